Background: an optimization exercise with open tools, aiming at small area. Do not read the settings as production practice.
In this exercise RTL edits were held to simulation tests only and were not proved equivalent to the original.
Runs are listed by start time; runs that overlapped did not see each other's results, and the first one shown may already differ from the original design.
The series may have gaps, and a smaller design here may also do less where the tests do not look.
The flow treats the clock pin as an ideal source, which a real chip does not have.

==> flow/design.v <==
module pix_clk(clk,reset,clkdiv4);
input clk, reset;
output clkdiv4;
reg [1:0] counter;
assign clkdiv4=(counter==2'd3);
always@(posedge clk or posedge reset)
begin
    if (reset) counter<=2'd0;
    else 
    begin
        if (counter==2'd3) counter<=2'd0;   
        else        counter<=counter+1;
    end
end
endmodule
module kbd_protocol (reset, clk, ce, ps2clk, ps2data, scancode,flag);
  input        reset, clk, ce, ps2clk, ps2data;
  output [7:0] scancode;
  output flag;
  reg    [7:0] scancode;
  reg    [7:0] ps2clksamples;  
  reg flag;
  always @(posedge clk or posedge reset)
    if (reset) ps2clksamples <= 8'd0;
      else if (ce) ps2clksamples <= {ps2clksamples[7:0], ps2clk};
  wire fall_edge;  
  assign fall_edge = (ps2clksamples[7:4] == 4'hF) & (ps2clksamples[3:0] == 4'h0);
  reg    [9:0] shift;    
  reg    [3:0] cnt;      
  reg          f0;       
  always @(posedge clk or posedge reset)
  begin
    if (reset) 
      begin
        cnt    <= 4'd0;
        scancode <= 8'd0;
        shift    <= 10'd0;
        f0       <= 1'b0;
        flag<=0;
      end  
     else if (ce)
       begin
       flag<=1'd0;
       if (fall_edge)
         begin
           if (cnt == 4'd10)  
             begin
               cnt <= 0;
               if ((shift[0] == 0) && (ps2data == 1) && (^shift[9:1]==1))  
                 begin
                   if (f0)  
                     begin
                       scancode <= shift[8:1];
                       f0 <= 0;
                       flag<=1;
                     end
                    else if (shift[8:1] == 8'hF0) f0 <= 1'b1;
                 end  
             end
            else
             begin
               shift <= {ps2data, shift[9:1]};  
               cnt <= cnt+1;
             end
         end
       end
         end
endmodule
module kbd_decoder(clock,ce,reset,flag,scancode,start_address_out,r,g,b,f,up,char_enable);
input [7:0] scancode;
input flag,clock,ce,reset;
output reg f,r,g,b,char_enable;
output reg [5:0] start_address_out;
output reg [2:0] up;
always @(posedge clock or posedge reset)  
if (reset)
begin
	r<=0;
    g<=0;
    b<=0;
    f<=0;
	char_enable<=0;
    up<=3'b000;
end
else if (ce) begin
    r<=0;
    g<=0;
    b<=0;
    f<=0;
    up<=3'b000;
if(flag)
begin
    case(scancode)
        8'h16: begin  
					start_address_out<=6'b000000; 
					char_enable<=1; 
					end
        8'h1e: begin  
					start_address_out<=6'b010000; 
					char_enable<=1;
					end					
        8'h26: begin  
					start_address_out<=6'b100000; 
					char_enable<=1;
					end
        8'h25: begin  
					start_address_out<=6'b110000 ; 
					char_enable<=1;
					end
        8'h2d: r<=1'b1;  
        8'h34: g<=1'b1;  
        8'h32: b<=1'b1;  
        8'h2b: f<=1'b1;  
        8'h75: up<=3'b100; 
        8'h72: up<=3'b011; 
        8'h6B: up<=3'b001; 
        8'h74: up<=3'b010; 
    endcase
end
else 
    begin
    r<=0;
    g<=0;
    b<=0;
    f<=0;
    up<=3'b000;
    end
end
endmodule
module vgasync(clk,ce,reset,up,hsync,vsync,display_area,line);
input ce,clk,reset;
input [2:0] up;
output hsync,vsync,display_area;
output[3:0] line;
wire hsync,vsync,visible;
reg [9:0] left,right;
reg [8:0] top,down;
reg [9:0] pixel_counter;
reg [8:0] line_counter;
parameter H_FRONT_PORCH = 16 ;
parameter H_SYNC_PULSE = 96 ;
parameter H_BACK_PORCH = 48 ;
parameter H_VISIBLE_PIXELS = 640 ;
parameter H_END=800;
parameter V_FRONT_PORCH = 12 ;
parameter V_SYNC_PULSE = 2 ;
parameter V_BACK_PORCH = 35 ;
parameter V_VISIBLE_LINES = 400 ;
parameter V_END=449;
parameter H_LEFT_BORDER=475; 
parameter H_RIGHT_BORDER=482; 
parameter V_TOP_BORDER=216; 
parameter V_BOTTOM_BORDER=231; 
always @(posedge clk or posedge reset) 
begin
    if (reset)  
    begin
        pixel_counter<=10'd0;
        line_counter<=9'd0;
    end
    else if (ce) begin
    if (pixel_counter==H_END)  
         begin
             pixel_counter<=10'd0;
             if (line_counter==V_END) line_counter<=9'd0;  
             else line_counter<=line_counter+9'd1;  
         end
    else pixel_counter<=pixel_counter+10'd1;  
    end
    end
 always @(posedge clk or posedge reset) 
begin
    if(reset)
    begin
        top<=V_TOP_BORDER;
        left<=H_LEFT_BORDER;
        down<=V_BOTTOM_BORDER;
        right<=H_RIGHT_BORDER;
    end
    else
    begin
        case(up)
         3'b100: begin
                    top<=top-1;
                    down<=down-1;
                    end
         3'b011: begin
                    top<=top+1;
                    down<=down+1;
                        end
         3'b001: begin
                    left<=left-1;
                    right<=right-1;
                       end
         3'b010: begin
                    left<=left+1;
                    right<=right+1;
                       end
        endcase
    end
end 
assign hsync =(pixel_counter>H_FRONT_PORCH-1 && pixel_counter<H_FRONT_PORCH+H_SYNC_PULSE)? 0:1; 
assign vsync =(line_counter>V_FRONT_PORCH-1 && line_counter<V_FRONT_PORCH+V_SYNC_PULSE)? 1:0;  
assign visible= (pixel_counter>H_FRONT_PORCH+H_SYNC_PULSE+H_BACK_PORCH-1 && line_counter>V_FRONT_PORCH+V_SYNC_PULSE+V_BACK_PORCH-1)? 1:0;
assign display_area=(pixel_counter>=left && pixel_counter<= right && line_counter>=top && line_counter<=down)? 1:0;
assign line[3:0]=(line_counter>=top ) ? (line_counter - top):0; 
endmodule
module iterator(line,display,starting_address,address_output);
input [5:0]starting_address;
input [3:0]line;
input display;
output [5:0]address_output;
assign address_output=(display) ? starting_address+line:0;
endmodule
module char_rom(enable,address,data_out);
input [5:0] address;
input enable;
output [7:0] data_out;
assign data_out=   (enable) ?   (address==6'b000000) ? 8'b00011000 : 
								(address==6'b000001) ? 8'b00111000 :		
								(address==6'b000010) ? 8'b01111000 :
								(address==6'b000011) ? 8'b11011000 :
								(address==6'b000100) ? 8'b00011000 :
								(address==6'b000101) ? 8'b00011000 :
								(address==6'b000110) ? 8'b00011000 :
								(address==6'b000111) ? 8'b00011000 :
								(address==6'b001000) ? 8'b00011000 :
								(address==6'b001001) ? 8'b00011000 :
								(address==6'b001010) ? 8'b00011000 :
								(address==6'b001011) ? 8'b00011000 :
								(address==6'b001100) ? 8'b00011000 :
								(address==6'b001101) ? 8'b00011000 :
								(address==6'b001110) ? 8'b11111111 :
								(address==6'b001111) ? 8'b11111111 :
								(address==6'b010000) ? 8'b00111100 :		
								(address==6'b010001) ? 8'b01111110 :
								(address==6'b010010) ? 8'b11000011 :
								(address==6'b010011) ? 8'b11000011 :
								(address==6'b010100) ? 8'b00000011 :
								(address==6'b010101) ? 8'b00000011 :
								(address==6'b010110) ? 8'b00000110 :
								(address==6'b010111) ? 8'b00001100 :
								(address==6'b011000) ? 8'b00011000 :
								(address==6'b011001) ? 8'b00110000 :
								(address==6'b011010) ? 8'b01100000 :
								(address==6'b011011) ? 8'b11000000 :
								(address==6'b011100) ? 8'b11000000 :
								(address==6'b011101) ? 8'b11000000 :
								(address==6'b011110) ? 8'b11111111 :
								(address==6'b011111) ? 8'b01111111 :
								(address==6'b100000) ? 8'b11111111 :		
								(address==6'b100001) ? 8'b11111111 :
								(address==6'b100010) ? 8'b00000011 :
								(address==6'b100011) ? 8'b00000011 :
								(address==6'b100100) ? 8'b00000011 :
								(address==6'b100101) ? 8'b00000011 :
								(address==6'b100110) ? 8'b00000011 :
								(address==6'b100111) ? 8'b01111110 :
								(address==6'b101000) ? 8'b01111110 :
								(address==6'b101001) ? 8'b00000010 :
								(address==6'b101010) ? 8'b00000011 :
								(address==6'b101011) ? 8'b00000011 :
								(address==6'b101100) ? 8'b00000011 :
								(address==6'b101101) ? 8'b00000011 :
								(address==6'b101110) ? 8'b11111111 :
								(address==6'b101111) ? 8'b11111111 :
								(address==6'b110000) ? 8'b11000011 :		
								(address==6'b110001) ? 8'b11000011 :
								(address==6'b110010) ? 8'b11000011 :
								(address==6'b110011) ? 8'b11000011 :
								(address==6'b110100) ? 8'b11000011 :
								(address==6'b110101) ? 8'b11000011 :
								(address==6'b110110) ? 8'b11000011 :
								(address==6'b110111) ? 8'b11111111 :
								(address==6'b111000) ? 8'b11111111 :
								(address==6'b111001) ? 8'b00000011 :
								(address==6'b111010) ? 8'b00000011 :
								(address==6'b111011) ? 8'b00000011 :
								(address==6'b111100) ? 8'b00000011 :
								(address==6'b111101) ? 8'b00000011 :
								(address==6'b111110) ? 8'b00000011 : 
                                                       8'b00000011 : 
								8'b00000000; 
endmodule
module shifter(reset,char_rom_data_out,clk,vga_clk,display_area_enable,one_bit_output);
input [7:0]char_rom_data_out;
input clk,vga_clk,display_area_enable,reset;
output reg one_bit_output;
reg [2:0]counter;
always @(posedge clk or posedge reset)
begin
if (reset)
	begin
		counter<=3'd0;
		one_bit_output<=0;
	end
	else if (vga_clk) begin
	if (display_area_enable==0) 
    begin
    counter<=0;
    one_bit_output<=0;
    end
	else  
		begin  
		if (char_rom_data_out[7-counter]==1) one_bit_output<=1; 
		else one_bit_output<=3'd0;
		counter<=counter+1;
        if (counter==3'd7) counter<=0;
        else counter<=counter+1;
		end
	end
end
endmodule
module coloriser(reset,fpga_clk,vga_clk,display_area,shifter_output,Rin,Gin,Bin,Redout,Greenout,Blueout);
input reset,Rin,Gin,Bin,vga_clk,display_area,fpga_clk;
input shifter_output;
output reg [2:0]  Redout,Greenout,Blueout;
reg [2:0]  Red,Green,Blue;
reg red_up,green_up,blue_up;  
always @(posedge fpga_clk or posedge reset)  
begin
if (reset)
    begin 
	    Red<=3'd0;
		Green<=3'd0;
		Blue<=3'd0;
		red_up<=1;
		green_up<=1;
		blue_up<=1;
    end
else if (vga_clk)
begin
	if (Rin==1)
		begin
			if (red_up==1) 
				begin
					Red<=Red+3'b1;
					if (Red==3'd6) red_up<=0;
				end
			else if (red_up==0) 
				begin
					Red<=Red-3'b1;
					if (Red==3'd1) red_up<=1;
				end
		end
		if (Gin==1)
		begin
			if (green_up==1) 
				begin
					Green<=Green+3'b1;
					if (Green==3'd6) green_up<=0;
				end
			else if (green_up==0) 
				begin
					Green<=Green-3'b1;
					if (Green==3'd1) green_up<=1;
				end
		end
		if (Bin==1)
		begin
			if (blue_up==1) 
				begin
					Blue<=Blue+3'b1;
					if (Blue==3'd6) blue_up<=0;
				end
			else if (blue_up==0) 
				begin
					Blue<=Blue-3'b1;
					if (Blue==3'd1) blue_up<=1;
				end
		end
end
end
always @(posedge fpga_clk)
begin
    if (vga_clk) begin
    if (display_area & shifter_output)
    begin
        Redout<=Red;
        Greenout<=Green;
        Blueout<=Blue;
    end
    else 
    begin 
        Redout<=3'b000;
        Greenout<=3'b000;
        Blueout<=3'b000;
    end
    end
end
endmodule
module bonus(clk,vga_clk,reset,f,vsync,rin,gin,bin,rout,gout,bout);
input clk,reset,vsync,f,vga_clk;
input [2:0] rin,gin,bin;
output [2:0] rout,gout,bout;
reg[6:0] counterv;
reg f_state;
reg [7:0]samples;
wire rising_edge;
always @(posedge clk or posedge reset)
begin
if (reset) samples <= 8'd0;
else if (vga_clk) samples <= {samples[7:0], vsync};
end
    assign rising_edge = (samples[7:4] == 4'h0) & (samples[3:0] == 4'hF);
always @(posedge clk or posedge reset )
begin
    if(reset)
    begin
        counterv<=7'd0;
        f_state<=1'd0;
    end
    else if (vga_clk)
    begin
        if(f==1'b1)  f_state<=~f_state;
        else if(rising_edge)
        begin
            if(counterv==127) counterv<=7'd0;
            else if(counterv<127) counterv<=counterv+1'd1;
        end
   end
end
assign rout =(f_state )? (counterv<63)? rin:3'b000:rin;
assign gout =(f_state )? (counterv<63)? gin:3'b000:gin;
assign bout =(f_state )? (counterv<63)? bin:3'b000:bin;
endmodule
module vga_kbd_top(reset,clk,ps2clk,ps2data,hsync,vsync, Red, Green, Blue);
input reset,clk;
input ps2clk,ps2data;
output hsync,vsync;
output [2:0]Red,Green,Blue;
wire [7:0]scancode,data_out;
wire clkdiv4,display_area,flag,char_enable;
wire [5:0] start_address_out,address_output;
wire one_bit_output,r,g,b,fv;
wire [3:0]line;
wire[2:0] r1,g1,b1,up;
pix_clk pix (clk,reset,clkdiv4);
kbd_protocol kbdp (reset, clk, clkdiv4, ps2clk, ps2data, scancode,flag);
kbd_decoder kbdd (clk,clkdiv4,reset,flag,scancode,start_address_out,r,g,b,fv,up,char_enable);
vgasync syn (clk,clkdiv4,reset,up,hsync,vsync,display_area,line);
iterator ite(line,display_area,start_address_out,address_output);
char_rom chr (char_enable,address_output,data_out);
shifter shf (reset,data_out,clk,clkdiv4,display_area,one_bit_output);
coloriser clr (reset,clk,clkdiv4,display_area,one_bit_output,r,g,b,r1,g1,b1);
bonus bns (clk,clkdiv4,reset,fv,vsync,r1,g1,b1,Red,Green,Blue);
endmodule
==> flow/run.sh <==
#!/bin/bash
# synth_recipe.tcl (not shown) runs the flow's synth.tcl, then flattens the netlist and writes it again
# the make line also repeats each setting of config.mk as NAME=value (left out here)
make -C /OpenROAD-flow-scripts/flow DESIGN_CONFIG=/design/flow/config.mk WORK_HOME=/design/flow/orfs CLKGATE_MAP_FILE= SYNTH_SCRIPT=/design/flow/synth_recipe.tcl finish
==> flow/config.mk <==
export PLATFORM = sky130hd
export DESIGN_NAME = vga_kbd_top
export DESIGN_NICKNAME = vga_kbd_top
export VERILOG_FILES = /design/flow/design.v
export SDC_FILE = /design/flow/constraint.sdc
export NUM_CORES = 4
export LEC_CHECK = 0
export CAP_MARGIN = 20
export CORE_MARGIN = 2
export CORE_UTILIZATION = 40
export PLACE_DENSITY = 0.6
export SLEW_MARGIN = 20
==> flow/constraint.sdc <==
create_clock -name core_clock -period 10.0 [get_ports {clk}]
set_input_delay 2.0000 -clock core_clock [delete_from_list [all_inputs] [get_ports {clk}]]
set_output_delay 2.0000 -clock core_clock [all_outputs]
set_load 0.01 [all_outputs]
==> impl_metrics.csv, run 1 <==
group,metric,value,unit
floorplanning,die_w,153.7,um
worst_hold_path,holdPathStages,1,
timing,setup_viol,0,
timing,fmax,222.5,MHz
clock_network,clk_path_buf_depth,2,
setup_path,r2r_start,"kbdd.up[0]",
drt,drt-initial-drc-count,362,
place,gp_congestion,0.8217,
clock_network,post_cts_buffers,0,
setup_path,path_max_fanout,7,
yosys,synth.avg_cell_area,9.562,sq um
drt,remaining_drc_errors,0,
timing,rsz0062_at_grt,"false",
yosys,syn_inst,937,
setup_path,r2r_end,"syn.top[8]",
place,dp.final_hpwl,12220,um
clock_network,numCtsBuffers,17,
global_route,met2_usage,25.08,%
drt,vias,6473,
global_route,grt_pass1_wl,30740,um
outcome,outcome,"no timing/DRC/antenna violations",
yosys,synthXorXnorAreaFrac,7.317,%
clock_network,clock_latency,430,ps
cells_and_area,drive_gt1_share,10.86,%
yosys,synth-simple-area-share,15.12,%
yosys,synth_mux_area_share,4.874,%
setup_path,start_kind,"flip-flop",
timing,slew_headroom,41.28,%
cells_and_area,syn2layout_area_growth,11.58,%
yosys,synth_fa_ha_area_share,13.96,%
yosys,synth-compound-area-share,13.36,%
drt,first_pass_iters,5,
drt,drt-vias-per-instance,5.229,
global_route,grt_pass1_vias,6367,
timing,drv_slew,0,
timing,hold_viol_final,0,
yosys,yosysSeqAreaShare,40.62,%
global_route,top_usage_layer,"met2",
timing,setup_tns,0,ps
setup_path,worstRegToRegCells,13,
yosys,ys_warn_count,7,
timing,finClkSkew,12.88,ps
yosys,synth_top_family_by_area,"simple AND/OR/NAND/NOR gates",
worst_hold_path,hold_end,"pix.counter[0]",
global_route,gr-usage-met3,2.959,%
clock_network,hold_buffers,0,
global_route,antenna_found_initial,0,
drt,ant_nets,0,
worst_hold_path,hp-class,"flip-flop to flip-flop",
timing,timing.final.crit_share,44.95,%
yosys,ys_ff_latch,142,
timing,worst_slew_pin_slew,880.7,ps
yosys,syn_area,8960,sq um
timing,period_minus_slack,4495,ps
drt,drt_wl_total,17250,um
yosys,syn_nets,1038,
global_route,met1_usage,21.41,%
yosys,synth_edf_count,11,
clock_network,clock-root-buffer,"clkbuf_16",
drt,routedWlPerCell,13.94,um
floorplanning,start_util,40.93,%
yosys,synth_ff_type,"dfrtp_1",
global_route,grt_max_degree,70,
place,port_buffers,14,
clock_network,cts_tree,"built",
global_route,overflow,0,
yosys,synth_cell_types,61,
yosys,async_reset_ff_share,92.25,%
floorplanning,die-area,23610,sq um
floorplanning,io-pin-count,15,
clock_network,postCtsResizedCells,0,
floorplanning,rows,54,
clock_network,cts_sinks,142,
clock_network,htree_levels,4,
run,drv_cap,0,
setup_path,required,8000,ps
floorplanning,die-height,153.7,um
setup_path,crit_type,"flip-flop to primary output",
setup_path,end_kind,"primary output",
setup_path,rrSetupSlack,6530,ps
setup_path,arrival,2490,ps
cells_and_area,num-nets-final,1046,
clock_network,cts.clk_slew.worst_paths,60,ps
global_route,grt.total_usage,15.55,%
worst_hold_path,hold_path_startpoint,"pix.counter[0]",
cells_and_area,num_antenna_cells,0,
floorplanning,core,21890,sq um
## layout by cell type, fill, tap and decap left out, types with 17 or more instances in the layout
| cell type | count |
|---|---|
| a21oi_1 | 45 |
| clkbuf_16 | 17 |
| dfrtp_1 | 106 |
| dfstp_2 | 25 |
| ha_1 | 91 |
| inv_1 | 82 |
| mux2_2 | 29 |
| nand2_1 | 83 |
| nand3_1 | 18 |
| nand4_1 | 22 |
| nor2_1 | 64 |
| nor3_1 | 19 |
| o21ai_0 | 72 |
| xnor2_1 | 44 |
| xor2_1 | 28 |
## worst max-delay path by stage
stage                      endpoint                 from  slack [ps]  depth (start not counted)
floorplan           bns.counterv[0]                reset        4540                          1
global placement              vsync  syn.line_counter[4]        5910                          3
detailed placement            vsync  syn.line_counter[4]        5880                          3
CTS                           vsync  syn.line_counter[4]        5420                          3
global route                  vsync  syn.line_counter[1]        5310                          5
finish                        vsync  syn.line_counter[4]        5510                          3
## cell type report
type                    count  area [sq um]
fillers                  2146         11890
multi-input cells         683          4921
flip-flops and latches    142          3640
clock buffers              17         425.4
well taps                 280         350.3
inverters                  83         316.6
clock inverters            15         173.9
repair buffers             18         170.2
## registers in the layout, indices dropped and copies added, names as in the netlist, 3 cells and up
signal / cells
syn.right: 10
clr.Redout: 3
syn.top: 9
kbdp.shift: 10
syn.left: 10
clr.Blue: 3
kbdd.up: 3
clr.Blueout: 3
kbdp.ps2clksamples: 8
bns.counterv: 7
kbdp.cnt: 4
syn.pixel_counter: 10
clr.Greenout: 3
syn.down: 9
clr.Red: 3
bns.samples: 8
syn.line_counter: 9
clr.Green: 3
shf.counter: 3
kbdp.scancode: 8
## critical path, stage by stage (launching register included)
cell,delay [ps]
dfrtp_1,460
or4_1,540
nor4b_1,450
clkdlybuf4s50_1,620
## cell families (layout without fill, tap and decap cells)
family,count (synthesis),count (layout)
and+or+nand+nor,276,276
AOI/OAI and AO/OA,196,196
DFF,142,142
buffers and inverters,112,133
adders and majority gates,97,97
xor gates and xnor gates,74,74
muxes,40,40
## metrics by stage
step / std cells / setup WS [ps] / area (sq um) / hold WS, ps / utilization (%)
final: 1238 / 5505 / 9997 / 443.9 / 45.67
after global routing: 1238 / 5308 / 9997 / 464.0 / 45.67
after CTS: 1238 / 5424 / 9988 / 445.6 / 45.63
after detailed placement: 1206 / 5881 / 9389 / 433.4 / 42.89
after global placement: 1206 / 5913 / 9382 / 419.4 / 42.86
after floorplan: 937 / 4544 / 8960 / 403.1 / -
## cells in the mapped netlist, types with 3 or more instances
cell      instances  area [sq um]
dfrtp_1         106          2653
ha_1             92          1151
nand2_1          84         315.3
inv_1            83         311.6
o21ai_0          72         360.4
nor2_1           64         240.2
a21oi_1          45         225.2
xnor2_1          45         394.1
mux2_2           29         326.6
xor2_1           28         245.2
dfstp_2          25         656.9
clkbuf_1         23         86.33
nand4_1          22         137.6
nor3_1           19         95.09
nand3_1          18         90.09
a31oi_1          15         93.84
nand2b_1         14         87.58
o21bai_1         13         97.59
a21o_1           12         90.09
and3_1           12         75.07
edfxtp_1         11         330.3
mux2i_1          11         110.1
and2_1            9         56.30
a211oi_1          6         45.04
nor2b_1           6         37.54
nor4_1            6         37.54
fa_1              5         100.1
o31ai_1           4         30.03
o41ai_1           4         35.03
buf_1             3         11.26
buf_2             3         15.01
nand3b_1          3         22.52
nor3b_1           3         22.52
o211ai_1          3         22.52
o22ai_1           3         18.77
o32ai_1           3         26.28
or3_1             3         18.77
## routing by layer
metal  part of all wire, %  vias up  routed length (um)
met5                     0        -                   0
met4                   1.2        0                 211
met3                   2.4       20                 406
met2                    47       85                8158
met1                    49     3075                8477
li1                      -     3293                   -
Power of run 1 is not shown: the default activity estimate is doubtful for this run.
==> run 2, diff against run 1 <==
==> flow/design.v (replaced) <==
module vga_kbd_top(reset,clk,ps2clk,ps2data,hsync,vsync, Red, Green, Blue);
input reset,clk;
input ps2clk,ps2data;
output hsync,vsync;
output [2:0] Red,Green,Blue;
genvar gi;
reg [1:0] div;
wire ce = div[1] & div[0];
always @(posedge clk or posedge reset)
  if (reset) div <= 2'd0;
  else div <= {div[1] ^ div[0], ~div[0]};
reg [9:0] pc;
reg [8:0] lc;
wire pwrap = pc[9] & pc[8] & pc[5];           
wire lwrap = lc[8] & lc[7] & lc[6] & lc[0];   
wire [9:0] pt;
wire [8:0] lt;
assign pt[0] = 1'b1;
assign lt[0] = 1'b1;
generate
  for (gi = 1; gi < 10; gi = gi + 1) begin : g_pt
    assign pt[gi] = pt[gi-1] & pc[gi-1];
  end
  for (gi = 1; gi < 9; gi = gi + 1) begin : g_lt
    assign lt[gi] = lt[gi-1] & lc[gi-1];
  end
endgenerate
always @(posedge clk or posedge reset)
  if (reset) begin
    pc <= 10'd0;
    lc <= 9'd0;
  end else if (ce) begin
    pc <= pwrap ? 10'd0 : pc ^ pt;
    if (pwrap) lc <= lwrap ? 9'd0 : lc ^ lt;
  end
assign hsync = ~(pc >= 10'd16 && pc <= 10'd111);
assign vsync = (lc == 9'd12 || lc == 9'd13);
wire rise = (lc == 9'd12 && pc == 10'd4);     
reg [3:0] ks;
wire fall = ks[3];
always @(posedge clk or posedge reset)
  if (reset) ks <= 4'd0;
  else if (ce) begin
    if (ps2clk) ks <= (ks[3] | (ks[2] & (ks[1] | ks[0]))) ? 4'd1 : ks[2] ? 4'd4 : ks + 4'd1;
    else        ks <= (ks[2] & ~ks[3]) ? ks + 4'd1 : 4'd0;
  end
reg [3:0] cnt;
reg [8:0] shift;
reg       par;
reg       f0;
wire [7:0] sc = shift[8:1];
wire c10  = cnt[3] & ~cnt[2] & cnt[1];            
wire cpst = cnt[3] & cnt[2];                       
always @(posedge clk or posedge reset)
  if (reset) begin
    cnt <= 4'd0;
    f0  <= 1'b0;
  end else if (ce) begin
    if (cpst) cnt <= cnt + 4'd1;
    else if (fall) begin
      if (c10) begin
        cnt <= 4'd0;
        if (~shift[0] & ps2data & par) begin
          if (f0) begin
            f0  <= 1'b0;
            cnt <= 4'd13;
          end else if (sc == 8'hF0) f0 <= 1'b1;
        end
      end else cnt <= cnt + 4'd1;
    end
  end
wire c_le8 = ~cnt[3] | ~(cnt[2] | cnt[1] | cnt[0]);    
wire c_le9 = ~cnt[3] | ~(cnt[2] | cnt[1]);             
wire c0    = ~(cnt[3] | cnt[2] | cnt[1] | cnt[0]);
always @(posedge clk)
  if (ce & fall & c_le8) shift <= {ps2data, shift[8:1]};
always @(posedge clk)
  if (ce & fall & c_le9) par <= ~c0 & (par ^ ps2data);
wire p1 = cpst & ~cnt[1];             
wire p2 = cpst & cnt[1] & ~cnt[0];    
wire p3 = cpst & cnt[1] & cnt[0];     
reg [1:0] sa;
reg       char_en;
wire k1 = (sc == 8'h16), k2 = (sc == 8'h1e), k3 = (sc == 8'h26), k4 = (sc == 8'h25);
wire dig = ce & p1 & (k1 | k2 | k3 | k4);
always @(posedge clk)
  if (dig) sa <= {k3 | k4, k2 | k4};
always @(posedge clk or posedge reset)
  if (reset) char_en <= 1'b0;
  else if (dig) char_en <= 1'b1;
reg [8:0] top;
reg [9:0] left;
wire vu = p2 & (sc == 8'h75), vd = p2 & (sc == 8'h72);
wire hl = p2 & (sc == 8'h6B), hr = p2 & (sc == 8'h74);
wire [8:0] tx = top ^ {9{vu}};
wire [9:0] lx = left ^ {10{hl}};
wire [8:0] tt;
wire [9:0] ltg;
assign tt[0] = vu | vd;
assign ltg[0] = hl | hr;
generate
  for (gi = 1; gi < 9; gi = gi + 1) begin : g_tt
    assign tt[gi] = tt[gi-1] & tx[gi-1];
  end
  for (gi = 1; gi < 10; gi = gi + 1) begin : g_lg
    assign ltg[gi] = ltg[gi-1] & lx[gi-1];
  end
endgenerate
always @(posedge clk or posedge reset)
  if (reset) begin
    top  <= 9'd216;
    left <= 10'd475;
  end else begin
    top  <= top ^ tt;
    left <= left ^ ltg;
  end
wire       hb = pc[2:0] < left[2:0];
wire [7:0] hc = {1'b0, left[9:3]} + {7'd0, hb};
wire       dh = ({1'b0, pc[9:3]} == hc);
wire [4:0] dl = {1'b0, lc[3:0]} - {1'b0, top[3:0]};
wire [5:0] vc = {1'b0, top[8:4]} + {5'd0, dl[4]};
wire       dv = ({1'b0, lc[8:4]} == vc);
wire disp = dh & dv;
wire [3:0] line = dl[3:0];
reg [7:0] row;
always @* begin
  case ({sa, line})
    6'o00: row = 8'b00011000; 6'o01: row = 8'b00111000; 6'o02: row = 8'b01111000; 6'o03: row = 8'b11011000;
    6'o04: row = 8'b00011000; 6'o05: row = 8'b00011000; 6'o06: row = 8'b00011000; 6'o07: row = 8'b00011000;
    6'o10: row = 8'b00011000; 6'o11: row = 8'b00011000; 6'o12: row = 8'b00011000; 6'o13: row = 8'b00011000;
    6'o14: row = 8'b00011000; 6'o15: row = 8'b00011000; 6'o16: row = 8'b11111111; 6'o17: row = 8'b11111111;
    6'o20: row = 8'b00111100; 6'o21: row = 8'b01111110; 6'o22: row = 8'b11000011; 6'o23: row = 8'b11000011;
    6'o24: row = 8'b00000011; 6'o25: row = 8'b00000011; 6'o26: row = 8'b00000110; 6'o27: row = 8'b00001100;
    6'o30: row = 8'b00011000; 6'o31: row = 8'b00110000; 6'o32: row = 8'b01100000; 6'o33: row = 8'b11000000;
    6'o34: row = 8'b11000000; 6'o35: row = 8'b11000000; 6'o36: row = 8'b11111111; 6'o37: row = 8'b01111111;
    6'o40: row = 8'b11111111; 6'o41: row = 8'b11111111; 6'o42: row = 8'b00000011; 6'o43: row = 8'b00000011;
    6'o44: row = 8'b00000011; 6'o45: row = 8'b00000011; 6'o46: row = 8'b00000011; 6'o47: row = 8'b01111110;
    6'o50: row = 8'b01111110; 6'o51: row = 8'b00000010; 6'o52: row = 8'b00000011; 6'o53: row = 8'b00000011;
    6'o54: row = 8'b00000011; 6'o55: row = 8'b00000011; 6'o56: row = 8'b11111111; 6'o57: row = 8'b11111111;
    6'o60: row = 8'b11000011; 6'o61: row = 8'b11000011; 6'o62: row = 8'b11000011; 6'o63: row = 8'b11000011;
    6'o64: row = 8'b11000011; 6'o65: row = 8'b11000011; 6'o66: row = 8'b11000011; 6'o67: row = 8'b11111111;
    6'o70: row = 8'b11111111; 6'o71: row = 8'b00000011; 6'o72: row = 8'b00000011; 6'o73: row = 8'b00000011;
    6'o74: row = 8'b00000011; 6'o75: row = 8'b00000011; 6'o76: row = 8'b00000011; default: row = 8'b00000011;
  endcase
end
reg [2:0] col;
reg       pbit;
always @(posedge clk)
  if (ce) begin
    if (disp) begin
      pbit <= char_en & row[~col];
      col  <= col + 3'd1;
    end else begin
      pbit <= 1'b0;
      col  <= 3'd0;
    end
  end
reg [2:0] rl, gl, bl;
reg       rdn, gdn, bdn;
wire rk = ce & p3 & (sc == 8'h2d);
wire gk = ce & p3 & (sc == 8'h34);
wire bk = ce & p3 & (sc == 8'h32);
always @(posedge clk or posedge reset)
  if (reset) begin
    rl <= 3'd0; gl <= 3'd0; bl <= 3'd0;
    rdn <= 1'b0; gdn <= 1'b0; bdn <= 1'b0;
  end else begin
    rl <= rl ^ {rk & (rl[1] ^ rdn) & (rl[0] ^ rdn), rk & (rl[0] ^ rdn), rk};
    gl <= gl ^ {gk & (gl[1] ^ gdn) & (gl[0] ^ gdn), gk & (gl[0] ^ gdn), gk};
    bl <= bl ^ {bk & (bl[1] ^ bdn) & (bl[0] ^ bdn), bk & (bl[0] ^ bdn), bk};
    if (rk & (rdn ? (rl == 3'd1) : (rl == 3'd6))) rdn <= ~rdn;
    if (gk & (gdn ? (gl == 3'd1) : (gl == 3'd6))) gdn <= ~gdn;
    if (bk & (bdn ? (bl == 3'd1) : (bl == 3'd6))) bdn <= ~bdn;
  end
reg lit;
always @(posedge clk)
  if (ce) lit <= disp & pbit;
reg [6:0] cv;
reg       fst;
always @(posedge clk or posedge reset)
  if (reset) begin
    cv  <= 7'd0;
    fst <= 1'b0;
  end else if (ce) begin
    if (p2 & (sc == 8'h2b)) fst <= ~fst;
    else if (rise) cv <= cv + 7'd1;
  end
wire on = lit & ~(fst & (cv[6] | (&cv[5:0])));
assign Red   = on ? rl : 3'd0;
assign Green = on ? gl : 3'd0;
assign Blue  = on ? bl : 3'd0;
endmodule
==> flow/flow/run.sh (new file) <==
#!/bin/bash
# Own layout flow: the standard flow (standard.sh) with these changes:
#  - synthesis maps logic with an area-oriented ABC script (flow/area.abc:
#    deepsyn for 200 s, then amap)
#    and leaves adders to ABC instead of fixed half/full-adder cells; the
#    registers are mapped before ABC and are the standard synthesis's;
#  - ports are buffered with the smallest buffer;
#  - the clock tree uses one buffer type, without dummy loads, and
#    flow/post_cts.tcl may merge its leaf buffers (flow/own.cfg).
# The make output goes to own_flow.log; each ORFS step logs to orfs/logs/.
set -euo pipefail
W=$(pwd)
source flow/own.cfg
export OWN_ABC_SCRIPT=$W/flow/area.abc
export OWN_CTS_LEAVES
EXTRA="SYNTH_SCRIPT=$W/flow/synth.tcl ADDER_MAP_FILE= 'BUFFER_PORTS_ARGS=-buffer_cell sky130_fd_sc_hd__buf_1' 'CTS_ARGS=-sink_clustering_enable -repair_clock_nets -buf_list $OWN_CTS_BUF -dont_use_dummy_load'"
if [ "$OWN_CTS_LEAVES" != 0 ]; then EXTRA="$EXTRA POST_CTS_TCL=$W/flow/post_cts.tcl"; fi
# standard.sh's make command, with the settings above added
sed -e "s|SYNTH_SCRIPT=[^ ]*|$EXTRA|" standard.sh > own_standard.sh
grep -q "$W/flow/synth.tcl" own_standard.sh
bash own_standard.sh finish > own_flow.log 2>&1
test -s out/final.def
==> flow/flow/area.abc (new file) <==
strash
&get -n
&deepsyn -T 200
&put
strash
dch -f
amap
==> flow/flow/own.cfg (new file) <==
# clock tree: buffer type, and number of leaf buffers to keep
# (0: as CTS builds them)
OWN_CTS_BUF=sky130_fd_sc_hd__clkbuf_8

OWN_CTS_LEAVES=0
==> flow/flow/post_cts.tcl (new file) <==
# Shrink the clock tree that CTS built: CTS always makes eight leaf buffers,
# more than this design's few flip-flops need. The leaves are merged into
# OWN_CTS_LEAVES groups by position; each group keeps one buffer, moved to the
# centre of its flip-flops. The clock port still drives only the root buffer.
set block [ord::get_db_block]
set nkeep $::env(OWN_CTS_LEAVES)
set clk_net [[$block findBTerm clk] getNet]
set roots {}
foreach it [$clk_net getITerms] { lappend roots [$it getInst] }
proc out_net {inst} {
  foreach o [$inst getITerms] { if {[$o isOutputSignal]} { return [$o getNet] } }
  return {}
}
if {[llength $roots] == 1} {
  set root [lindex $roots 0]
  set rnet [out_net $root]
  set leaves {}
  foreach it [$rnet getITerms] {
    set inst [$it getInst]
    if {$inst ne $root && [string match *clkbuf* [[$inst getMaster] getName]]} { lappend leaves $inst }
  }
  # groups: split by y, then by x
  proc ycoord {i} { return [lindex [$i getLocation] 1] }
  proc xcoord {i} { return [lindex [$i getLocation] 0] }
  set byy [lsort -command {apply {{a b} {expr {[ycoord $a] - [ycoord $b]}}}} $leaves]
  set n [llength $byy]
  if {$nkeep == 1} {
    set groups [list $byy]
  } elseif {$nkeep == 2} {
    set groups [list [lrange $byy 0 [expr {$n/2 - 1}]] [lrange $byy [expr {$n/2}] end]]
  } else {
    set groups {}
    foreach half [list [lrange $byy 0 [expr {$n/2 - 1}]] [lrange $byy [expr {$n/2}] end]] {
      set bx [lsort -command {apply {{a b} {expr {[xcoord $a] - [xcoord $b]}}}} $half]
      set m [llength $bx]
      lappend groups [lrange $bx 0 [expr {$m/2 - 1}]] [lrange $bx [expr {$m/2}] end]
    }
  }
  foreach g $groups {
    if {[llength $g] == 0} { continue }
    set keep [lindex $g 0]
    set knet [out_net $keep]
    foreach inst [lrange $g 1 end] {
      set onet [out_net $inst]
      set sinks {}
      foreach s [$onet getITerms] { if {[$s getInst] ne $inst} { lappend sinks $s } }
      foreach s $sinks { $s disconnect; $s connect $knet }
      odb::dbInst_destroy $inst
      odb::dbNet_destroy $onet
    }
    set sx 0; set sy 0; set k 0
    foreach s [$knet getITerms] {
      set i [$s getInst]
      if {$i eq $keep} { continue }
      set loc [$i getLocation]
      incr sx [lindex $loc 0]; incr sy [lindex $loc 1]; incr k
    }
    if {$k} {
      $keep setPlacementStatus PLACED
      $keep setLocation [expr {$sx / $k}] [expr {$sy / $k}]
    }
    puts "post_cts: leaf [$keep getName] drives $k flip-flops"
  }
  detailed_placement
  check_placement
} else {
  puts "post_cts: clock port drives [llength $roots] cells; tree left as built"
}
==> flow/flow/synth.tcl (new file) <==
# synth_recipe.tcl with one change: ABC maps the logic with an area-oriented
# script (flow/area.abc) instead of ORFS's delay-oriented one. Registers are
# mapped before ABC runs, so they are the same as in the standard synthesis.
proc synth {args} { yosys synth -nofsm -noshare {*}$args }
proc abc {args} {
  set i [lsearch -exact $args -script]
  if {$i >= 0} {
    set args [lreplace $args [expr {$i + 1}] [expr {$i + 1}] $::env(OWN_ABC_SCRIPT)]
  }
  yosys abc {*}$args
}
source $::env(SCRIPTS_DIR)/synth.tcl
# left out here: clear keep_hierarchy, flatten, clean up, hide names made inside functions, write 1_2_yosys.v
==> flow/standard.sh (new file) <==
#!/bin/bash
# synth_recipe.tcl (not shown) runs the flow's synth.tcl, then flattens the netlist and writes it again
# the make line also repeats each setting of config.mk as NAME=value (left out here)
make -C /OpenROAD-flow-scripts/flow DESIGN_CONFIG=/design/flow/config.mk WORK_HOME=/design/flow/orfs CLKGATE_MAP_FILE= SYNTH_SCRIPT=/design/flow/synth_recipe.tcl "${@:-finish}"
removed: flow/run.sh
==> run 2 against run 1 <==
Effect of this change: first-iteration DRC count down 43%; non-clock buffer count decreased by 1; via count down 40%; global-route usage grew 0.72 points; final area is 51% lower; core utilization is 1.8 points lower; register-to-register slack better by 270 ps; highest routed layer unchanged.
==> impl_metrics.csv, run 2 <==
group,metric,value,unit
timing,drv_slew,0,
timing,worst_slew_pin_slew,888.9,ps
setup_path,end_kind,"primary output",
drt,vias,3872,
timing,rsz0062_at_grt,"false",
floorplanning,die_w,110.8,um
setup_path,cp_slowest_cell,"dfrtp_1",
drt,drt-vias-per-instance,5.311,
global_route,grt_pass1_vias,3641,
setup_path,worstRegToRegCells,11,
clock_network,cts_sinks,87,
global_route,grt_max_degree,71,
place,gp_congestion,0.8276,
run,drv_cap,0,
global_route,met1_usage,21.16,%
setup_path,critical_path.top_delay_family,"simple AND/OR/NAND/NOR gates",
yosys,synth.avg_cell_area,8.151,sq um
place,place_inst,720,
timing,setup_tns,0,ps
setup_path,crit_chain,"and3_1, nand4_1, clkinv_1, o21ai_0, nand2_1, nor2_1, buf_1",
timing,slew_headroom,40.74,%
clock_network,cts_tree,"built",
global_route,overflow,0,
timing,timing.final.crit_share,37.93,%
global_route,grt.total_usage,16.27,%
yosys,yosysSeqAreaShare,49.86,%
global_route,top_usage_layer,"met2",
setup_path,rrSetupSlack,6800,ps
drt,remaining_drc_errors,0,
drt,drt_wl_total,9321,um
yosys,synth_ff_type,"dfrtp_1",
place,dp.final_hpwl,7109,um
setup_path,slowest_delay,410,ps
cells_and_area,drive_gt1_share,4.096,%
worst_hold_path,holdPathStages,1,
global_route,met2_usage,26.91,%
cells_and_area,num_antenna_cells,0,
cells_and_area,num-nets-final,592,
yosys,ys_warn_count,1,
cells_and_area,largestRegisters,"left x10, pc x10",
floorplanning,die-height,110.8,um
global_route,gr-usage-met3,3.554,%
setup_path,crit_type,"flip-flop to primary output",
floorplanning,io-pin-count,15,
yosys,ys_ff_latch,87,
floorplanning,rows,39,
global_route,grt_pass1_wl,16410,um
timing,period_minus_slack,3793,ps
setup_path,start_kind,"flip-flop",
cells_and_area,mostFrequentLayoutCell,"nor2_1",
clock_network,cts.clk_slew.worst_paths,90,ps
yosys,syn_area,4564,sq um
floorplanning,core,11270,sq um
drt,first_pass_iters,4,
floorplanning,die-area,12280,sq um
timing,finClkSkew,27.00,ps
drt,routedWlPerCell,12.79,um
yosys,syn_nets,564,
yosys,syn_inst,560,
cells_and_area,layout.cells.non_filler,729,
cells_and_area,syn2layout_area_growth,8.278,%
yosys,synth_cell_types,43,
outcome,outcome,"no timing/DRC/antenna violations",
place,port_buffers,14,
setup_path,arrival,1790,ps
global_route,antenna_found_initial,0,
yosys,yosys.area.top_type,"dfrtp_1",
yosys,synth_edf_count,17,
cells_and_area,final_cell_mix,"117 x nor2_1, 86 x clkinv_1, 59 x dfrtp_1",
yosys,yosys.cell_count.top_type,"nor2_1",
timing,fmax,263.7,MHz
timing,setup_viol,0,
yosys,synth_top_cells_by_count,"117 x nor2_1, 87 x clkinv_1, 59 x dfrtp_1, 57 x o21ai_0, 49 x nand2_1",
floorplanning,start_util,40.49,%
drt,ant_nets,0,
setup_path,path_buf_inv,2,
clock_network,clock_latency,360,ps
setup_path,cp_num_cells,7,
drt,drt-initial-drc-count,207,
yosys,synth_area_leaders,"dfrtp_1 32%, edfxtp_1 11%, nor2_1 9.6%",
setup_path,required,8000,ps
yosys,yosysTopAreaCellShare,32.35,%
yosys,async_reset_ff_share,80.46,%
timing,hold_viol_final,0,
setup_path,path_max_fanout,9,
worst_hold_path,hp-class,"flip-flop to flip-flop",
==> run 2: cell count changes after synthesis, sizes merged, moves of 29 or more <==
| cell | previous run | this run |
|---|---|---|
| dfrtp | 106 | 59 |
| mux2 | 29 | 0 |
| inv | 83 | 0 |
| xnor2 | 45 | 0 |
| nor2 | 64 | 117 |
| ha | 92 | 0 |
| clkinv | 0 | 87 |
| nand2 | 84 | 49 |
==> run 2: path summary, 6_finish.rpt <==
check	endpoint	start
max	Red[2]	cv[4]
min	cv[6]	cv[6]
max reg2reg	col[2]	left[3]
min reg2reg	cv[6]	cv[6]
max in group asynchronous	top[2]	reset
min in group asynchronous	rl[2]	reset
==> run 2: kinds of logic (layout without fill, tap and decap cells) <==
kind of cell / count (synthesis) / after routing / share of synthesized area, %
AOI/OAI and AO/OA: 156 / 156 / 21.13
xor gates and xnor gates: 1 / 1 / 0.1919
buffers and inverters: 87 / 113 / 7.155
DFF: 87 / 87 / 49.86
and+or+nand+nor: 229 / 229 / 21.66
==> run 2: area by class of cell <==
type,instances,area (sq um)
Clock buffer,9,123.9
Tap cell,143,178.9
Multi-Input combinational cell,386,1962
Fill cell,1140,6330
Timing Repair Buffer,17,75.07
Inverter,87,326.6
Sequential cell,87,2276
==> run 2: through the flow <==
step	setup slack (ps)	hold slack, ps	util (%)	cell area, sq um
6_report	6207	464.9	43.85	4942
5_1_grt	6049	487.2	43.85	4942
3_5_place_dp	6601	456.6	42.75	4818
3_3_place_gp	6613	445.6	42.75	4818
2_1_floorplan	6802	434.3	-	4564
==> run 2: routing by layer <==
| metal | vias up | routed length [um] |
|---|---|---|
| met1 | 1788 | 4510 |
| met4 | 0 | 148 |
| met5 | - | 0 |
| met3 | 10 | 332 |
| li1 | 2029 | - |
| met2 | 45 | 4330 |
==> run 2: worst reg2reg max path: cells and delay by family (launching register included) <==
kind,cells,cell delay (ps)
AO/OA/AOI/OAI,3,590
buffers and inverters,2,390
flip-flops,1,550
AND/OR/NAND/NOR,6,1500
Power of run 2 is not shown: the default activity estimate is doubtful for this run.
==> run 3, diff against run 2 <==
--- a/flow/design.v
+++ b/flow/design.v
@@ -90,4 +90,6 @@
   else if (dig) char_en <= 1'b1;
-reg [8:0] top;
-reg [9:0] left;
+reg [8:0] topx;
+reg [9:0] leftx;
+wire [8:0] top  = topx ^ 9'd216;
+wire [9:0] left = leftx ^ 10'd475;
 wire vu = p2 & (sc == 8'h75), vd = p2 & (sc == 8'h72);
@@ -110,7 +112,7 @@
   if (reset) begin
-    top  <= 9'd216;
-    left <= 10'd475;
+    topx  <= 9'd0;
+    leftx <= 10'd0;
   end else begin
-    top  <= top ^ tt;
-    left <= left ^ ltg;
+    topx  <= topx ^ tt;
+    leftx <= leftx ^ ltg;
   end
==> flow/flow/run.sh (replaced) <==
#!/bin/bash
# Own layout flow: the standard flow (standard.sh) with these changes:
#  - synthesis maps logic with an area-oriented ABC script (flow/area.abc:
#    deepsyn for 300 s, then amap)
#    and leaves adders to ABC instead of fixed half/full-adder cells; the
#    registers are mapped before ABC and are the standard synthesis's;
#  - ports are buffered with the smallest buffer;
#  - the clock tree uses one buffer type (flow/own.cfg), without dummy loads.
# The make output goes to own_flow.log; each ORFS step logs to orfs/logs/.
set -euo pipefail
W=$(pwd)
source flow/own.cfg
export OWN_ABC_SCRIPT=$W/flow/area.abc
EXTRA="SYNTH_SCRIPT=$W/flow/synth.tcl ADDER_MAP_FILE= 'BUFFER_PORTS_ARGS=-buffer_cell sky130_fd_sc_hd__buf_1' 'CTS_ARGS=-sink_clustering_enable -repair_clock_nets -buf_list $OWN_CTS_BUF -dont_use_dummy_load'"
# standard.sh's make command, with the settings above added
sed -e "s|SYNTH_SCRIPT=[^ ]*|$EXTRA|" standard.sh > own_standard.sh
grep -q "$W/flow/synth.tcl" own_standard.sh
bash own_standard.sh finish > own_flow.log 2>&1
test -s out/final.def
==> flow/flow/area.abc (replaced) <==
strash
&get -n
&deepsyn -T 300
&put
strash
dch -f
amap
==> flow/flow/own.cfg (replaced) <==
# clock tree buffer
OWN_CTS_BUF=sky130_fd_sc_hd__clkbuf_8
removed: flow/flow/post_cts.tcl
==> run 3 against run 2 <==
Effect of this change: still clean on timing, DRC and antenna; worst setup slack worse by 250 ps; sequential share of layout area up 0.52 points; synthesized cell count shrank 1.8%; clock-buffer cell count unchanged; first-iteration DRC count shrank 28%; routed wire length is 0.59% higher; non-clock buffer count is 2 lower; final area is 1.7% lower; maximum frequency shrank 6.2%; final cell count shrank 2.1%; synthesized area is 1.6% lower; register-to-register slack worse by 230 ps.
==> impl_metrics.csv, run 3 <==
group,metric,value,unit
yosys,ys_ff_latch,87,
timing,hold_viol_final,0,
yosys,synth_edf_count,17,
worst_hold_path,hp-class,"flip-flop to flip-flop",
floorplanning,die-height,110.0,um
setup_path,path_max_fanout,9,
floorplanning,die_w,110.0,um
clock_network,clock_latency,350,ps
yosys,synth_ff_type,"dfrtp_1",
global_route,antenna_found_initial,0,
timing,fmax,247.3,MHz
drt,drt-initial-drc-count,149,
yosys,synth.avg_cell_area,8.167,sq um
timing,setup_tns,0,ps
timing,rsz0062_at_grt,"false",
drt,routedWlPerCell,13.13,um
timing,period_minus_slack,4043,ps
floorplanning,die-area,12090,sq um
cells_and_area,drive_gt1_share,2.091,%
run,drv_cap,0,
floorplanning,rows,38,
floorplanning,start_util,41.25,%
setup_path,cp_slowest_cell,"o21ai_0",
setup_path,slowest_delay,710,ps
drt,remaining_drc_errors,0,
yosys,yosys.cell_count.top_type,"nor2_1",
global_route,grt.total_usage,16.91,%
timing,worst_slew_pin_slew,949.7,ps
yosys,ys_warn_count,1,
yosys,synth_cell_types,36,
yosys,syn_nets,554,
timing,slew_headroom,36.11,%
place,gp_congestion,0.9416,
global_route,grt_pass1_wl,16010,um
clock_network,post_cts_buffers,0,
timing,setup_viol,0,
setup_path,rrSetupSlack,6570,ps
setup_path,required,8000,ps
setup_path,crit_type,"flip-flop to primary output",
clock_network,numCtsBuffers,9,
clock_network,cts_sinks,87,
yosys,async_reset_ff_share,80.46,%
setup_path,crit_chain,"clkinv_1, nor3_1, a31oi_1, o21ai_0, nor2_1, buf_1",
setup_path,end_kind,"primary output",
clock_network,htree_levels,3,
floorplanning,core,10890,sq um
drt,vias,3853,
setup_path,critical_path.top_delay_family,"compound AO/OA/AOI/OAI gates",
global_route,grt_max_degree,71,
drt,drt_wl_total,9376,um
yosys,syn_area,4492,sq um
timing,drv_slew,0,
cells_and_area,largestRegisters,"leftx x10, pc x10",
outcome,outcome,"no timing/DRC/antenna violations",
timing,finClkSkew,24.16,ps
setup_path,path_buf_inv,2,
clock_network,hold_buffers,0,
cells_and_area,num-nets-final,580,
cells_and_area,mostFrequentLayoutCell,"nor2_1",
timing,timing.final.crit_share,40.43,%
place,port_buffers,14,
floorplanning,io-pin-count,15,
yosys,yosysSeqAreaShare,50.36,%
cells_and_area,final_cell_mix,"116 x nor2_1, 81 x clkinv_1, 70 x dfrtp_1",
drt,ant_nets,0,
clock_network,postCtsResizedCells,0,
setup_path,start_kind,"flip-flop",
setup_path,arrival,2040,ps
drt,first_pass_iters,5,
global_route,overflow,0,
cells_and_area,syn2layout_area_growth,8.134,%
yosys,yosysTopAreaCellShare,39.00,%
clock_network,cts.clk_slew.worst_paths,90,ps
cells_and_area,num_antenna_cells,0,
timing,finalHoldWorstSlack,470.2,ps
yosys,synth_area_leaders,"dfrtp_1 39%, edfxtp_1 11%, nor2_1 9.7%",
yosys,synth_top_cells_by_count,"116 x nor2_1, 82 x clkinv_1, 70 x dfrtp_1, 61 x o21ai_0, 51 x nand2_1",
clock_network,clock-root-buffer,"clkbuf_8",
clock_network,clk_path_buf_depth,2,
yosys,syn_inst,550,
yosys,yosys.area.top_type,"dfrtp_1",
global_route,grt_pass1_vias,3614,
clock_network,cts_tree,"built",
place,dp.final_hpwl,7126,um
drt,drt-vias-per-instance,5.396,
run 3: cell count changes after synthesis, moves of 4 or more:
cell | previous run | this run
clkinv_1 | 87 | 82
a21oi_1 | 36 | 25
o21ai_0 | 57 | 61
a31oi_1 | 2 | 10
dfrtp_1 | 59 | 70
dfstp_2 | 11 | 0
run 3: metal layers:
metal | global-route usage, % | vias to the layer above | routed length (um)
met4 | 6.872 | 0 | 152
met3 | 2.646 | 10 | 353
met2 | 27.17 | 65 | 4326
met1 | 22.88 | 1789 | 4544
met5 | 0 | - | 0
li1 | - | 1989 | -
run 3: worst paths after layout:
check / from / to / cells after the start
min reg2reg: f0 / f0 / 1
max: cv[3] / Blue[1] / 6
max reg2reg: pc[5] / lc[8] / 14
max in group asynchronous: reset / div[1] / 3
min in group asynchronous: reset / cv[6] / 3
min: f0 / f0 / 1
run 3: cell families (layout without fill, tap and decap cells):
kind of cell / after synthesis / in the layout / share of synthesized area, %
compound gates: 153 / 153 / 21.14
buf+inv: 82 / 106 / 6.852
flops: 87 / 87 / 50.36
simple gates: 228 / 228 / 21.64
run 3: area by class of cell:
type	instances	area, sq um
timing repair buffer	15	60.06
multi-input combinational	381	1928
fill	1066	6031
inverter	82	307.8
sequential	87	2262
clock buffer	9	123.9
tap	140	175.2
run 3: through the flow:
stage,instances,cell area [sq um],setup WS [ps],utilization (%)
after detailed placement,705,4727,6326,43.42
after global placement,705,4727,6388,43.42
final,714,4857,5957,44.61
after floorplan,550,4492,6647,-
after global routing,714,4857,5659,44.61
after CTS,714,4851,5915,44.55
Power of run 3 is not shown: the default activity estimate is doubtful for this run.
==> run 4, diff against run 3 <==
--- a/flow/flow/run.sh
+++ b/flow/flow/run.sh
@@ -3,4 +3,4 @@
 #  - synthesis maps logic with an area-oriented ABC script (flow/area.abc:
-#    deepsyn for 300 s, then amap)
-#    and leaves adders to ABC instead of fixed half/full-adder cells; the
+#    deepsyn for 150 s, then amap), once per seed in flow/own.cfg, keeping
+#    the smallest result, and leaves adders to ABC instead of fixed half/full-adder cells; the
 #    registers are mapped before ABC and are the standard synthesis's;
@@ -13,2 +13,4 @@
 export OWN_ABC_SCRIPT=$W/flow/area.abc
+export OWN_ABC_SEEDS
+export OWN_WORK=$W
 EXTRA="SYNTH_SCRIPT=$W/flow/synth.tcl ADDER_MAP_FILE= 'BUFFER_PORTS_ARGS=-buffer_cell sky130_fd_sc_hd__buf_1' 'CTS_ARGS=-sink_clustering_enable -repair_clock_nets -buf_list $OWN_CTS_BUF -dont_use_dummy_load'"
==> flow/flow/area.abc (replaced) <==
strash
&get -n
&deepsyn -T 150 -S @SEED@
&put
strash
dch -f
amap
==> flow/flow/own.cfg (replaced) <==
# clock tree buffer
OWN_CTS_BUF=sky130_fd_sc_hd__clkbuf_8
# random seeds for the ABC runs (the smallest result is kept)
OWN_ABC_SEEDS="0 1 2"
==> flow/flow/synth.tcl (replaced) <==
# synth_recipe.tcl with one change: ABC maps the logic with an area-oriented
# script (flow/area.abc) instead of ORFS's delay-oriented one, once for each
# random seed in OWN_ABC_SEEDS; the smallest result is kept. Registers are
# mapped before ABC runs, so they are the same as in the standard synthesis.
proc synth {args} { yosys synth -nofsm -noshare {*}$args }
proc own_area {lib} {
  yosys tee -q -o $::env(OWN_WORK)/own_abc_stat.txt stat -liberty $lib
  set f [open $::env(OWN_WORK)/own_abc_stat.txt r]
  set t [read $f]
  close $f
  if {[regexp {Chip area for module [^:]*: *([0-9.eE+]+)} $t -> a]} { return $a }
  return 1e18
}
proc abc {args} {
  set i [lsearch -exact $args -script]
  set lib [lindex $args [expr {[lsearch -exact $args -liberty] + 1}]]
  set f [open $::env(OWN_ABC_SCRIPT) r]
  set text [read $f]
  close $f
  yosys design -save own_pre_abc
  set best {}
  set best_area 1e18
  foreach seed $::env(OWN_ABC_SEEDS) {
    yosys design -load own_pre_abc
    set script $::env(OWN_WORK)/own_abc_$seed.script
    set g [open $script w]
    puts -nonewline $g [string map [list @SEED@ $seed] $text]
    close $g
    yosys abc {*}[lreplace $args [expr {$i + 1}] [expr {$i + 1}] $script]
    set a [own_area $lib]
    puts "own_abc: seed $seed area $a"
    if {$a < $best_area} {
      set best_area $a
      set best $seed
      yosys design -save own_best_abc
    }
  }
  puts "own_abc: kept seed $best area $best_area"
  yosys design -load own_best_abc
}
source $::env(SCRIPTS_DIR)/synth.tcl
# left out here: clear keep_hierarchy, flatten, clean up, hide names made inside functions, write 1_2_yosys.v
==> run 4 against run 3 <==
Effect of this change: still clean; die area is the same; non-clock buffer count is the same; clock-buffer cell count is the same; worst hold slack is the same; synthesized cell count is the same; register-to-register slack is essentially flat; maximum frequency is the same; clock skew is the same; final area is the same; synthesized area is the same; worst setup slack is the same; final cell count is the same; critical path type unchanged; largest cell class unchanged.
==> impl_metrics.csv, run 4 <==
group,metric,value,unit
cells_and_area,multi_input_area,1928,sq um
place,gp_congestion,0.9416,
yosys,async_reset_ff_share,80.46,%
clock_network,post_cts_buffers,0,
setup_path,rrSetupSlack,6570,ps
outcome,outcome,"no timing/DRC/antenna violations",
drt,drt-vias-per-instance,5.396,
timing,rsz0062_at_grt,"false",
clock_network,clk_path_buf_depth,2,
timing,fmax,247.3,MHz
floorplanning,core,10890,sq um
clock_network,cts.clk_slew.worst_paths,90,ps
worst_hold_path,hp-class,"flip-flop to flip-flop",
yosys,synth_area_leaders,"dfrtp_1 39%, edfxtp_1 11%, nor2_1 9.7%",
timing,period_minus_slack,4043,ps
global_route,grt_pass1_vias,3614,
timing,timing.final.crit_share,40.43,%
setup_path,required,8000,ps
yosys,syn_area,4492,sq um
yosys,ys_ff_latch,87,
timing,setup_viol,0,
timing,hold_viol_final,0,
global_route,grt_max_degree,71,
cells_and_area,num_antenna_cells,0,
global_route,overflow,0,
yosys,synth_ff_type,"dfrtp_1",
clock_network,clock-root-buffer,"clkbuf_8",
timing,drv_slew,0,
run,drv_cap,0,
yosys,yosysSeqAreaShare,50.36,%
global_route,antenna_found_initial,0,
timing,worst_slew_pin_slew,949.7,ps
yosys,yosys.area.top_type,"dfrtp_1",
setup_path,r2r_start,"pc[5]",
drt,vias,3853,
global_route,grt_pass1_wl,16010,um
cells_and_area,syn2layout_area_growth,8.134,%
yosys,syn_inst,550,
clock_network,cts_tree,"built",
clock_network,postCtsResizedCells,0,
yosys,synth.avg_cell_area,8.167,sq um
drt,ant_nets,0,
clock_network,numCtsBuffers,9,
setup_path,start_kind,"flip-flop",
setup_path,arrival,2040,ps
floorplanning,die_w,110.0,um
floorplanning,die-area,12090,sq um
setup_path,critPathLaunch,"cv[3]",
yosys,synth_edf_count,17,
clock_network,cts_sinks,87,
floorplanning,io-pin-count,15,
setup_path,cp-endpoint,"Blue[1]",
cells_and_area,mostFrequentLayoutCell,"nor2_1",
drt,remaining_drc_errors,0,
drt,drt-initial-drc-count,149,
setup_path,crit_type,"flip-flop to primary output",
drt,first_pass_iters,5,
timing,slew_headroom,36.11,%
setup_path,end_kind,"primary output",
floorplanning,rows,38,
place,port_buffers,14,
drt,drt_wl_total,9376,um
yosys,synth_top_cells_by_count,"116 x nor2_1, 82 x clkinv_1, 70 x dfrtp_1, 61 x o21ai_0, 51 x nand2_1",
setup_path,r2r_end,"lc[8]",
setup_path,path_max_fanout,9,
place,dp.final_hpwl,7126,um
clock_network,htree_levels,3,
cells_and_area,num-nets-final,580,
clock_network,hold_buffers,0,
yosys,ys_warn_count,1,
yosys,yosys.cell_count.top_type,"nor2_1",
yosys,yosysTopAreaCellShare,39.00,%
setup_path,worstRegToRegCells,14,
cells_and_area,nFillCells,1066,
yosys,synth_cell_types,36,
timing,finClkSkew,24.16,ps
floorplanning,die-height,110.0,um
floorplanning,start_util,41.25,%
yosys,syn_nets,554,
cells_and_area,drive_gt1_share,2.091,%
clock_network,clock_latency,350,ps
drt,routedWlPerCell,13.13,um
global_route,grt.total_usage,16.91,%
cells_and_area,largestRegisters,"leftx x10, pc x10",
cells_and_area,final_cell_mix,"116 x nor2_1, 81 x clkinv_1, 70 x dfrtp_1",
cells_and_area,seqCellArea,2262,sq um
timing,setup_tns,0,ps
==> run 4: critical path, cell delays in order, from the launching register on <==
cell and delay (ps):
dfrtp_1 340, clkinv_1 90, nor3_1 190, a31oi_1 110, o21ai_0 710, nor2_1 80
buf_1 170
==> run 4: worst min-delay path by stage <==
| stage | depth (start not counted) | slack [ps] | end | startpoint |
|---|---|---|---|---|
| 6_report | 1 | 470 | f0 | f0 |
| 3_3_place_gp | 1 | 450 | char_en | char_en |
| 4_1_cts | 1 | 470 | f0 | f0 |
| 3_5_place_dp | 1 | 460 | div[0] | div[0] |
| 2_1_floorplan | 1 | 430 | char_en | char_en |
| 5_1_grt | 1 | 490 | f0 | f0 |
==> run 4: cell families after synthesis <==
logic type             after synthesis  synth area share [%]
buffers and inverters               82                 6.852
AOI/OAI and AO/OA                  153                 21.14
DFF                                 87                 50.36
and+or+nand+nor                    228                 21.64
==> run 4: final cells by class <==
class	instances	area share [%]
multi-input combinational	381	39.70
inverter	82	6.337
sequential	87	46.57
timing repair buffer	15	1.236
tap	140	3.606
clock buffer	9	2.550
==> run 4: stage by stage <==
stage / setup slack (ps) / cell area [sq um] / utilization (%) / cells / hold slack [ps]
floorplan: 6647 / 4492 / - / 550 / 434.7
global placement: 6388 / 4727 / 43.42 / 705 / 450.9
global route: 5659 / 4857 / 44.61 / 714 / 490.2
finish: 5957 / 4857 / 44.61 / 714 / 470.2
detailed placement: 6326 / 4727 / 43.42 / 705 / 456.7
CTS: 5915 / 4851 / 44.55 / 714 / 472.6
==> run 4: routing by layer <==
metal | share of wire, % | vias up | track usage [%]
met1 | 48 | 1789 | 22.88
met2 | 46 | 65 | 27.17
met4 | 1.6 | 0 | 6.872
met3 | 3.8 | 10 | 2.646
li1 | - | 1989 | -
met5 | 0 | - | 0
Power of run 4 is not shown: the default activity estimate is doubtful for this run.
==> run 5, diff against run 4 <==
==> flow/flow/run.sh (replaced) <==
#!/bin/bash
# Own layout flow: the standard flow (standard.sh) with these changes:
#  - synthesis maps logic with an area-oriented ABC script (flow/area.abc:
#    deepsyn for up to 150 s, then amap), once per seed in flow/own.cfg, keeping
#    the smallest result, and leaves adders to ABC instead of fixed half/full-adder cells; the
#    registers are mapped before ABC and are the standard synthesis's;
#  - ports are buffered with the smallest buffer;
#  - the clock tree uses one buffer type (flow/own.cfg), without dummy loads;
#    then flow/post_cts.tcl downsizes the root buffer and the leaf buffers
#    whose flip-flops keep a small clock slew.
# The make output goes to own_flow.log; each ORFS step logs to orfs/logs/.
set -euo pipefail
W=$(pwd)
source flow/own.cfg
export OWN_ABC_SCRIPT=$W/flow/area.abc
export OWN_ABC_SEEDS
export OWN_WORK=$W
export OWN_CTS_ROOT_CELL OWN_CTS_LEAF_SMALL_CELL OWN_CTS_SLEW_PS
EXTRA="SYNTH_SCRIPT=$W/flow/synth.tcl ADDER_MAP_FILE= 'BUFFER_PORTS_ARGS=-buffer_cell sky130_fd_sc_hd__buf_1' 'CTS_ARGS=-sink_clustering_enable -repair_clock_nets -buf_list $OWN_CTS_BUF -dont_use_dummy_load' POST_CTS_TCL=$W/flow/post_cts.tcl"
# standard.sh's make command, with the settings above added
sed -e "s|SYNTH_SCRIPT=[^ ]*|$EXTRA|" standard.sh > own_standard.sh
grep -q "$W/flow/synth.tcl" own_standard.sh
bash own_standard.sh finish > own_flow.log 2>&1
test -s out/final.def
==> flow/flow/own.cfg (replaced) <==
# clock tree buffer
OWN_CTS_BUF=sky130_fd_sc_hd__clkbuf_8
# after CTS (flow/post_cts.tcl): root buffer cell, smaller leaf cell to try,
# and the estimated clock-pin slew (ps) a smaller leaf must stay under
OWN_CTS_ROOT_CELL=sky130_fd_sc_hd__clkbuf_2
OWN_CTS_LEAF_SMALL_CELL=sky130_fd_sc_hd__clkbuf_4
OWN_CTS_SLEW_PS=110
# random seeds for the ABC runs (the smallest result is kept)
OWN_ABC_SEEDS="0 1 2 3 4"
==> flow/flow/post_cts.tcl (new file) <==
set block [ord::get_db_block]
set db [ord::get_db]
set clk_net [[$block findBTerm clk] getNet]
set roots {}
foreach it [$clk_net getITerms] { lappend roots [$it getInst] }
proc own_out_net {inst} {
  foreach o [$inst getITerms] { if {[$o isOutputSignal]} { return [$o getNet] } }
  return {}
}
proc own_max_slew_ps {net} {
  set mx 0
  foreach it [$net getITerms] {
    if {![$it isInputSignal]} { continue }
    set name "[[$it getInst] getName]/[[$it getMTerm] getName]"
    set p [get_pins $name]
    foreach edge {rise fall} {
      foreach an {min max} {
        set s [get_property $p slew_${an}_$edge]
        set mx [expr {max($mx, [sta::time_ui_sta $s] * 1e12)}]
      }
    }
  }
  return $mx
}
if {[llength $roots] == 1} {
  set root [lindex $roots 0]
  set rmaster [$root getMaster]
  set rnet [own_out_net $root]
  $root swapMaster [$db findMaster $::env(OWN_CTS_ROOT_CELL)]
  estimate_parasitics -placement
  set worst 0
  foreach it [$rnet getITerms] {
    set inst [$it getInst]
    if {$inst eq $root} { continue }
    set worst [expr {max($worst, [own_max_slew_ps [own_out_net $inst]])}]
  }
  if {$worst > $::env(OWN_CTS_SLEW_PS)} {
    $root swapMaster $rmaster
    estimate_parasitics -placement
  }
  puts "post_cts: root [$root getName] is [[$root getMaster] getName] (worst slew [format %.1f $worst] ps)"
  foreach it [$rnet getITerms] {
    set inst [$it getInst]
    if {$inst eq $root} { continue }
    set old [$inst getMaster]
    $inst swapMaster [$db findMaster $::env(OWN_CTS_LEAF_SMALL_CELL)]
    estimate_parasitics -placement
    set s [own_max_slew_ps [own_out_net $inst]]
    if {$s > $::env(OWN_CTS_SLEW_PS)} {
      $inst swapMaster $old
      estimate_parasitics -placement
    }
    puts "post_cts: leaf [$inst getName] is [[$inst getMaster] getName] (slew as small cell [format %.1f $s] ps)"
  }
}
==> run 5 against run 4 <==
Effect of this change: sequential cell count is the same; synthesized area is the same; final area shrank 0.39%; still clean; core utilization shrank 0.17 points; non-clock buffer count is the same; worst hold slack is essentially flat; final cell count grew 0.14%; highest routed layer unchanged.
==> impl_metrics.csv, run 5 <==
group,metric,value,unit
timing,slew_headroom,35.80,%
yosys,yosysSeqAreaShare,50.36,%
cells_and_area,largestRegisters,"leftx x10, pc x10",
timing,timing.final.crit_share,42.03,%
drt,drt-vias-per-instance,5.385,
timing,fmax,237.9,MHz
timing,period_minus_slack,4203,ps
yosys,ys_warn_count,1,
place,place_area,4727,sq um
drt,routedWlPerCell,13.20,um
clock_network,cts.clk_slew.worst_paths,90,ps
yosys,async_reset_ff_share,80.46,%
cells_and_area,nFillCells,1074,
yosys,ys_ff_latch,87,
global_route,overflow,0,
setup_path,crit_type,"flip-flop to primary output",
timing,setup_viol,0,
timing,worst_slew_pin_slew,954.2,ps
setup_path,start_kind,"flip-flop",
cells_and_area,num-nets-final,580,
outcome,outcome,"no timing/DRC/antenna violations",
floorplanning,die_w,110.0,um
floorplanning,die-area,12090,sq um
cells_and_area,final_util,44.44,%
drt,first_pass_iters,5,
floorplanning,die-height,110.0,um
drt,drt_wl_total,9438,um
cells_and_area,syn2layout_area_growth,7.716,%
worst_hold_path,hp-class,"flip-flop to flip-flop",
setup_path,rrSetupSlack,6520,ps
yosys,yosysTopAreaCellShare,39.00,%
timing,setup_ws,5797,ps
timing,hold_viol_final,0,
yosys,yosys.cell_count.top_type,"nor2_1",
yosys,synth_area_leaders,"dfrtp_1 39%, edfxtp_1 11%, nor2_1 9.7%",
clock_network,cts_sinks,87,
place,pre_cts_slack,6326,ps
cells_and_area,mostFrequentLayoutCell,"nor2_1",
run,drv_cap,0,
timing,setup_tns,0,ps
drt,remaining_drc_errors,0,
drt,ant_nets,0,
global_route,antenna_found_initial,1,
yosys,synth_fa_ha_area_share,0,%
yosys,syn_area,4492,sq um
yosys,synth_cell_types,36,
setup_path,arrival,2200,ps
setup_path,end_kind,"primary output",
floorplanning,core,10890,sq um
floorplanning,io-pin-count,15,
yosys,synth_top_cells_by_count,"116 x nor2_1, 82 x clkinv_1, 70 x dfrtp_1, 61 x o21ai_0, 51 x nand2_1",
yosys,syn_inst,550,
yosys,synth_top_family_by_area,"simple AND/OR/NAND/NOR gates",
global_route,grt_max_degree,71,
timing,drv_slew,0,
yosys,synth-simple-area-share,21.64,%
place,gp_congestion,0.9416,
setup_path,required,8000,ps
floorplanning,start_util,41.25,%
setup_path,path_max_fanout,9,
yosys,syn_nets,554,
clock_network,clock_latency,530,ps
clock_network,cts_tree,"built",
cells_and_area,design_area,4838,sq um
yosys,synth_ff_type,"dfrtp_1",
floorplanning,rows,38,
yosys,synth.avg_cell_area,8.167,sq um
drt,vias,3850,
global_route,grt_pass1_wl,16000,um
timing,finClkSkew,36.15,ps
cells_and_area,drive_gt1_share,2.091,%
cells_and_area,final_cell_mix,"116 x nor2_1, 81 x clkinv_1, 70 x dfrtp_1",
timing,rsz0062_at_grt,"false",
yosys,synth_mux_area_share,0,%
global_route,grt_pass1_vias,3611,
yosys,synth_edf_count,17,
place,port_buffers,14,
global_route,grt.total_usage,16.87,%
yosys,synthXorXnorAreaFrac,0,%
drt,drt-initial-drc-count,199,
yosys,yosys.area.top_type,"dfrtp_1",
yosys,synth-compound-area-share,21.14,%
place,dp.final_hpwl,7126,um
[run 5: cell counts after synthesis]
Identical to the previous run, type by type.
[run 5: area by class of cell]
cell class | instances | area (sq um) | share of cell area (%)
Antenna cell | 1 | 2.502 | 0.05172
Clock buffer | 9 | 102.6 | 2.120
Tap cell | 140 | 175.2 | 3.620
Inverter | 82 | 307.8 | 6.362
Sequential cell | 87 | 2262 | 46.75
Timing Repair Buffer | 15 | 60.06 | 1.241
Multi-Input combinational cell | 381 | 1928 | 39.85
[run 5: critical path, cell delays in order, from the launching register on]
cell and delay (ps):
dfrtp_1 340, clkinv_1 90, nor3_1 190, a31oi_1 110, o21ai_0 710, nor2_1 80, buf_1 170
[run 5: cells by family after synthesis]
logic type | Yosys count
and+or+nand+nor | 228
AOI/OAI and AO/OA | 153
DFF | 87
buffers and inverters | 82
[run 5: through the flow]
step                      std cells  hold slack [ps]
final                           715            470.6
after global routing            715            490.6
after detailed placement        705            456.7
after global placement          705            450.9
after floorplan                 550            434.7
[run 5: per-layer routing]
metal	share of wire, %	GRT usage [%]
met1	49	22.88
met4	1.4	5.787
met2	47	27.17
met5	0	0
met3	3.0	3.175
[run 5: worst paths after layout]
path | end | depth (start not counted) | start
max reg2reg | lc[8] | 14 | pc[5]
min reg2reg | f0 | 1 | f0
max in group asynchronous | ks[1] | 3 | reset
max | Blue[1] | 6 | cv[3]
min | f0 | 1 | f0
min in group asynchronous | lc[3] | 3 | reset
Power of run 5 is not shown: the default activity estimate is doubtful for this run.

-- what the ideal ports hide --
The flow's constraints put no driver on any port. The routed layouts listed below were extracted and timed again, unchanged, in two steps.
Step 1 (the two cells are an assumption about what drives the block):
set clk [get_ports {clk}]
set_driving_cell -lib_cell sky130_fd_sc_hd__clkbuf_16 $clk
set_driving_cell -lib_cell sky130_fd_sc_hd__buf_2 [delete_from_list [all_inputs] $clk]
Step 2 moves the port delays by t, midway between the first and last clock arrival at a register: inputs arrive t later, outputs are due t later. That takes back most of the time a late clock gives input paths.
Slacks: no drivers / after step 1 / after step 2; pairs: no drivers / after step 1.
| run | shift t [ns] | setup slack, ns | latest minus earliest clock arrival (ns) | cell pins on the clock port's net |
|---|---|---|---|---|
| run 1 | 0.464 | 5.505 / 5.463 / 5.926 | 0.013 / 0.013 | 1 |
| run 2 | 0.384 | 6.207 / 6.174 / 6.558 | 0.028 / 0.028 | 1 |
| run 3 | 0.375 | 5.957 / 5.923 / 6.298 | 0.024 / 0.024 | 1 |
| run 4 | 0.375 | 5.957 / 5.923 / 6.298 | 0.024 / 0.024 | 1 |
| run 5 | 0.549 | 5.797 / 5.761 / 6.310 | 0.037 / 0.037 | 1 |
After both steps setup and hold are still met in every run listed.
